This design comes from an exercise in tuning for small area on the open sky130 flow, not from production work.
At most, simulation tests tie the RTL to the original design; equivalence was not proved.
Runs are listed by start time; runs that overlapped did not see each other's results, and the first one shown may already differ from the original design.
The series may have gaps, and a smaller design here may also do less where the tests do not look.
No functional check of the RTL was part of runs 3 and 4.

**flow/design.v**
```verilog
module top_module (
    input wire clk,               
    input wire rst,               
    input wire white_turn,        
    input wire [7:0] col_in,      
    output wire [2:0] row_addr,   
    output wire row_addr_en,      
    output wire [255:0] piece_values,  
    output wire move_executed,    
    output wire invalid_move,     
    output wire [2:0] start_row,  
    output wire [2:0] start_col,  
    output wire [2:0] end_row,    
    output wire [2:0] end_col,    
    output wire [3:0] lifted_piece  
);
    wire [63:0] sensor_state;           
    wire [255:0] initial_piece_values;  
    wire [63:0] prev_sensor_state;      
    wire [255:0] new_board;             
    wire move_exec_internal;            
    wire invalid_move_internal;         
    wire [2:0] start_row_int, start_col_int;  
    wire [2:0] end_row_int, end_col_int;      
    wire [3:0] lifted_piece_int;              
    localparam CHECK_INITIAL = 1'b0;
    localparam PROCESS_MOVES = 1'b1;
    reg state;                          
    reg [255:0] current_board;          
    reg [63:0] sensor_state_reg;        
    reg move_executed_reg;              
    reg invalid_move_reg;               
    reg [2:0] start_row_reg, start_col_reg;  
    reg [2:0] end_row_reg, end_col_reg;      
    reg [3:0] lifted_piece_reg;              
    wire [63:0] expected_initial_state = 64'hFFFF00000000FFFF;
    top_module_initial initial_module (
        .clk(clk),
        .rst(rst),
        .col_in(col_in),
        .row_addr(row_addr),
        .row_addr_en(row_addr_en),
        .piece_values(initial_piece_values),
        .sensor_state(sensor_state)
    );
    piece_identifier identifier (
        .clk(clk),
        .rst(rst),
        .white_turn(white_turn),
        .sensor_state(sensor_state),
        .prev_sensor_state(prev_sensor_state),
        .board(current_board),
        .new_board(new_board),
        .move_executed(move_exec_internal),
        .invalid_move(invalid_move_internal),
        .start_row(start_row_int),
        .start_col(start_col_int),
        .end_row(end_row_int),
        .end_col(end_col_int),
        .lifted_piece(lifted_piece_int)
    );
    genvar sq;
    generate
        for (sq = 0; sq < 64; sq = sq + 1) begin : occ_gen
            assign prev_sensor_state[sq] = |current_board[sq*4 +: 4];
        end
    endgenerate
    assign piece_values = current_board;
    assign move_executed = move_executed_reg;
    assign invalid_move = invalid_move_reg;
    assign start_row = start_row_reg;
    assign start_col = start_col_reg;
    assign end_row = end_row_reg;
    assign end_col = end_col_reg;
    assign lifted_piece = lifted_piece_reg;
    always @(posedge clk or posedge rst) begin
        if (rst) begin
            state <= CHECK_INITIAL;
            current_board <= 256'b0;
            sensor_state_reg <= 64'b0;
            move_executed_reg <= 1'b0;
            invalid_move_reg <= 1'b0;
            start_row_reg <= 3'b0;
            start_col_reg <= 3'b0;
            end_row_reg <= 3'b0;
            end_col_reg <= 3'b0;
            lifted_piece_reg <= 4'b0;
        end else begin
            sensor_state_reg <= sensor_state;
            move_executed_reg <= 1'b0;
            invalid_move_reg <= invalid_move_internal;
            start_row_reg <= start_row_int;
            start_col_reg <= start_col_int;
            end_row_reg <= end_row_int;
            end_col_reg <= end_col_int;
            lifted_piece_reg <= lifted_piece_int;
            case (state)
                CHECK_INITIAL: begin
                    if (sensor_state == expected_initial_state) begin
                        current_board <= initial_piece_values;  
                        state <= PROCESS_MOVES;  
                    end else begin
                        current_board <= 256'b0;  
                        invalid_move_reg <= 1'b1;  
                    end
                end
                PROCESS_MOVES: begin
                    if (move_exec_internal) begin
                        current_board <= new_board;  
                        move_executed_reg <= 1'b1;  
                    end
                end
            endcase
        end
    end
endmodule
module top_module_initial (
    input wire clk,               
    input wire rst,               
    input wire [7:0] col_in,      
    output wire [2:0] row_addr,   
    output wire row_addr_en,      
    output wire [255:0] piece_values,  
    output wire [63:0] sensor_state    
);
    wire [2:0] internal_row_sel;
    wire internal_row_en;
    wire [63:0] internal_sensor_state;
    reg [2:0] row_addr_reg;
    reg row_addr_en_reg;
    reg [63:0] sensor_state_reg;
    assign row_addr = row_addr_reg;
    assign row_addr_en = row_addr_en_reg;
    assign sensor_state = sensor_state_reg;
    matrix_scanner scanner (
        .clk(clk),
        .rst(rst),
        .col_in(col_in),
        .row_sel(internal_row_sel),
        .row_en(internal_row_en),
        .sensor_state(internal_sensor_state)
    );
    always @(posedge clk or posedge rst) begin
        if (rst) begin
            row_addr_reg <= 3'b000;
            row_addr_en_reg <= 1'b1;   
            sensor_state_reg <= 64'b0;
        end else begin
            row_addr_reg <= internal_row_sel;
            row_addr_en_reg <= internal_row_en;   
            sensor_state_reg <= internal_sensor_state;
        end
    end
    piece_value_converter converter (
        .clk(clk),
        .rst(rst),
        .sensor_state(internal_sensor_state),
        .piece_values(piece_values)
    );
endmodule
module matrix_scanner (
    input wire clk,               
    input wire rst,               
    input wire [7:0] col_in,      
    output reg [2:0] row_sel,     
    output reg row_en,            
    output reg [63:0] sensor_state  
);
    reg [16:0] clk_div;           
    reg scan_en;                  
    integer i;                    
    always @(posedge clk or posedge rst) begin
        if (rst) begin
            clk_div <= 0;
            scan_en <= 0;
        end else begin
            clk_div <= clk_div + 1;
            if (clk_div == 17'd15) begin  
                clk_div <= 0;
                scan_en <= 1;  
            end else begin
                scan_en <= 0;
            end
        end
    end
    always @(posedge clk or posedge rst) begin
        if (rst) begin
            row_sel <= 0;           
            row_en <= 0;            
            sensor_state <= 64'b0;
        end else begin
            row_en <= 0;            
            if (scan_en) begin
                sensor_state[row_sel * 8 +: 8] <= ~col_in;  
                row_sel <= row_sel + 1;
                if (row_sel == 3'd7) begin
                    row_sel <= 0;  
                end
            end
        end
    end
endmodule
`timescale 1ns / 1ps
module piece_value_converter (
    input wire clk,               
    input wire rst,               
    input wire [63:0] sensor_state,  
    output wire [255:0] piece_values  
);
    reg signed [3:0] piece_values_internal [0:7][0:7];
    integer row, col;  
    genvar i, j;
    generate
        for (i = 0; i < 8; i = i + 1) begin : row_gen
            for (j = 0; j < 8; j = j + 1) begin : col_gen
                assign piece_values[(i * 8 + j) * 4 + 3 : (i * 8 + j) * 4] = piece_values_internal[i][j];
            end
        end
    endgenerate
    always @(posedge clk or posedge rst) begin
        if (rst) begin
            for (row = 0; row < 8; row = row + 1) begin
                for (col = 0; col < 8; col = col + 1) begin
                    piece_values_internal[row][col] <= 4'd0;
                end
            end
        end else begin
            for (row = 0; row < 8; row = row + 1) begin
                for (col = 0; col < 8; col = col + 1) begin
                    if (sensor_state[row * 8 + col]) begin
                        if (row == 0) begin
                            case (col)
                                0, 7: piece_values_internal[row][col] <= -4;     
                                1, 6: piece_values_internal[row][col] <= -5;     
                                2, 5: piece_values_internal[row][col] <= -6;     
                                3:    piece_values_internal[row][col] <= -3;     
                                4:    piece_values_internal[row][col] <= -2;     
                                default: piece_values_internal[row][col] <= 4'd0;
                            endcase
                        end else if (row == 1) begin
                            piece_values_internal[row][col] <= -1;               
                        end
                        else if (row == 6) begin
                            piece_values_internal[row][col] <= 1;                
                        end else if (row == 7) begin
                            case (col)
                                0, 7: piece_values_internal[row][col] <= 4;      
                                1, 6: piece_values_internal[row][col] <= 5;      
                                2, 5: piece_values_internal[row][col] <= 6;      
                                3:    piece_values_internal[row][col] <= 3;      
                                4:    piece_values_internal[row][col] <= 2;      
                                default: piece_values_internal[row][col] <= 4'd0;
                            endcase
                        end
                    end else begin
                        piece_values_internal[row][col] <= 4'd0;                 
                    end
                end
            end
        end
    end
endmodule
module piece_identifier(
    input wire clk,                          
    input wire rst,                          
    input wire white_turn,                   
    input wire [63:0] sensor_state,          
    input wire [63:0] prev_sensor_state,     
    input wire [255:0] board,                
    output reg [255:0] new_board,            
    output reg move_executed,                
    output reg invalid_move,                 
    output reg [2:0] start_row, start_col,   
    output reg [2:0] end_row, end_col,       
    output reg [3:0] lifted_piece            
);
    localparam EMPTY = 4'h0;
    localparam W_PAWN = 4'h1;
    localparam W_KING = 4'h2;
    localparam W_QUEEN = 4'h3;
    localparam W_ROOK = 4'h4;
    localparam W_KNIGHT = 4'h5;
    localparam W_BISHOP = 4'h6;
    localparam B_PAWN = 4'hF;    
    localparam B_KING = 4'hE;    
    localparam B_QUEEN = 4'hD;   
    localparam B_ROOK = 4'hC;    
    localparam B_KNIGHT = 4'hB;  
    localparam B_BISHOP = 4'hA;  
    localparam IDLE = 3'b000;
    localparam DETECT_LIFT = 3'b001;
    localparam DETECT_LIFT_SCAN = 3'b010;
    localparam WAIT_PLACEMENT = 3'b011;
    localparam WAIT_PLACEMENT_SCAN = 3'b100;
    localparam VALIDATE_MOVE = 3'b101;
    localparam INVALID_WAIT = 3'b110;
    reg [2:0] state;                     
    reg [2:0] orig_row, orig_col;        
    reg move_in_progress;                
    reg valid_move;                      
    reg [5:0] scan_idx;                  
    reg [5:0] i;                         
    reg cap_valid;                       
    reg [5:0] cap_idx;                   
    reg [255:0] nb;                      
    always @(posedge clk) begin
        if (rst) begin
            state <= IDLE;
            move_executed <= 0;
            invalid_move <= 0;
            move_in_progress <= 0;
            lifted_piece <= EMPTY;
            start_row <= 0;
            start_col <= 0;
            end_row <= 0;
            end_col <= 0;
            orig_row <= 0;
            orig_col <= 0;
            new_board <= board;  
            scan_idx <= 0;
            cap_valid <= 0;
            cap_idx <= 0;
        end else begin
            move_executed <= 0;
            invalid_move <= invalid_move;  
            case (state)
                IDLE: begin
                    if (!move_in_progress) begin
                        state <= DETECT_LIFT;
                        scan_idx <= 0;
                    end
                end
                DETECT_LIFT: begin
                    state <= DETECT_LIFT_SCAN;
                    scan_idx <= 0;
                end
                DETECT_LIFT_SCAN: begin
                    if (scan_idx < 64) begin
                        if (prev_sensor_state[scan_idx] && !sensor_state[scan_idx]) begin
                            if (board[scan_idx*4 +: 4] != EMPTY) begin
                                if ((white_turn && board[scan_idx*4 + 3] == 0) ||
                                    (!white_turn && board[scan_idx*4 + 3] == 1)) begin
                                    lifted_piece <= board[scan_idx*4 +: 4];
                                    start_row <= scan_idx[5:3];
                                    start_col <= scan_idx[2:0];
                                    orig_row <= scan_idx[5:3];
                                    orig_col <= scan_idx[2:0];
                                    move_in_progress <= 1;
                                    invalid_move <= 0;
                                    cap_valid <= 0;
                                    state <= WAIT_PLACEMENT;
                                end else begin
                                    lifted_piece <= board[scan_idx*4 +: 4];
                                    orig_row <= scan_idx[5:3];
                                    orig_col <= scan_idx[2:0];
                                    invalid_move <= 1;
                                    move_in_progress <= 0;
                                    state <= INVALID_WAIT;
                                end
                            end
                        end
                        scan_idx <= scan_idx + 1;
                    end else begin
                        state <= DETECT_LIFT;
                    end
                end
                WAIT_PLACEMENT: begin
                    state <= WAIT_PLACEMENT_SCAN;
                    scan_idx <= 0;
                end
                WAIT_PLACEMENT_SCAN: begin
                    if (scan_idx == orig_row * 8 + orig_col && sensor_state[scan_idx] == 1) begin
                        state <= WAIT_PLACEMENT;
                    end else if (scan_idx < 64) begin
                        if (scan_idx[5:3] != start_row || scan_idx[2:0] != start_col) begin
                            if ((!prev_sensor_state[scan_idx] && sensor_state[scan_idx]) ||  
                                (cap_valid && scan_idx == cap_idx &&
                                 prev_sensor_state[scan_idx] && sensor_state[scan_idx])) begin  
                                end_row <= scan_idx[5:3];
                                end_col <= scan_idx[2:0];
                                state <= VALIDATE_MOVE;
                            end else if (prev_sensor_state[scan_idx] && !sensor_state[scan_idx]) begin
                                cap_valid <= 1;
                                cap_idx <= scan_idx;
                            end
                        end
                        scan_idx <= scan_idx + 1;
                    end else begin
                        state <= WAIT_PLACEMENT;
                    end
                end
                VALIDATE_MOVE: begin
                    valid_move = 0;
                    i = end_row * 8 + end_col;  
                    if (start_row != end_row || start_col != end_col) begin
                        if ((white_turn && (board[i*4 +: 4] == EMPTY || (board[i*4 + 3] == 1 && board[i*4 +: 4] != EMPTY))) ||
                            (!white_turn && (board[i*4 +: 4] == EMPTY || (board[i*4 + 3] == 0 && board[i*4 +: 4] != EMPTY)))) begin
                            case (lifted_piece)
                                W_PAWN, B_PAWN: valid_move = validate_pawn_move(1'b0);
                                W_ROOK, B_ROOK: valid_move = validate_rook_move(1'b0);
                                W_KNIGHT, B_KNIGHT: valid_move = validate_knight_move(1'b0);
                                W_BISHOP, B_BISHOP: valid_move = validate_bishop_move(1'b0);
                                W_QUEEN, B_QUEEN: valid_move = validate_rook_move(1'b0) || validate_bishop_move(1'b0);  
                                W_KING, B_KING: valid_move = validate_king_move(1'b0);
                                default: valid_move = 0;
                            endcase
                        end
                    end
                    if (valid_move) begin
                        nb = board;
                        nb[end_row * 8 * 4 + end_col * 4 +: 4] = lifted_piece;
                        nb[start_row * 8 * 4 + start_col * 4 +: 4] = EMPTY;
                        new_board <= nb;
                        move_executed <= 1;
                        move_in_progress <= 0;
                        invalid_move <= 0;
                        state <= IDLE;
                    end else begin
                        invalid_move <= 1;
                        state <= INVALID_WAIT;
                    end
                end
                INVALID_WAIT: begin
                    i = orig_row * 8 + orig_col;
                    if (sensor_state[i]) begin
                        invalid_move <= 0;
                        move_in_progress <= 0;
                        lifted_piece <= EMPTY;
                        state <= IDLE;
                    end
                end
                default: state <= IDLE;
            endcase
        end
    end
function validate_pawn_move(input reg dummy);
    reg [3:0] delta_row;
    reg [3:0] delta_col;
    reg valid;
    reg [5:0] end_idx, mid_idx;
    begin
        end_idx = end_row * 8 + end_col;
        valid = 0;
        if (white_turn) begin
            if (lifted_piece == W_PAWN) begin
                delta_row = start_row - end_row;  
                delta_col = (end_col > start_col) ? (end_col - start_col) : (start_col - end_col);
                if (delta_row == 1 && delta_col == 0 && board[end_idx*4 +: 4] == EMPTY) begin
                    valid = 1;
                end
                else if (start_row == 6 && delta_row == 2 && delta_col == 0 && 
                         board[end_idx*4 +: 4] == EMPTY) begin
                    mid_idx = (start_row - 1) * 8 + start_col;
                    if (board[mid_idx*4 +: 4] == EMPTY) begin
                        valid = 1;
                    end
                end
                else if (delta_row == 1 && delta_col == 1) begin
                    if (board[end_idx*4 +: 4] != EMPTY && board[end_idx*4 + 3] == 1) begin
                        valid = 1;
                    end
                end
            end
        end else begin
            if (lifted_piece == B_PAWN) begin
                delta_row = end_row - start_row;  
                delta_col = (end_col > start_col) ? (end_col - start_col) : (start_col - end_col);
                if (delta_row == 1 && delta_col == 0 && board[end_idx*4 +: 4] == EMPTY) begin
                    valid = 1;
                end
                else if (start_row == 1 && delta_row == 2 && delta_col == 0 && 
                         board[end_idx*4 +: 4] == EMPTY) begin
                    mid_idx = (start_row + 1) * 8 + start_col;
                    if (board[mid_idx*4 +: 4] == EMPTY) begin
                        valid = 1;
                    end
                end
                else if (delta_row == 1 && delta_col == 1) begin
                    if (board[end_idx*4 +: 4] != EMPTY && board[end_idx*4 + 3] == 0) begin
                        valid = 1;
                    end
                end
            end
        end
        validate_pawn_move = valid;
    end
endfunction
    function validate_rook_move(input reg dummy);
        reg valid;
        reg [5:0] path_idx;
        reg path_clear;
        reg [2:0] delta_row, delta_col;
        begin
            path_clear = 1;
            valid = 0;
            delta_row = (start_row > end_row) ? (start_row - end_row) : (end_row - start_row);
            delta_col = (start_col > end_col) ? (start_col - end_col) : (end_col - start_col);
            if (delta_row == 0 || delta_col == 0) begin  
                if (delta_row == 0) begin  
                    if (start_col < end_col) begin
                        if (start_col + 1 < end_col) begin path_idx = start_row * 8 + (start_col + 1); if (board[path_idx*4 +: 4] != EMPTY) path_clear = 0; end
                        if (start_col + 2 < end_col) begin path_idx = start_row * 8 + (start_col + 2); if (board[path_idx*4 +: 4] != EMPTY) path_clear = 0; end
                        if (start_col + 3 < end_col) begin path_idx = start_row * 8 + (start_col + 3); if (board[path_idx*4 +: 4] != EMPTY) path_clear = 0; end
                        if (start_col + 4 < end_col) begin path_idx = start_row * 8 + (start_col + 4); if (board[path_idx*4 +: 4] != EMPTY) path_clear = 0; end
                        if (start_col + 5 < end_col) begin path_idx = start_row * 8 + (start_col + 5); if (board[path_idx*4 +: 4] != EMPTY) path_clear = 0; end
                        if (start_col + 6 < end_col) begin path_idx = start_row * 8 + (start_col + 6); if (board[path_idx*4 +: 4] != EMPTY) path_clear = 0; end
                    end else begin
                        if (end_col + 1 < start_col) begin path_idx = start_row * 8 + (end_col + 1); if (board[path_idx*4 +: 4] != EMPTY) path_clear = 0; end
                        if (end_col + 2 < start_col) begin path_idx = start_row * 8 + (end_col + 2); if (board[path_idx*4 +: 4] != EMPTY) path_clear = 0; end
                        if (end_col + 3 < start_col) begin path_idx = start_row * 8 + (end_col + 3); if (board[path_idx*4 +: 4] != EMPTY) path_clear = 0; end
                        if (end_col + 4 < start_col) begin path_idx = start_row * 8 + (end_col + 4); if (board[path_idx*4 +: 4] != EMPTY) path_clear = 0; end
                        if (end_col + 5 < start_col) begin path_idx = start_row * 8 + (end_col + 5); if (board[path_idx*4 +: 4] != EMPTY) path_clear = 0; end
                        if (end_col + 6 < start_col) begin path_idx = start_row * 8 + (end_col + 6); if (board[path_idx*4 +: 4] != EMPTY) path_clear = 0; end
                    end
                end else begin  
                    if (start_row < end_row) begin
                        if (start_row + 1 < end_row) begin path_idx = (start_row + 1) * 8 + start_col; if (board[path_idx*4 +: 4] != EMPTY) path_clear = 0; end
                        if (start_row + 2 < end_row) begin path_idx = (start_row + 2) * 8 + start_col; if (board[path_idx*4 +: 4] != EMPTY) path_clear = 0; end
                        if (start_row + 3 < end_row) begin path_idx = (start_row + 3) * 8 + start_col; if (board[path_idx*4 +: 4] != EMPTY) path_clear = 0; end
                        if (start_row + 4 < end_row) begin path_idx = (start_row + 4) * 8 + start_col; if (board[path_idx*4 +: 4] != EMPTY) path_clear = 0; end
                        if (start_row + 5 < end_row) begin path_idx = (start_row + 5) * 8 + start_col; if (board[path_idx*4 +: 4] != EMPTY) path_clear = 0; end
                        if (start_row + 6 < end_row) begin path_idx = (start_row + 6) * 8 + start_col; if (board[path_idx*4 +: 4] != EMPTY) path_clear = 0; end
                    end else begin
                        if (end_row + 1 < start_row) begin path_idx = (end_row + 1) * 8 + start_col; if (board[path_idx*4 +: 4] != EMPTY) path_clear = 0; end
                        if (end_row + 2 < start_row) begin path_idx = (end_row + 2) * 8 + start_col; if (board[path_idx*4 +: 4] != EMPTY) path_clear = 0; end
                        if (end_row + 3 < start_row) begin path_idx = (end_row + 3) * 8 + start_col; if (board[path_idx*4 +: 4] != EMPTY) path_clear = 0; end
                        if (end_row + 4 < start_row) begin path_idx = (end_row + 4) * 8 + start_col; if (board[path_idx*4 +: 4] != EMPTY) path_clear = 0; end
                        if (end_row + 5 < start_row) begin path_idx = (end_row + 5) * 8 + start_col; if (board[path_idx*4 +: 4] != EMPTY) path_clear = 0; end
                        if (end_row + 6 < start_row) begin path_idx = (end_row + 6) * 8 + start_col; if (board[path_idx*4 +: 4] != EMPTY) path_clear = 0; end
                    end
                end
                if (path_clear) begin
                    valid = 1;
                    path_idx = end_row * 8 + end_col;
                    if (board[path_idx*4 +: 4] != EMPTY) begin
                        if ((white_turn && board[path_idx*4 + 3] == 0) || 
                            (!white_turn && board[path_idx*4 + 3] == 1)) begin
                            valid = 0;  
                        end
                    end
                end
            end
            validate_rook_move = valid;
        end
    endfunction
    function validate_knight_move(input reg dummy);
        reg [3:0] delta_row, delta_col;
        reg [5:0] end_idx;
        begin
            end_idx = end_row * 8 + end_col;
            delta_row = (end_row > start_row) ? (end_row - start_row) : (start_row - end_row);
            delta_col = (end_col > start_col) ? (end_col - start_col) : (start_col - end_col);
            validate_knight_move = ((delta_row == 2 && delta_col == 1) || (delta_row == 1 && delta_col == 2));
            if (validate_knight_move && board[end_idx*4 +: 4] != EMPTY) begin
                if ((white_turn && board[end_idx*4 + 3] == 0) || 
                    (!white_turn && board[end_idx*4 + 3] == 1)) begin
                    validate_knight_move = 0;  
                end
            end
        end
    endfunction
    function validate_bishop_move(input reg dummy);
        reg valid;
        reg [5:0] path_idx;
        reg path_clear;
        reg [2:0] delta_row, delta_col;
        reg [2:0] row_step, col_step;
        reg [2:0] check_row, check_col;
        begin
            valid = 0;
            path_clear = 1;
            delta_row = (end_row > start_row) ? (end_row - start_row) : (start_row - end_row);
            delta_col = (end_col > start_col) ? (end_col - start_col) : (start_col - end_col);
            if (delta_row == delta_col) begin
                row_step = (end_row > start_row) ? 1 : -1;
                col_step = (end_col > start_col) ? 1 : -1;
                check_row = start_row + row_step;
                check_col = start_col + col_step;
                if (delta_row > 1) begin
                    path_idx = check_row * 8 + check_col; if (board[path_idx*4 +: 4] != EMPTY) path_clear = 0;
                    check_row = check_row + row_step; check_col = check_col + col_step;
                end
                if (delta_row > 2) begin
                    path_idx = check_row * 8 + check_col; if (board[path_idx*4 +: 4] != EMPTY) path_clear = 0;
                    check_row = check_row + row_step; check_col = check_col + col_step;
                end
                if (delta_row > 3) begin
                    path_idx = check_row * 8 + check_col; if (board[path_idx*4 +: 4] != EMPTY) path_clear = 0;
                    check_row = check_row + row_step; check_col = check_col + col_step;
                end
                if (delta_row > 4) begin
                    path_idx = check_row * 8 + check_col; if (board[path_idx*4 +: 4] != EMPTY) path_clear = 0;
                    check_row = check_row + row_step; check_col = check_col + col_step;
                end
                if (delta_row > 5) begin
                    path_idx = check_row * 8 + check_col; if (board[path_idx*4 +: 4] != EMPTY) path_clear = 0;
                    check_row = check_row + row_step; check_col = check_col + col_step;
                end
                if (delta_row > 6) begin
                    path_idx = check_row * 8 + check_col; if (board[path_idx*4 +: 4] != EMPTY) path_clear = 0;
                end
                if (path_clear) begin
                    valid = 1;
                    path_idx = end_row * 8 + end_col;
                    if (board[path_idx*4 +: 4] != EMPTY) begin
                        if ((white_turn && board[path_idx*4 + 3] == 0) || 
                            (!white_turn && board[path_idx*4 + 3] == 1)) begin
                            valid = 0;  
                        end
                    end
                end
            end
            validate_bishop_move = valid;
        end
    endfunction
    function validate_king_move(input reg dummy);
        reg [3:0] delta_row, delta_col;
        reg [5:0] end_idx;
        begin
            end_idx = end_row * 8 + end_col;
            delta_row = (end_row > start_row) ? (end_row - start_row) : (start_row - end_row);
            delta_col = (end_col > start_col) ? (end_col - start_col) : (start_col - end_col);
            validate_king_move = (delta_row <= 1 && delta_col <= 1 && (delta_row != 0 || delta_col != 0));
            if (validate_king_move && board[end_idx*4 +: 4] != EMPTY) begin
                if ((white_turn && board[end_idx*4 + 3] == 0) || 
                    (!white_turn && board[end_idx*4 + 3] == 1)) begin
                    validate_king_move = 0;  
                end
            end
        end
    endfunction
endmodule
```
**flow/run.sh**
```bash
#!/bin/bash
# synth_recipe.tcl (not shown) runs the flow's synth.tcl, then flattens the netlist and writes it again
# the make line also repeats each setting of config.mk as NAME=value (left out here)
make -C /OpenROAD-flow-scripts/flow DESIGN_CONFIG=/design/flow/config.mk WORK_HOME=/design/flow/orfs CLKGATE_MAP_FILE= SYNTH_SCRIPT=/design/flow/synth_recipe.tcl finish
```
**flow/config.mk**
```make
export PLATFORM = sky130hd
export DESIGN_NAME = top_module
export DESIGN_NICKNAME = top_module
export VERILOG_FILES = /design/flow/design.v
export SDC_FILE = /design/flow/constraint.sdc
export NUM_CORES = 4
export LEC_CHECK = 0
export CAP_MARGIN = 20
export CORE_MARGIN = 2
export CORE_UTILIZATION = 30
export SLEW_MARGIN = 20
```
**flow/constraint.sdc**
```tcl
create_clock -name core_clock -period 12.0 [get_ports {clk}]
set_input_delay 2.4000 -clock core_clock [delete_from_list [all_inputs] [get_ports {clk}]]
set_output_delay 2.4000 -clock core_clock [all_outputs]
set_load 0.01 [all_outputs]
```
==> flow_metrics.env, run 1 <==
export IMPL_status="complete, no violations"
export IMPL_end_kind="flop"
export IMPL_fp_dieW_um=420
export IMPL_fin_crit_sh_pct=90.0
export IMPL_drt_iter0_markers=7530
export IMPL_cts_buffers=79
export IMPL_syn_nets=4982
export IMPL_grt_pass1_vias=45600
export IMPL_cp_slowest_cell="xnor2_4"
export IMPL_fin_worst_skew_ps=44.4
export IMPL_routed_wl_um=287000
export IMPL_hold_path_class="reg -> reg"
export IMPL_ys_flop_type="dfrtp_1"
export IMPL_hold_viol=0
export IMPL_synth_edf_count=256
export IMPL_start_util_pct=30.2
export IMPL_syn_to_final_growth_pct=18.1
export IMPL_final_util_pct=35.7
export IMPL_grt_pass1_wl_um=391000
export IMPL_critPathMaxStageDelay_ps=900
export IMPL_cts_num_sinks=725
export IMPL_grtUsageTotal_pct=31.9
export IMPL_crit_path_max_fanout=64
export IMPL_io_buffers=288
export IMPL_setup_viol=0
export IMPL_drv_slew=0
export IMPL_maxCapViolations=0
export IMPL_slew_headroom_pct=18.1
export IMPL_grt_start_max_net_pins=139
export IMPL_synth_area_um2=52000
export IMPL_cts_tree="yes"
export IMPL_gp_congestion=1.07
export IMPL_core_um2=172000
export IMPL_yosysWarnings=6
export IMPL_reg_largest_list="current_board: 256 flops, identifier.new_board: 256 flops"
export IMPL_yosysTopAreaCell="dfrtp_1"
export IMPL_synth_seq_cells=725
export IMPL_ios=289
export IMPL_startpoint_type="flop"
export IMPL_mostFrequentLayoutCell="nor2_1"
export IMPL_synth_area_leaders="dfrtp_1 21%, mux4_2 19%, edfxtp_1 15%, mux2i_1 7.0%, a22o_1 3.4%"
export IMPL_drc=0
export IMPL_synth_top_cell_area_share_pct=20.6
export IMPL_overflow=0
export IMPL_synth_area_per_cell_um2=10.7
export IMPL_holdBufCountCts=0
export IMPL_dr_pass1_iters=6
export IMPL_clk_latency_ps=730
export IMPL_vias_per_cell=6.54
export IMPL_period_minus_slack_ps=10800
export IMPL_wl_per_cell_um=38.6
export IMPL_rsz0062_at_grt="false"
export IMPL_mostFrequentLayoutCells="432 x nor2_1, 428 x mux4_2, 426 x dfrtp_1"
export IMPL_critPathRequiredTime_ps=12340
export IMPL_clk_path_buf_depth=3
export IMPL_post_cts_resized=0
export IMPL_worstPathArrival_ps=11140
export IMPL_vias=48600
export IMPL_r2r_slack_ps=1200
export IMPL_h_tree_depth=3
export IMPL_critical_path_class="reg -> reg"
export IMPL_dp_hpwl_um=208000
export IMPL_worstMarginPinSlew_ps=1220
export IMPL_fp_row_count=152
export IMPL_drive_gt1_share_pct=18.5
export IMPL_yosysSeqAreaShare_pct=37.0
export IMPL_postSynth_asyncResetShare_pct=59.0
export IMPL_nNetsFinal=5188
export IMPL_ys_types=98
export IMPL_cts_root_buf="clkbuf_16"
export IMPL_die_area_um2=177000
export IMPL_antenna_found_initial=34
export IMPL_timing_fmax_mhz=92.6
export IMPL_die_height_um=420
export IMPL_synthCells=4839
export IMPL_ant_nets=0
export IMPL_cts_setup_buffers=0
export IMPL_clk_pin_slew_worst_paths_ps=70
export IMPL_cpMostUsedCell="fa_1"
## per-layer routing
layer  GRT usage (%)  vias to the layer above  wire length [um]
met5               0                        -               160
met4            20.3                       20             22100
met3            11.9                      861             37300
met2            45.3                     3760            120000
met1            40.6                    25000            108000
li1                -                    19000                 -
## synth_stat cells, types with 18 or more instances
master     count
a21oi_1      186
o211ai_1      46
mux2_2        33
clkbuf_1     245
inv_1        100
and3_1        27
a31oi_1       34
o22ai_1       36
edfxtp_1     256
a22o_1       204
nor3_1       158
mux2i_1      362
nand3_1       80
mux4_2       428
nor2_1       434
a211oi_1      56
nand4_1       38
dfxtp_1       41
ha_1         111
or3_1         18
a2111oi_0     20
buf_1         71
nor2b_1      203
buf_2         44
or4_1         18
dfrtp_1      427
o21ai_0      234
nor4_1       104
nand2_1      410
xor2_1        41
fa_1          21
xnor2_1       59
## metrics by stage
stage,TNS [ps],area [um2],std cells,hold slack (ps),setup slack [ps]
CTS,0,61300,7422,376,1400
finish,0,61400,7436,373,1200
detailed placement,0,58600,7274,362,1420
global route,0,61400,7422,381,767
global placement,0,58600,7272,357,1520
floorplan,-2014980,52400,4839,331,-7870
## final cells by class
class                           instances  area (um2)
Fill cell                           17100      111000
Multi-Input combinational cell       3625       31500
Sequential cell                       725       19300
Timing Repair Buffer                  497        4490
Tap cell                             2310        2890
Clock buffer                          110        2270
Inverter                              117         479
Clock inverter                         38         427
Antenna cell                           14        35.0
## worst max-delay path, delay by kind of cell, from the launching register on
kind / cells / cell delay, ps
and+or+nand+nor: 7 / 1120
AOI/OAI and AO/OA: 7 / 2060
adders and majority gates: 5 / 2410
muxes: 3 / 950
xor gates and xnor gates: 2 / 1220
DFF: 1 / 330
buffers and inverters: 8 / 2200
## cell families (layout without fill, tap and decap cells)
family,after synthesis,after routing,synth area share (%)
compound gates,983,983,12.9
xor+xnor,108,108,2.01
fa+ha+maj,132,132,3.48
buf+inv,489,762,3.75
flops,725,725,37.0
mux,823,823,26.2
other cells,1,15,0.00721
simple gates,1578,1578,14.6
## worst paths after layout
kind                            depth (start not counted)                                    start                             endpoint
worst max-delay path                                   32                  identifier.start_row[0]             identifier.new_board[14]
worst min-delay path                                    0  initial_module.scanner.sensor_state[30]  initial_module.sensor_state_reg[30]
worst max register to register                         32                  identifier.start_row[0]             identifier.new_board[14]
worst min register to register                          0  initial_module.scanner.sensor_state[30]  initial_module.sensor_state_reg[30]
max in group asynchronous                               5                                      rst  initial_module.sensor_state_reg[16]
min in group asynchronous                               2                                      rst                   current_board[237]
Power of run 1 is not shown: the default activity estimate is doubtful for this run.
==> run 2, diff against run 1 <==
==> flow/design.v (replaced) <==
module top_module (
    input  wire         clk,
    input  wire         rst,
    input  wire         white_turn,
    input  wire [7:0]   col_in,
    output reg  [2:0]   row_addr,
    output reg          row_addr_en,
    output wire [255:0] piece_values,
    output reg          move_executed,
    output reg          invalid_move,
    output reg  [2:0]   start_row,
    output reg  [2:0]   start_col,
    output reg  [2:0]   end_row,
    output reg  [2:0]   end_col,
    output reg  [3:0]   lifted_piece
);
    reg  [3:0] div;       
    reg        running;   
    reg  [7:0] col_d;     
    wire [63:0] sn;       
    wire row_step = (div == 4'd1) & running;
    always @(posedge clk or posedge rst) begin
        if (rst) begin
            div         <= 4'd0;
            running     <= 1'b0;
            row_addr    <= 3'd0;
            row_addr_en <= 1'b1;
        end else begin
            div         <= div + 4'd1;
            running     <= running | (div == 4'd15);
            row_addr_en <= 1'b0;
            if (row_step)
                row_addr <= row_addr + 3'd1;
        end
    end
    always @(posedge clk)
        col_d <= col_in;
    genvar gr, gc;
    generate
        for (gr = 0; gr < 8; gr = gr + 1) begin : srow
            for (gc = 0; gc < 8; gc = gc + 1) begin : scol
                reg q;
                assign sn[gr*8+gc] = q;
                if (gr == 7 && gc == 0) begin : rbit
                    always @(posedge clk or posedge rst)
                        if (rst)
                            q <= 1'b1;
                        else if (row_step && row_addr == gr)
                            q <= col_d[gc];
                end else begin : nbit
                    always @(posedge clk)
                        if (row_step && row_addr == gr)
                            q <= col_d[gc];
                end
            end
        end
    endgenerate
    wire match = (sn == 64'h0000_FFFF_FFFF_0000);
    localparam [2:0] S_IDLE_C = 3'd0;   
    localparam [2:0] S_IDLE_M = 3'd1;   
    localparam [2:0] S_DL     = 3'd2;
    localparam [2:0] S_DLS    = 3'd3;
    localparam [2:0] S_WP     = 3'd4;
    localparam [2:0] S_WPS    = 3'd5;
    localparam [2:0] S_VAL    = 3'd6;
    localparam [2:0] S_IW     = 3'd7;
    reg        proc;        
    reg  [2:0] st;
    reg  [5:0] idx;         
    reg        cap_valid;
    reg  [5:0] cap_idx;
    wire [255:0] board;
    assign piece_values = board;
    wire [3:0] bsel  = board[idx*4 +: 4];
    wire       occ_x = bsel[0] | bsel[1] | bsel[2];    
    wire       sens_x = ~sn[idx];
    wire [5:0] sidx  = {start_row, start_col};
    wire       at_start = (idx == sidx);
    wire [2:0] sr = start_row, sc = start_col;
    wire [2:0] er = idx[5:3],  ec = idx[2:0];
    wire [2:0] adr = (sr > er) ? (sr - er) : (er - sr);
    wire [2:0] adc = (sc > ec) ? (sc - ec) : (ec - sc);
    wire hz = (sr == er);
    wire vt = (sc == ec);
    wire dg = (adr == adc);
    wire up_r = (er > sr);
    wire up_c = (ec > sc);
    wire same_sign = (up_r == up_c);
    wire [3:0] d1 = {1'b0, sr} - {1'b0, sc} + 4'd7;   
    wire [3:0] d2 = {1'b0, sr} + {1'b0, sc};          
    wire [7:0] rbt, cbt, rh, cv;
    wire [14:0] p1, p2;
    genvar gk;
    generate
        for (gk = 0; gk < 8; gk = gk + 1) begin : rc
            assign rbt[gk] = (gk > sr && gk < er) || (gk > er && gk < sr);
            assign cbt[gk] = (gk > sc && gk < ec) || (gk > ec && gk < sc);
            assign rh[gk]  = hz && (sr == gk);
            assign cv[gk]  = vt && (sc == gk);
        end
        for (gk = 0; gk < 15; gk = gk + 1) begin : dl
            assign p1[gk] = !vt && same_sign  && (d1 == gk);
            assign p2[gk] = !vt && !same_sign && (d2 == gk);
        end
    endgenerate
    wire [63:0] blk;
    generate
        for (gr = 0; gr < 8; gr = gr + 1) begin : brow
            for (gc = 0; gc < 8; gc = gc + 1) begin : bcol
                wire occ = board[(gr*8+gc)*4] | board[(gr*8+gc)*4+1] | board[(gr*8+gc)*4+2];
                assign blk[gr*8+gc] = occ &
                    ((rbt[gr] & (cv[gc] | p1[gr-gc+7] | p2[gr+gc])) | (rh[gr] & cbt[gc]));
            end
        end
    endgenerate
    wire clear = ~|blk;
    wire dest_ok = !occ_x || (bsel[3] == white_turn);
    wire knight  = (adr == 3'd2 && adc == 3'd1) || (adr == 3'd1 && adc == 3'd2);
    wire king    = (adr <= 3'd1) && (adc <= 3'd1);
    wire rook    = (hz || vt) && clear;
    wire bishop  = dg && clear;
    wire w_fwd1  = ({1'b0, er} + 4'd1) == {1'b0, sr};
    wire b_fwd1  = ({1'b0, sr} + 4'd1) == {1'b0, er};
    wire pawn_w  = white_turn && lifted_piece == 4'h1 &&
                   ((w_fwd1 && vt && !occ_x) ||
                    (sr == 3'd6 && er == 3'd4 && vt && !occ_x && clear) ||
                    (w_fwd1 && adc == 3'd1 && occ_x && bsel[3]));
    wire pawn_b  = !white_turn && lifted_piece == 4'hF &&
                   ((b_fwd1 && vt && !occ_x) ||
                    (sr == 3'd1 && er == 3'd3 && vt && !occ_x && clear) ||
                    (b_fwd1 && adc == 3'd1 && occ_x && !bsel[3]));
    reg rule_ok;
    always @* begin
        case (lifted_piece)
            4'h1, 4'hF: rule_ok = pawn_w | pawn_b;
            4'h4, 4'hC: rule_ok = rook;
            4'h5, 4'hB: rule_ok = knight;
            4'h6, 4'hA: rule_ok = bishop;
            4'h3, 4'hD: rule_ok = rook | bishop;
            4'h2, 4'hE: rule_ok = king;
            default:    rule_ok = 1'b0;
        endcase
    end
    wire valid = dest_ok & rule_ok;
    wire lift     = occ_x & ~sens_x;
    wire own      = white_turn ? ~bsel[3] : bsel[3];
    wire place    = ~at_start & ((~occ_x & sens_x) |
                                 (cap_valid & (idx == cap_idx) & occ_x & sens_x));
    wire returned = at_start & sens_x;
    always @(posedge clk or posedge rst) begin
        if (rst) begin
            st <= S_IDLE_C;
        end else begin
            case (st)
                S_IDLE_C, S_IDLE_M: st <= S_DL;
                S_DL:  st <= S_DLS;
                S_DLS: if (lift) st <= own ? S_WP : S_IW;
                S_WP:  st <= S_WPS;
                S_WPS: if (returned) st <= S_WP; else if (place) st <= S_VAL;
                S_VAL: st <= valid ? S_IDLE_M : S_IW;
                S_IW:  if (sens_x) st <= S_IDLE_C;
            endcase
        end
    end
    always @(posedge clk) begin
        case (st)
            S_DL, S_WP: idx <= 6'd0;
            S_DLS: if (!lift) idx <= idx + 6'd1;
            S_WPS: if (!returned && !place) idx <= idx + 6'd1;
            S_VAL: if (!valid) idx <= sidx;
            default: ;
        endcase
        if (st == S_DLS && lift && own)
            cap_valid <= 1'b0;
        else if (st == S_WPS && !at_start && occ_x && !sens_x) begin
            cap_valid <= 1'b1;
            cap_idx   <= idx;
        end
    end
    always @(posedge clk or posedge rst) begin
        if (rst) begin
            proc          <= 1'b0;
            move_executed <= 1'b0;
            invalid_move  <= 1'b0;
            start_row     <= 3'd0;
            start_col     <= 3'd0;
            end_row       <= 3'd0;
            end_col       <= 3'd0;
            lifted_piece  <= 4'd0;
        end else begin
            proc          <= proc | match;
            move_executed <= proc & (st == S_IDLE_M);
            invalid_move  <= (~proc & ~match) | (st == S_IW);
            if (st == S_WP) begin
                start_row <= idx[5:3];
                start_col <= idx[2:0];
            end
            if (st == S_VAL) begin
                end_row <= idx[5:3];
                end_col <= idx[2:0];
            end
            if (st == S_IDLE_C)
                lifted_piece <= 4'd0;
            else if (st == S_WP || st == S_IW)
                lifted_piece <= bsel;
        end
    end
    localparam [255:0] INIT = {
        32'h45623654, 32'h11111111, 32'h00000000, 32'h00000000,
        32'h00000000, 32'h00000000, 32'hFFFFFFFF, 32'hCBAEDABC };
    wire load = ~proc & match;
    wire upd  = proc & (st == S_IDLE_M);
    wire [5:0] eidx = {end_row, end_col};
    generate
        for (gk = 0; gk < 64; gk = gk + 1) begin : sq
            reg [3:0] q;
            assign board[gk*4 +: 4] = q;
            always @(posedge clk or posedge rst) begin
                if (rst)
                    q <= 4'd0;
                else if (load)
                    q <= INIT[gk*4 +: 4];
                else if (upd && eidx == gk)
                    q <= lifted_piece;
                else if (upd && sidx == gk)
                    q <= 4'd0;
            end
        end
    endgenerate
endmodule
==> run 2 against run 1 <==
Net effect:
- via count decreased by 54%
- routed wire length decreased by 60%
- count of clock-buffer cells in the layout decreased by 50
- critical path depth decreased by 20
- utilization increased by 1.8 points
- critical endpoint is now idx[0]
==> flow_metrics.env, run 2 <==
export IMPL_drv_slew=0
export IMPL_die_area_um2=75600
export IMPL_clk_path_buf_depth=3
export IMPL_synthCells=2433
export IMPL_rsz0062_at_grt="false"
export IMPL_hold_path_class="reg -> reg"
export IMPL_mostFrequentLayoutCells="443 x nand2_1, 288 x clkdlybuf4s50_1, 282 x dfrtp_1"
export IMPL_period_minus_slack_ps=5960
export IMPL_gp_congestion=1.08
export IMPL_dr_pass1_iters=6
export IMPL_largest_reg_flops=256
export IMPL_synth_seq_cells=372
export IMPL_worstMarginPinSlew_ps=1260
export IMPL_worstPathArrival_ps=6250
export IMPL_critPathMaxStageDelay_ps=970
export IMPL_antenna_found_initial=2
export IMPL_synth_most_common_cell="nand2_1"
export IMPL_grt_pass1_vias=21000
export IMPL_synth_edf_count=75
export IMPL_vias_per_cell=6.06
export IMPL_grt_start_max_net_pins=112
export IMPL_final_instance_count_excl_fill=3668
export IMPL_routed_wl_um=115000
export IMPL_yosysWarnings=1
export IMPL_hold_viol=0
export IMPL_critical_path_class="reg -> reg"
export IMPL_fin_crit_sh_pct=49.7
export IMPL_synth_commonest_cells="443 x nand2_1, 286 x dfrtp_1, 253 x o21ai_0, 140 x nor2_1, 139 x nor3_1"
export IMPL_ys_types=92
export IMPL_grt_pass1_wl_um=162000
export IMPL_fin_tns_setup_ps=0
export IMPL_crit_path_max_fanout=21
export IMPL_cp_num_buf_inv=1
export IMPL_dp_hpwl_um=85900
export IMPL_syn_nets=2486
export IMPL_grtUsageTotal_pct=30.0
export IMPL_holdBufCountCts=0
export IMPL_io_buffers=288
export IMPL_reg_largest_list="sq.q: 256 flops, srow.scol.q: 64 flops, col_d: 8 flops"
export IMPL_ant_nets=0
export IMPL_status="complete, no violations"
export IMPL_clk_pin_slew_worst_paths_ps=60
export IMPL_die_height_um=275
export IMPL_synth_area_leaders="dfrtp_1 33%, edfxtp_1 10%, nand2_1 7.6%, o21ai_0 5.8%, nor3_1 3.2%"
export IMPL_postSynth_asyncResetShare_pct=77.4
export IMPL_mostFrequentLayoutCell="nand2_1"
export IMPL_clk_latency_ps=600
export IMPL_core_um2=72800
export IMPL_nNetsFinal=2729
export IMPL_vias=22200
export IMPL_start_util_pct=30.2
export IMPL_top_register="sq.q"
export IMPL_cts_root_buf="clkbuf_16"
export IMPL_wl_per_cell_um=31.5
export IMPL_cts_num_sinks=372
export IMPL_crit_path_cell_trace="inv_1 -> ha_1 -> and3_1 -> a21oi_2 -> xnor2_2 -> or3_1 -> a21oi_1 -> or4_1 -> nor4_1 -> nand4b_1 -> a211oi_1 -> o21ai_1"
export IMPL_cts_buffers=43
export IMPL_cp_slowest_cell="dfrtp_1"
export IMPL_fp_dieW_um=275
export IMPL_slew_headroom_pct=15.6
export IMPL_place_area_um2=25900
export IMPL_maxCapViolations=0
export IMPL_end_kind="flop"
export IMPL_yosysSeqAreaShare_pct=43.8
export IMPL_setup_viol=0
export IMPL_post_cts_resized=0
export IMPL_critPathRequiredTime_ps=12290
export IMPL_crit_family="simple AND/OR/NAND/NOR gates"
export IMPL_synth_area_per_cell_um2=9.05
export IMPL_overflow=0
export IMPL_dp_cells=3590
export IMPL_drc=0
export IMPL_fin_worst_skew_ps=31.7
export IMPL_drive_gt1_share_pct=8.05
export IMPL_h_tree_depth=2
export IMPL_cts_setup_buffers=0
export IMPL_drt_iter0_markers=2948
export IMPL_syn_to_final_growth_pct=24.2
export IMPL_fin_area_um2=27300
export IMPL_startpoint_type="flop"
export IMPL_ios=289
export IMPL_fp_row_count=99
export IMPL_cts_tree="yes"
export IMPL_timing_fmax_mhz=168
export IMPL_synth_top_cell_area_share_pct=32.5
export IMPL_yosysTopAreaCell="dfrtp_1"
export IMPL_synth_area_um2=22000
export IMPL_ys_flop_type="dfrtp_1"
[run 2: cell types whose count changed after synthesis, moves of 54 or more]
cell / delta
a22o_1: -194
dfrtp_1: -141
a21oi_1: -54
nor4_1: -76
nor2b_1: -185
ha_1: -75
edfxtp_1: -181
nor2_1: -294
buf_1: -66
clkbuf_1: -159
mux2i_1: -295
mux4_2: -400
inv_1: -69
[run 2: metal layers]
layer	global-route usage [%]	vias up	wire (um)
li1	-	9512	-
met1	39.8	11100	46800
met2	46.5	1308	52200
met3	5.94	278	9770
met4	15.1	2	6680
met5	0	-	13
[run 2: layout make-up]
| cell class | count | area, um2 |
|---|---|---|
| fillers | 7417 | 45500 |
| multi-input cells | 1881 | 11600 |
| flip-flops and latches | 372 | 9650 |
| repair buffers | 340 | 3300 |
| clock buffers | 60 | 1240 |
| well taps | 959 | 1200 |
| clock inverters | 17 | 225 |
| inverters | 38 | 150 |
| diodes | 1 | 2.50 |
[run 2: kinds of logic (layout without fill, tap and decap cells)]
logic type                 Yosys count  after routing  share of synthesized area (%)
AOI/OAI and AO/OA                  665            665                           18.7
buffers and inverters              180            455                           4.03
and+or+nand+nor                   1021           1021                           21.6
DFF                                372            372                           43.8
xor gates and xnor gates            27             27                           1.07
muxes                              125            125                           8.19
adders and majority gates           42             42                           2.59
other                                1              2                         0.0170
[run 2: final timing paths]
kind                                   end  slack [ps]    startpoint  cells past startpoint
setup / recovery                    idx[0]        6040  start_row[1]                     12
hold / removal                     running         460       running                      1
setup reg to reg                    idx[0]        6040  start_row[1]                     12
hold reg to reg                    running         460       running                      1
max in group asynchronous      sq[12].q[2]        7500           rst                      4
min in group asynchronous  lifted_piece[0]        2300           rst                      2
[run 2: worst reg2reg max path, cell delays in order, from the launching register on]
cell,delay (ps)
dfrtp_1,970
inv_1,460
ha_1,520
and3_1,310
a21oi_2,90
xnor2_2,660
or3_1,420
a21oi_1,100
or4_1,530
nor4_1,630
nand4b_1,430
a211oi_1,320
o21ai_1,230
[run 2: metrics by stage]
| step | hold slack [ps] | setup slack, ps | utilization (%) |
|---|---|---|---|
| 3_3_place_gp | 444 | 6200 | 35.5 |
| 3_5_place_dp | 448 | 6250 | 35.5 |
| 2_1_floorplan | 434 | 1650 | - |
| 6_report | 460 | 6040 | 37.5 |
| 5_1_grt | 485 | 5940 | 37.5 |
| 4_1_cts | 461 | 6220 | 37.5 |
Power of run 2 is not shown: the default activity estimate is doubtful for this run.
==> run 3, diff against run 2 <==
--- a/flow/design.v
+++ b/flow/design.v
@@ -36,21 +36,20 @@
     always @(posedge clk)
         col_d <= col_in;
     genvar gr, gc;
+    wire [7:0] row_we = {8{row_step}} & (8'd1 << row_addr);
     generate
         for (gr = 0; gr < 8; gr = gr + 1) begin : srow
             for (gc = 0; gc < 8; gc = gc + 1) begin : scol
                 reg q;
                 assign sn[gr*8+gc] = q;
+                wire d = (q & ~row_we[gr]) | (col_d[gc] & row_we[gr]);
                 if (gr == 7 && gc == 0) begin : rbit
                     always @(posedge clk or posedge rst)
-                        if (rst)
-                            q <= 1'b1;
-                        else if (row_step && row_addr == gr)
-                            q <= col_d[gc];
+                        if (rst) q <= 1'b1;
+                        else     q <= d;
                 end else begin : nbit
                     always @(posedge clk)
-                        if (row_step && row_addr == gr)
-                            q <= col_d[gc];
+                        q <= d;
                 end
             end
         end
@@ -88,19 +87,18 @@
     wire same_sign = (up_r == up_c);
     wire [3:0] d1 = {1'b0, sr} - {1'b0, sc} + 4'd7;   
     wire [3:0] d2 = {1'b0, sr} + {1'b0, sc};          
-    wire [7:0] rbt, cbt, rh, cv;
-    wire [14:0] p1, p2;
+    wire hv = hz | vt;
+    wire [7:0] rb, cb;
+    wire [14:0] on1, on2;
     genvar gk;
     generate
         for (gk = 0; gk < 8; gk = gk + 1) begin : rc
-            assign rbt[gk] = (gk > sr && gk < er) || (gk > er && gk < sr);
-            assign cbt[gk] = (gk > sc && gk < ec) || (gk > ec && gk < sc);
-            assign rh[gk]  = hz && (sr == gk);
-            assign cv[gk]  = vt && (sc == gk);
+            assign rb[gk] = (gk > sr && gk < er) || (gk > er && gk < sr) || (hz && sr == gk);
+            assign cb[gk] = (gk > sc && gk < ec) || (gk > ec && gk < sc) || (vt && sc == gk);
         end
         for (gk = 0; gk < 15; gk = gk + 1) begin : dl
-            assign p1[gk] = !vt && same_sign  && (d1 == gk);
-            assign p2[gk] = !vt && !same_sign && (d2 == gk);
+            assign on1[gk] = hv || (same_sign  && d1 == gk);
+            assign on2[gk] = hv || (!same_sign && d2 == gk);
         end
     endgenerate
     wire [63:0] blk;
@@ -108,8 +106,7 @@
         for (gr = 0; gr < 8; gr = gr + 1) begin : brow
             for (gc = 0; gc < 8; gc = gc + 1) begin : bcol
                 wire occ = board[(gr*8+gc)*4] | board[(gr*8+gc)*4+1] | board[(gr*8+gc)*4+2];
-                assign blk[gr*8+gc] = occ &
-                    ((rbt[gr] & (cv[gc] | p1[gr-gc+7] | p2[gr+gc])) | (rh[gr] & cbt[gc]));
+                assign blk[gr*8+gc] = occ & rb[gr] & cb[gc] & (on1[gr-gc+7] | on2[gr+gc]);
             end
         end
     endgenerate
@@ -211,19 +208,21 @@
     wire load = ~proc & match;
     wire upd  = proc & (st == S_IDLE_M);
     wire [5:0] eidx = {end_row, end_col};
+    wire [7:0] e_r = {8{upd}} & (8'd1 << end_row);
+    wire [7:0] e_c = 8'd1 << end_col;
+    wire [7:0] s_r = {8{upd}} & (8'd1 << start_row);
+    wire [7:0] s_c = 8'd1 << start_col;
     generate
         for (gk = 0; gk < 64; gk = gk + 1) begin : sq
             reg [3:0] q;
             assign board[gk*4 +: 4] = q;
+            wire wr   = e_r[gk/8] & e_c[gk%8];
+            wire keep = ~(wr | (s_r[gk/8] & s_c[gk%8]));
+            wire [3:0] d = (q & {4{keep}}) | (lifted_piece & {4{wr}}) |
+                           (INIT[gk*4 +: 4] & {4{load}});
             always @(posedge clk or posedge rst) begin
-                if (rst)
-                    q <= 4'd0;
-                else if (load)
-                    q <= INIT[gk*4 +: 4];
-                else if (upd && eidx == gk)
-                    q <= lifted_piece;
-                else if (upd && sidx == gk)
-                    q <= 4'd0;
+                if (rst) q <= 4'd0;
+                else     q <= d;
             end
         end
     endgenerate
==> flow/flow/run.sh (new file) <==
#!/bin/bash
# Own layout flow: the standard flow (standard.sh) with three changes that
# only affect how the layout is made:
#  1. Yosys's ABC step maps the logic with an area-oriented script
#     (flow/abc_area.script) instead of ORFS's; the rest of the synthesis,
#     and so every register, is the standard one.
#  2. Ports are buffered with the smallest buffer (buf_1).
#  3. Clock tree synthesis without dummy loads and with smaller buffers.
# Each step's full output goes to a log file in this folder.
set -euo pipefail
w=$(pwd)
rm -rf "$w/sd"
cp -r "$FLOW_HOME/scripts" "$w/sd"
cp "$w/flow/abc_area.script" "$w/sd/abc_area.script"
export SCRIPTS_DIR="$w/sd"
export ABC_AREA=1
bash standard.sh synth > "$w/synth.log" 2>&1
export BUFFER_PORTS_ARGS="-buffer_cell sky130_fd_sc_hd__buf_1"
export CTS_ARGS="-sink_clustering_enable -repair_clock_nets -dont_use_dummy_load -buf_list {sky130_fd_sc_hd__clkbuf_2 sky130_fd_sc_hd__clkbuf_4}"
bash standard.sh finish > "$w/layout.log" 2>&1
==> flow/flow/abc_area.script (new file) <==
&get -n
&st
&dch -f
&nf -R 1000
&put
topo
==> flow/standard.sh (new file) <==
#!/bin/bash
# synth_recipe.tcl (not shown) runs the flow's synth.tcl, then flattens the netlist and writes it again
# the make line also repeats each setting of config.mk as NAME=value (left out here)
make -C /OpenROAD-flow-scripts/flow DESIGN_CONFIG=/design/flow/config.mk WORK_HOME=/design/flow/orfs CLKGATE_MAP_FILE= SYNTH_SCRIPT=/design/flow/synth_recipe.tcl "${@:-finish}"
==> flow/config.mk (replaced) <==
export PLATFORM = sky130hd
export DESIGN_NAME = top_module
export DESIGN_NICKNAME = top_module
export VERILOG_FILES = /design/flow/design.v
export SDC_FILE = /design/flow/constraint.sdc
export NUM_CORES = 4
export LEC_CHECK = 0
export ABC_AREA = 1
export CAP_MARGIN = 0
export CORE_MARGIN = 2
export CORE_UTILIZATION = 55
export SLEW_MARGIN = 0
removed: flow/run.sh
==> run 3 against run 2 <==
Net effect:
- now fails the layout checks on slew limit
- register-to-register slack got worse by 540 ps
- setup slack got worse by 540 ps
- clock skew rose by 54 ps
- die area fell by 54%
- area after synthesis fell by 16%
- non-clock buffer count fell by 17
- critical path type unchanged
==> flow_metrics.env, run 3 <==
export IMPL_status="finished with violations"
export IMPL_violations="slew limit"
export IMPL_h_tree_depth=3
export IMPL_synth_area_leaders="dfrtp_1 39%, edfxtp_1 12%, a22o_1 9.5%, a22oi_1 6.1%, nand2_1 4.1%"
export IMPL_met2_wirelength_um=32900
export IMPL_cts_root_buf="clkbuf_4"
export IMPL_synth_top_family_by_area="compound AO/OA/AOI/OAI gates"
export IMPL_holdBufCountCts=0
export IMPL_mostFrequentLayoutCell="buf_1"
export IMPL_dr_pass1_iters=8
export IMPL_ys_flop_type="dfrtp_1"
export IMPL_routed_wl_um=76700
export IMPL_n_fill_cell=2688
export IMPL_vias_per_cell=7.22
export IMPL_die_area_um2=34900
export IMPL_nNetsFinal=2217
export IMPL_antenna_found_initial=9
export IMPL_fin_tns_setup_ps=0
export IMPL_synth_edf_count=75
export IMPL_synth_most_common_cell="dfrtp_1"
export IMPL_drv_slew=8
export IMPL_start_util_pct=56.3
export IMPL_wl_per_cell_um=29.4
export IMPL_yosysWarnings=1
export IMPL_hold_viol=0
export IMPL_grtUsageTotal_pct=43.2
export IMPL_clk_latency_ps=850
export IMPL_clk_path_buf_depth=3
export IMPL_synth_area_per_cell_um2=10.6
export IMPL_top_layer="met5"
export IMPL_cts_tree="yes"
export IMPL_hold_path_class="reg -> reg"
export IMPL_fp_dieW_um=187
export IMPL_ant_nets=0
export IMPL_synthAdderAreaFrac_pct=3.24
export IMPL_timing_fmax_mhz=154
export IMPL_critPathRequiredTime_ps=12430
export IMPL_fin_crit_sh_pct=54.2
export IMPL_mostFrequentLayoutCells="288 x buf_1, 282 x dfrtp_1, 202 x nand2_1"
export IMPL_cts_num_sinks=372
export IMPL_fp_row_count=66
export IMPL_yosysTopAreaCell="dfrtp_1"
export IMPL_io_buffers=288
export IMPL_rsz0062_at_grt="false"
export IMPL_ios=289
export IMPL_synth_compound_area_share_pct=26.6
export IMPL_synth_seq_cells=372
export IMPL_worstMarginPinSlew_ps=1540
export IMPL_slew_headroom_pct=-2.47
export IMPL_syn_nets=1799
export IMPL_crit_path_max_fanout=48
export IMPL_synth_simple_area_share_pct=14.8
export IMPL_synth_area_um2=18400
export IMPL_synth_top_cell_area_share_pct=38.9
export IMPL_period_minus_slack_ps=6510
export IMPL_wl_met3_um=10800
export IMPL_synth_commonest_cells="286 x dfrtp_1, 202 x nand2_1, 200 x a22o_1, 150 x a22oi_1, 147 x nor2_1"
export IMPL_grt_pass1_wl_um=113000
export IMPL_startpoint_type="flop"
export IMPL_overflow=0
export IMPL_drt_iter0_markers=3106
export IMPL_fin_worst_skew_ps=86.1
export IMPL_maxCapViolations=0
export IMPL_setup_viol=0
export IMPL_die_height_um=187
export IMPL_synth_xor_area_share_pct=1.29
export IMPL_muxShareOfSynthArea_pct=1.07
export IMPL_critical_path_class="reg -> reg"
export IMPL_postSynth_asyncResetShare_pct=77.4
export IMPL_met1_length_um=28800
export IMPL_post_cts_resized=0
export IMPL_ys_types=53
export IMPL_cts_setup_buffers=0
export IMPL_dp_hpwl_um=53600
export IMPL_clk_pin_slew_worst_paths_ps=50
export IMPL_core_um2=32700
export IMPL_drive_gt1_share_pct=6.99
export IMPL_cts_buffers=93
export IMPL_end_kind="flop"
export IMPL_syn_to_final_growth_pct=14.6
export IMPL_worstPathArrival_ps=6930
export IMPL_yosysSeqAreaShare_pct=52.4
export IMPL_grt_start_max_net_pins=124
export IMPL_vias=18800
export IMPL_synthCells=1744
export IMPL_gp_congestion=1.04
export IMPL_grt_pass1_vias=17500
export IMPL_drc=0
[run 3: cell types whose count changed in the layout (fill, tap and decap cells not counted), moves of 51 or more]
| cell | before | now |
|---|---|---|
| mux2i_1 | 67 | 5 |
| clkbuf_4 | 0 | 93 |
| a22o_1 | 10 | 200 |
| nand2_1 | 443 | 202 |
| o21ai_0 | 253 | 31 |
| clkdlybuf4s50_1 | 288 | 0 |
| nand3_1 | 93 | 42 |
| a22oi_1 | 19 | 150 |
| buf_1 | 0 | 288 |
[run 3: area by class of cell]
cell class / count / area (um2) / share of cell area (%)
Sequential cell: 372 / 9650 / 45.7
Multi-Input combinational cell: 1343 / 8710 / 41.3
Timing Repair Buffer: 323 / 1340 / 6.37
Clock buffer: 93 / 698 / 3.31
Tap cell: 442 / 553 / 2.62
Inverter: 29 / 116 / 0.552
Antenna cell: 10 / 25.0 / 0.119
[run 3: final timing paths]
check	from	to	slack (ps)	cells past startpoint
max in group asynchronous	rst	sq[11].q[1]	8500	3
setup reg to reg	idx[1]	idx[1]	5490	15
hold reg to reg	running	running	470	1
setup / recovery	idx[1]	idx[1]	5490	15
min in group asynchronous	rst	sq[47].q[2]	1790	2
hold / removal	running	running	470	1
[run 3: kinds of logic (layout without fill, tap and decap cells)]
family | Yosys count | in the layout
fa+ha+maj | 44 | 44
mux | 12 | 12
simple gates | 601 | 601
compound gates | 658 | 658
xor+xnor | 27 | 27
flops | 372 | 372
buf+inv | 29 | 445
other cells | 1 | 11
[run 3: critical path, stage by stage (launching register included)]
cell	delay [ps]
edfxtp_1	1030
clkinv_1	690
nor2_4	690
buf_4	660
a22oi_1	150
a21oi_1	430
a2111oi_0	210
a21oi_1	370
or2_0	310
or3_1	320
o21ai_0	140
nand3_1	100
nand2_1	50
o21ai_0	220
nor3_1	90
nor3_1	640
[run 3: routing by layer]
layer | vias to the layer above | GRT usage, %
met5 | - | 0
met4 | 2 | 21.2
met3 | 329 | 14.0
met2 | 1657 | 63.2
met1 | 9039 | 58.4
li1 | 7820 | -
[run 3: through the flow]
stage	std cells	worst slack [ps]	hold WS, ps	instance area (um2)	utilization [%]
6_report	2612	5490	471	21100	64.5
5_1_grt	2605	5280	502	21100	64.4
4_1_cts	2602	5750	477	21100	64.4
3_5_place_dp	2509	5790	464	20400	62.3
3_3_place_gp	2509	5840	451	20400	62.3
2_1_floorplan	1744	4290	439	18400	-
Power of run 3 is not shown: the default activity estimate is doubtful for this run.
==> run 4, diff against run 3 <==
--- a/flow/flow/run.sh
+++ b/flow/flow/run.sh
@@ -16,5 +16,5 @@
 export ABC_AREA=1
 bash standard.sh synth > "$w/synth.log" 2>&1
 export BUFFER_PORTS_ARGS="-buffer_cell sky130_fd_sc_hd__buf_1"
-export CTS_ARGS="-sink_clustering_enable -repair_clock_nets -dont_use_dummy_load -buf_list {sky130_fd_sc_hd__clkbuf_2 sky130_fd_sc_hd__clkbuf_4}"
+export CTS_ARGS="-sink_clustering_enable -repair_clock_nets -dont_use_dummy_load -sink_clustering_size 24 -buf_list {sky130_fd_sc_hd__clkbuf_4}"
 bash standard.sh finish > "$w/layout.log" 2>&1
==> run 4 against run 3 <==
Net effect:
- the layout still fails its checks (slew limit)
- area after synthesis unchanged
- critical path depth unchanged
- sequential cell count unchanged
- routed wire length unchanged
- global-route usage unchanged
- cell area unchanged
- via count unchanged
- die area unchanged
- critical endpoint unchanged
- largest cell class unchanged
- highest routed layer unchanged
==> flow_metrics.env, run 4 <==
export IMPL_status="finished with violations"
export IMPL_violations="slew limit"
export IMPL_vias_per_cell=7.22
export IMPL_synth_commonest_cells="286 x dfrtp_1, 202 x nand2_1, 200 x a22o_1, 150 x a22oi_1, 147 x nor2_1"
export IMPL_synthAdderAreaFrac_pct=3.24
export IMPL_timing_fmax_mhz=154
export IMPL_synth_top_cell_area_share_pct=38.9
export IMPL_rsz0062_at_grt="false"
export IMPL_syn_to_final_growth_pct=14.6
export IMPL_holdPathStages=1
export IMPL_critical_path_class="reg -> reg"
export IMPL_postSynth_asyncResetShare_pct=77.4
export IMPL_ios=289
export IMPL_period_minus_slack_ps=6510
export IMPL_crit_path_cell_trace="clkinv_1 -> nor2_4 -> buf_4 -> a22oi_1 -> a21oi_1 -> a2111oi_0 -> a21oi_1 -> or2_0 -> or3_1 -> o21ai_0 -> nand3_1 -> nand2_1 -> o21ai_0 -> nor3_1 -> nor3_1"
export IMPL_dr_pass1_iters=8
export IMPL_crit_family="simple AND/OR/NAND/NOR gates"
export IMPL_cts_tree="yes"
export IMPL_clk_pin_slew_worst_paths_ps=50
export IMPL_yosysSeqAreaShare_pct=52.4
export IMPL_synth_seq_cells=372
export IMPL_core_um2=32700
export IMPL_worstPathArrival_ps=6930
export IMPL_hold_start="running"
export IMPL_synth_most_common_cell="dfrtp_1"
export IMPL_place_area_um2=20400
export IMPL_critPathRequiredTime_ps=12430
export IMPL_mostFrequentLayoutCells="288 x buf_1, 282 x dfrtp_1, 202 x nand2_1"
export IMPL_cts_setup_buffers=0
export IMPL_drive_gt1_share_pct=6.99
export IMPL_startpoint_type="flop"
export IMPL_io_buffers=288
export IMPL_ys_flop_type="dfrtp_1"
export IMPL_yosysTopAreaCell="dfrtp_1"
export IMPL_synth_top_family_by_area="compound AO/OA/AOI/OAI gates"
export IMPL_synth_xor_area_share_pct=1.29
export IMPL_crit_path_max_fanout=48
export IMPL_timing_rr_start="idx[1]"
export IMPL_gp_congestion=1.04
export IMPL_die_area_um2=34900
export IMPL_cts_buffers=93
export IMPL_fin_area_um2=21100
export IMPL_drc=0
export IMPL_routed_wl_um=76700
export IMPL_synth_area_leaders="dfrtp_1 39%, edfxtp_1 12%, a22o_1 9.5%, a22oi_1 6.1%, nand2_1 4.1%"
export IMPL_syn_nets=1799
export IMPL_h_tree_depth=3
export IMPL_end_kind="flop"
export IMPL_mostFrequentLayoutCell="buf_1"
export IMPL_post_cts_resized=0
export IMPL_start_util_pct=56.3
export IMPL_grt_pass1_vias=17500
export IMPL_fin_crit_sh_pct=54.2
export IMPL_drv_slew=8
export IMPL_cts_num_sinks=372
export IMPL_holdBufCountCts=0
export IMPL_yosysWarnings=1
export IMPL_worstReg2RegEnd="idx[1]"
export IMPL_hold_viol=0
export IMPL_clk_latency_ps=850
export IMPL_synth_area_per_cell_um2=10.6
export IMPL_min_to="running"
export IMPL_hold_path_class="reg -> reg"
export IMPL_clk_path_buf_depth=3
export IMPL_ys_types=53
export IMPL_critPathMaxStageDelay_ps=1030
export IMPL_synthCells=1744
export IMPL_synth_area_um2=18400
export IMPL_synth_compound_area_share_pct=26.6
export IMPL_fin_worst_skew_ps=86.1
export IMPL_r2r_slack_ps=5490
export IMPL_muxShareOfSynthArea_pct=1.07
export IMPL_cp_num_buf_inv=2
export IMPL_synth_edf_count=75
export IMPL_grt_pass1_wl_um=113000
export IMPL_maxCapViolations=0
export IMPL_dp_hpwl_um=53600
export IMPL_grtUsageTotal_pct=43.2
export IMPL_setup_viol=0
export IMPL_drt_iter0_markers=3106
export IMPL_ff2ff_path_depth=15
export IMPL_die_height_um=187
export IMPL_ant_nets=0
export IMPL_synth_simple_area_share_pct=14.8
export IMPL_nNetsFinal=2217
export IMPL_vias=18800
export IMPL_overflow=0
export IMPL_worstMarginPinSlew_ps=1540
export IMPL_fp_dieW_um=187
export IMPL_fp_row_count=66
export IMPL_n_fill_cell=2688
export IMPL_grt_start_max_net_pins=124
export IMPL_fin_tns_setup_ps=0
export IMPL_wl_per_cell_um=29.4
export IMPL_crit_cells=15
export IMPL_slew_headroom_pct=-2.47
export IMPL_cts_root_buf="clkbuf_4"
export IMPL_antenna_found_initial=9
export IMPL_cp_slowest_cell="edfxtp_1"
run 4: final cells by class:
class	instances	area (um2)	area share, %
Antenna cell	10	25.0	0.119
Clock buffer	93	698	3.31
Inverter	29	116	0.552
Multi-Input combinational cell	1343	8710	41.3
Sequential cell	372	9650	45.7
Tap cell	442	553	2.62
Timing Repair Buffer	323	1340	6.37
run 4: worst max-delay path by stage:
| stage | start | end | slack, ps |
|---|---|---|---|
| 4_1_cts | idx[1] | idx[1] | 5750 |
| 6_report | idx[1] | idx[1] | 5490 |
| 3_3_place_gp | start_col[1] | idx[1] | 5840 |
| 3_5_place_dp | idx[1] | idx[1] | 5790 |
| 2_1_floorplan | rst | div[0] | 4290 |
| 5_1_grt | idx[1] | idx[1] | 5280 |
run 4: routing by layer:
metal,vias up,part of all wire (%),track usage (%)
met3,329,14,14.0
met1,9039,38,58.4
met5,-,0.017,0
li1,7820,-,-
met4,2,5.5,21.2
met2,1657,43,63.2
run 4: worst register-to-register path, cell delays in order, from the launching register on:
cell and delay [ps]:
edfxtp_1 1030, clkinv_1 690, nor2_4 700, buf_4 660, a22oi_1 170, a21oi_1 430
a2111oi_0 220, a21oi_1 380, or2_0 310, or3_1 320, o21ai_0 140, nand3_1 100
nand2_1 50, o21ai_0 220, nor3_1 90, nor3_1 640
run 4: logic make-up after synthesis:
kind of cell / Yosys count
AO/OA/AOI/OAI: 658
XOR/XNOR: 27
adder cells (fa/ha/maj): 44
buffers and inverters: 29
flip-flops: 372
multiplexers: 12
other: 1
AND/OR/NAND/NOR: 601
run 4: metrics by stage:
step	setup slack, ps	instances	hold slack (ps)	utilization [%]
2_1_floorplan	4290	1744	439	-
3_3_place_gp	5840	2509	451	62.3
3_5_place_dp	5790	2509	464	62.3
4_1_cts	5750	2602	477	64.4
5_1_grt	5280	2605	502	64.4
6_report	5490	2612	471	64.5
Power of run 4 is not shown: the default activity estimate is doubtful for this run.
==> run 5, diff against run 4 <==
--- a/flow/design.v
+++ b/flow/design.v
@@ -42,14 +42,16 @@
             for (gc = 0; gc < 8; gc = gc + 1) begin : scol
                 reg q;
                 assign sn[gr*8+gc] = q;
-                wire d = (q & ~row_we[gr]) | (col_d[gc] & row_we[gr]);
                 if (gr == 7 && gc == 0) begin : rbit
                     always @(posedge clk or posedge rst)
-                        if (rst) q <= 1'b1;
-                        else     q <= d;
+                        if (rst)
+                            q <= 1'b1;
+                        else if (row_we[gr])
+                            q <= col_d[gc];
                 end else begin : nbit
                     always @(posedge clk)
-                        q <= d;
+                        if (row_we[gr])
+                            q <= col_d[gc];
                 end
             end
         end
==> flow/flow/run.sh (replaced) <==
#!/bin/bash
# Own layout flow: the standard flow (standard.sh) with three changes that
# only affect how the layout is made:
#  1. Yosys's ABC step maps the logic with an area-oriented script
#     (flow/abc_area.script) instead of ORFS's, and adders are left to ABC
#     instead of being mapped to half/full-adder cells; the rest of the
#     synthesis, and so every register, is the standard one.
#  2. Ports are buffered with the smallest buffer (buf_1).
#  3. Clock tree synthesis without dummy loads, with smaller buffers and
#     larger sink clusters.
# Each step's full output goes to a log file in this folder.
set -euo pipefail
w=$(pwd)
rm -rf "$w/sd"
cp -r "$FLOW_HOME/scripts" "$w/sd"
cp "$w/flow/abc_area.script" "$w/sd/abc_area.script"
export SCRIPTS_DIR="$w/sd"
export ABC_AREA=1
export ADDER_MAP_FILE=
bash standard.sh synth > "$w/synth.log" 2>&1
export BUFFER_PORTS_ARGS="-buffer_cell sky130_fd_sc_hd__buf_1"
export CTS_ARGS="-sink_clustering_enable -repair_clock_nets -dont_use_dummy_load -sink_clustering_size 10 -sink_clustering_max_diameter 60 -buf_list {sky130_fd_sc_hd__clkbuf_8}"
bash standard.sh finish > "$w/layout.log" 2>&1
--- a/flow/config.mk
+++ b/flow/config.mk
@@ -6,7 +6,7 @@
 export NUM_CORES = 4
 export LEC_CHECK = 0
 export ABC_AREA = 1
-export CAP_MARGIN = 0
+export CAP_MARGIN = 10
 export CORE_MARGIN = 2
 export CORE_UTILIZATION = 55
-export SLEW_MARGIN = 0
+export SLEW_MARGIN = 10
==> run 5 against run 4 <==
Net effect:
- now clean on timing, DRC and antenna
- setup slack lost 210 ps
- synthesized cell count shrank 2.1%
- clock skew shrank 31 ps
- area after synthesis shrank 3.0%
- non-clock buffer count shrank 6
- fmax shrank 3.1%
- register-to-register slack lost 210 ps
- routed wire length shrank 5.1%
- sequential share of layout area grew 1.7 points
- via count shrank 3.7%
- first-iteration DRC count shrank 11%
==> flow_metrics.env, run 5 <==
export IMPL_fin_worst_skew_ps=55.1
export IMPL_dp_cells=2427
export IMPL_holdWs_ps=483
export IMPL_largest_reg_flops=256
export IMPL_routed_wl_um=72800
export IMPL_mostFrequentLayoutCell="buf_1"
export IMPL_vias_per_cell=7.34
export IMPL_rsz0062_at_grt="false"
export IMPL_hold_viol=0
export IMPL_critical_path_class="reg -> reg"
export IMPL_grtUsageTotal_pct=42.2
export IMPL_fin_crit_sh_pct=55.9
export IMPL_critPathRequiredTime_ps=12150
export IMPL_cts_tree="yes"
export IMPL_cts_num_sinks=372
export IMPL_startpoint_type="flop"
export IMPL_drt_iter0_markers=2763
export IMPL_grt_busiest_layer="met2"
export IMPL_vias=18200
export IMPL_crit_cells=22
export IMPL_yosysWarnings=1
export IMPL_grt_pass1_vias=16500
export IMPL_met3_usage_pct=11.2
export IMPL_use_met2_pct=61.7
export IMPL_ff2ff_path_depth=22
export IMPL_cp_num_buf_inv=1
export IMPL_cts_setup_buffers=0
export IMPL_cts_root_buf="clkbuf_8"
export IMPL_syn_nets=1719
export IMPL_crit_family="simple AND/OR/NAND/NOR gates"
export IMPL_gp_congestion=0.983
export IMPL_ios=289
export IMPL_reg_largest_list="sq.q: 256 flops, srow.scol.q: 64 flops, col_d: 8 flops"
export IMPL_holdBufCountCts=0
export IMPL_die_area_um2=33900
export IMPL_drive_gt1_share_pct=4.35
export IMPL_antenna_found_initial=1
export IMPL_wl_per_cell_um=29.4
export IMPL_setup_viol=0
export IMPL_core_um2=31700
export IMPL_synth_seq_cells=372
export IMPL_top_register="sq.q"
export IMPL_h_tree_depth=2
export IMPL_synth_commonest_cells="286 x dfrtp_1, 207 x a22oi_1, 194 x a22o_1, 176 x nand2_1, 145 x nor2_1"
export IMPL_cts_buffers=43
export IMPL_period_minus_slack_ps=6710
export IMPL_timing_fmax_mhz=149
export IMPL_synthCells=1708
export IMPL_synth_top_cell_area_share_pct=40.1
export IMPL_status="complete, no violations"
export IMPL_crit_path_cell_trace="clkinv_1 -> nand2_1 -> nand2_1 -> and3b_1 -> a21oi_1 -> nand2_1 -> nand2_1 -> xnor2_1 -> a41oi_1 -> a2111oi_0 -> nor4_1 -> and4_1 -> nand4_1 -> nor3_1 -> nand3_1 -> o211ai_1 -> a21oi_1 -> and4_1 -> nor2_1 -> nand2_1 -> nand2_1 -> nor4_1"
export IMPL_io_buffers=288
export IMPL_start_util_pct=56.3
export IMPL_synth_area_per_cell_um2=10.4
export IMPL_cpMostUsedCell="nand2_1"
export IMPL_clk_pin_slew_worst_paths_ps=80
export IMPL_grt_pass1_wl_um=106000
export IMPL_dr_pass1_iters=7
export IMPL_critPathMaxStageDelay_ps=880
export IMPL_nNetsFinal=2081
export IMPL_grt_use_met1_pct=58.1
export IMPL_die_height_um=184
export IMPL_fin_tns_setup_ps=0
export IMPL_drv_slew=0
export IMPL_fp_row_count=65
export IMPL_grt_start_max_net_pins=156
export IMPL_mostFrequentLayoutCells="288 x buf_1, 282 x dfrtp_1, 207 x a22oi_1"
export IMPL_slew_headroom_pct=13.4
export IMPL_holdPathStages=1
export IMPL_drc=0
export IMPL_clk_latency_ps=590
export IMPL_synth_area_um2=17800
export IMPL_fp_dieW_um=184
export IMPL_post_cts_resized=0
export IMPL_postSynth_asyncResetShare_pct=77.4
export IMPL_dp_hpwl_um=48900
export IMPL_ys_flop_type="dfrtp_1"
export IMPL_synth_edf_count=75
export IMPL_crit_path_max_fanout=15
export IMPL_ant_nets=0
export IMPL_worstMarginPinSlew_ps=1290
export IMPL_synth_most_common_cell="dfrtp_1"
export IMPL_n_fill_cell=2662
export IMPL_overflow=0
export IMPL_maxCapViolations=0
export IMPL_final_instance_count_excl_fill=2472
export IMPL_worstPathArrival_ps=6860
export IMPL_yosysTopAreaCell="dfrtp_1"
export IMPL_synth_area_leaders="dfrtp_1 40%, edfxtp_1 13%, a22o_1 9.5%, a22oi_1 8.7%, a21oi_1 3.9%"
export IMPL_ys_types=52
export IMPL_syn_to_final_growth_pct=13.9
export IMPL_cp_slowest_cell="nor4_1"
export IMPL_yosysSeqAreaShare_pct=54.0
export IMPL_clk_path_buf_depth=3
export IMPL_end_kind="flop"
export IMPL_hold_path_class="reg -> reg"
run 5: through the flow:
step	worst slack, ps	utilization, %	area, um2
3_5_place_dp	5500	62.2	19700
2_1_floorplan	4290	-	17800
4_1_cts	5450	64.1	20300
5_1_grt	4870	64.1	20300
3_3_place_gp	5600	62.2	19700
6_report	5290	64.1	20300
run 5: layer usage:
layer	wire length [um]	share of wire (%)
met3	9740	13
met5	0	0
met4	4160	5.7
met1	27600	38
met2	31300	43
run 5: area by class of cell:
class,count,area (um2),area share [%]
sequential,372,9650,47.5
multi-input combinational,1324,8220,40.4
timing repair buffer,317,1310,6.45
clock buffer,43,592,2.91
tap,402,503,2.47
inverter,12,52.6,0.259
antenna,2,5.00,0.0246
run 5: path summary, 6_finish.rpt:
| path | start | endpoint | slack (ps) |
|---|---|---|---|
| max in group asynchronous | rst | sq[0].q[0] | 8610 |
| setup reg to reg | start_col[0] | idx[4] | 5290 |
| setup / recovery | start_col[0] | idx[4] | 5290 |
| hold reg to reg | cap_valid | cap_valid | 480 |
| hold / removal | cap_valid | cap_valid | 480 |
| min in group asynchronous | rst | sq[38].q[2] | 2020 |
run 5: kinds of logic (layout without fill, tap and decap cells):
| kind of cell | count (synthesis) | after routing | synth area share [%] |
|---|---|---|---|
| muxes | 6 | 6 | 0.379 |
| AOI/OAI and AO/OA | 711 | 711 | 29.0 |
| DFF | 372 | 372 | 54.0 |
| xor gates and xnor gates | 30 | 30 | 1.47 |
| and+or+nand+nor | 576 | 576 | 14.8 |
| buffers and inverters | 12 | 372 | 0.252 |
| other | 1 | 3 | 0.0210 |
Power of run 5 is not shown: the default activity estimate is doubtful for this run.
==> run 6, diff against run 5 <==
--- a/flow/design.v
+++ b/flow/design.v
@@ -72,20 +72,41 @@
     reg  [5:0] cap_idx;
     wire [255:0] board;
     assign piece_values = board;
-    wire [3:0] bsel  = board[idx*4 +: 4];
+    wire [7:0] ic = 8'd1 << idx[2:0];
+    wire [7:0] ir = 8'd1 << idx[5:3];
+    wire [39:0] rowsel;    
+    wire [4:0] sel;
+    genvar gm, gn;
+    generate
+        for (gm = 0; gm < 8; gm = gm + 1) begin : mrow
+            wire [39:0] t;
+            for (gn = 0; gn < 8; gn = gn + 1) begin : mcol
+                assign t[gn*5 +: 5] = {sn[gm*8+gn], board[(gm*8+gn)*4 +: 4]} & {5{ic[gn]}};
+            end
+            assign rowsel[gm*5 +: 5] = t[0 +: 5] | t[5 +: 5] | t[10 +: 5] | t[15 +: 5] |
+                                       t[20 +: 5] | t[25 +: 5] | t[30 +: 5] | t[35 +: 5];
+        end
+    endgenerate
+    assign sel = (rowsel[0 +: 5] & {5{ir[0]}}) | (rowsel[5 +: 5] & {5{ir[1]}}) |
+                 (rowsel[10 +: 5] & {5{ir[2]}}) | (rowsel[15 +: 5] & {5{ir[3]}}) |
+                 (rowsel[20 +: 5] & {5{ir[4]}}) | (rowsel[25 +: 5] & {5{ir[5]}}) |
+                 (rowsel[30 +: 5] & {5{ir[6]}}) | (rowsel[35 +: 5] & {5{ir[7]}});
+    wire [3:0] bsel  = sel[3:0];
     wire       occ_x = bsel[0] | bsel[1] | bsel[2];    
-    wire       sens_x = ~sn[idx];
+    wire       sens_x = ~sel[4];
     wire [5:0] sidx  = {start_row, start_col};
     wire       at_start = (idx == sidx);
     wire [2:0] sr = start_row, sc = start_col;
     wire [2:0] er = idx[5:3],  ec = idx[2:0];
-    wire [2:0] adr = (sr > er) ? (sr - er) : (er - sr);
-    wire [2:0] adc = (sc > ec) ? (sc - ec) : (ec - sc);
-    wire hz = (sr == er);
-    wire vt = (sc == ec);
+    wire [3:0] dr = {1'b0, er} - {1'b0, sr};
+    wire [3:0] dc = {1'b0, ec} - {1'b0, sc};
+    wire [2:0] adr = dr[3] ? (3'd0 - dr[2:0]) : dr[2:0];
+    wire [2:0] adc = dc[3] ? (3'd0 - dc[2:0]) : dc[2:0];
+    wire hz = (dr == 4'd0);
+    wire vt = (dc == 4'd0);
     wire dg = (adr == adc);
-    wire up_r = (er > sr);
-    wire up_c = (ec > sc);
+    wire up_r = ~dr[3];
+    wire up_c = ~dc[3];
     wire same_sign = (up_r == up_c);
     wire [3:0] d1 = {1'b0, sr} - {1'b0, sc} + 4'd7;   
     wire [3:0] d2 = {1'b0, sr} + {1'b0, sc};          
@@ -118,8 +139,8 @@
     wire king    = (adr <= 3'd1) && (adc <= 3'd1);
     wire rook    = (hz || vt) && clear;
     wire bishop  = dg && clear;
-    wire w_fwd1  = ({1'b0, er} + 4'd1) == {1'b0, sr};
-    wire b_fwd1  = ({1'b0, sr} + 4'd1) == {1'b0, er};
+    wire w_fwd1  = (dr == 4'hF);
+    wire b_fwd1  = (dr == 4'h1);
     wire pawn_w  = white_turn && lifted_piece == 4'h1 &&
                    ((w_fwd1 && vt && !occ_x) ||
                     (sr == 3'd6 && er == 3'd4 && vt && !occ_x && clear) ||
==> run 6 against run 5 <==
Net effect:
- area after synthesis is 2.3% lower
- non-clock buffer count is 1 higher
- critical path depth is 5 lower
- synthesized cell count is 3.4% lower
- die area is 2.2% lower
- cell area is 1.8% lower
- setup slack better by 670 ps
- global-route usage hardly changed
- cell count is 2.3% lower
- critical path type unchanged
- largest cell class unchanged
- highest routed layer is now met5
==> flow_metrics.env, run 6 <==
export IMPL_critPathRequiredTime_ps=12180
export IMPL_n_fill_cell=2690
export IMPL_dp_hpwl_um=48600
export IMPL_yosysSeqAreaShare_pct=55.3
export IMPL_critical_path_class="reg -> reg"
export IMPL_yosysWarnings=1
export IMPL_fin_tns_setup_ps=0
export IMPL_yosysTopAreaCell="dfrtp_1"
export IMPL_slew_headroom_pct=7.52
export IMPL_die_area_um2=33100
export IMPL_dr_pass1_iters=10
export IMPL_period_minus_slack_ps=6040
export IMPL_critPathMaxStageDelay_ps=770
export IMPL_synth_most_common_cell="dfrtp_1"
export IMPL_vias=17500
export IMPL_clk_latency_ps=610
export IMPL_nNetsFinal=2025
export IMPL_fin_worst_skew_ps=95.0
export IMPL_ys_flop_type="dfrtp_1"
export IMPL_fin_area_um2=20000
export IMPL_r2r_slack_ps=5960
export IMPL_synth_commonest_cells="286 x dfrtp_1, 194 x a22o_1, 190 x nand2_1, 165 x nor2_1, 121 x a21oi_1"
export IMPL_antenna_found_initial=2
export IMPL_drv_slew=0
export IMPL_clk_pin_slew_worst_paths_ps=70
export IMPL_crit_path_cell_trace="clkinv_1 -> a221oi_1 -> a21oi_1 -> xor2_1 -> or3_1 -> o21ai_0 -> a21oi_1 -> o32a_1 -> o311ai_0 -> o21ai_0 -> o2111ai_1 -> nor3_1 -> a221oi_1 -> nor4_1 -> a21oi_1 -> a22oi_1 -> a211oi_1"
export IMPL_drt_iter0_markers=2750
export IMPL_worstPathArrival_ps=6220
export IMPL_synth_area_um2=17400
export IMPL_final_util_pct=63.6
export IMPL_fp_row_count=65
export IMPL_mostFrequentLayoutCells="288 x buf_1, 282 x dfrtp_1, 194 x a22o_1"
export IMPL_end_kind="flop"
export IMPL_largest_reg_flops=256
export IMPL_ant_nets=0
export IMPL_post_cts_resized=0
export IMPL_hold_path_class="reg -> reg"
export IMPL_drive_gt1_share_pct=4.67
export IMPL_routed_wl_um=71300
export IMPL_synth_seq_cells=372
export IMPL_cts_root_buf="clkbuf_8"
export IMPL_synth_area_leaders="dfrtp_1 41%, edfxtp_1 13%, a22o_1 9.7%, a22oi_1 4.6%, nand2_1 4.1%"
export IMPL_cts_setup_buffers=0
export IMPL_io_buffers=288
export IMPL_ys_types=50
export IMPL_syn_to_final_growth_pct=14.5
export IMPL_grtUsageTotal_pct=42.2
export IMPL_cts_num_sinks=372
export IMPL_cpMostUsedCell="a21oi_1"
export IMPL_holdWs_ps=499
export IMPL_rsz0062_at_grt="false"
export IMPL_maxCapViolations=0
export IMPL_wl_per_cell_um=29.5
export IMPL_holdBufCountCts=0
export IMPL_core_um2=31400
export IMPL_status="complete, no violations"
export IMPL_synth_edf_count=75
export IMPL_worstMarginPinSlew_ps=1380
export IMPL_gp_congestion=1.00
export IMPL_setup_viol=0
export IMPL_grt_start_max_net_pins=181
export IMPL_synthCells=1650
export IMPL_synth_area_per_cell_um2=10.6
export IMPL_top_register="sq.q"
export IMPL_crit_path_max_fanout=18
export IMPL_crit_family="compound AO/OA/AOI/OAI gates"
export IMPL_cts_buffers=44
export IMPL_ios=289
export IMPL_clk_path_buf_depth=3
export IMPL_cts_tree="yes"
export IMPL_hold_viol=0
export IMPL_reg_largest_list="sq.q: 256 flops, srow.scol.q: 64 flops, col_d: 8 flops"
export IMPL_grt_pass1_wl_um=104000
export IMPL_cp_slowest_cell="dfrtp_1"
export IMPL_syn_nets=1661
export IMPL_die_height_um=182
export IMPL_timing_fmax_mhz=166
export IMPL_postSynth_asyncResetShare_pct=77.4
export IMPL_grt_pass1_vias=16100
export IMPL_start_util_pct=55.5
export IMPL_mostFrequentLayoutCell="buf_1"
export IMPL_overflow=0
export IMPL_synth_top_cell_area_share_pct=41.0
export IMPL_h_tree_depth=2
export IMPL_vias_per_cell=7.24
export IMPL_drc=0
export IMPL_startpoint_type="flop"
export IMPL_place_area_um2=19400
export IMPL_cp_num_buf_inv=1
export IMPL_fin_crit_sh_pct=50.3
export IMPL_fp_dieW_um=182
[run 6: routing by layer]
| layer | routed length (um) | track usage (%) |
|---|---|---|
| met5 | 13 | 0 |
| met4 | 3840 | 19.8 |
| met3 | 9250 | 11.3 |
| met2 | 30900 | 62.4 |
| met1 | 27300 | 58.3 |
[run 6: area by class of cell]
type / count / area, um2 / area share (%)
antenna: 1 / 2.50 / 0.0125
tap: 402 / 503 / 2.52
inverter: 13 / 56.3 / 0.282
timing repair buffer: 318 / 1320 / 6.61
clock buffer: 44 / 606 / 3.03
multi-input combinational: 1265 / 7830 / 39.2
sequential: 372 / 9650 / 48.3
[run 6: kinds of logic (layout without fill, tap and decap cells)]
group	after synthesis	after routing	synth area share, %
AO/OA/AOI/OAI	638	638	27.0
flip-flops	372	372	55.3
multiplexers	8	8	0.517
other	1	2	0.0215
buffers and inverters	13	375	0.280
XOR/XNOR	37	37	1.86
AND/OR/NAND/NOR	581	581	15.1
[run 6: worst register-to-register path: stages, from the launching register on]
cell	delay, ps
dfrtp_1	770
clkinv_1	410
a221oi_1	400
a21oi_1	190
xor2_1	270
or3_1	460
o21ai_0	680
a21oi_1	90
o32a_1	350
o311ai_0	80
o21ai_0	170
o2111ai_1	170
nor3_1	200
a221oi_1	320
nor4_1	80
a21oi_1	160
a22oi_1	130
a211oi_1	750
[run 6: final timing paths]
check,from,end,depth (start not counted)
max,start_col[2],idx[1],17
min,running,running,1
max reg2reg,start_col[2],idx[1],17
min reg2reg,running,running,1
max in group asynchronous,rst,lifted_piece[0],3
min in group asynchronous,rst,sq[17].q[3],2
[run 6: per-stage QoR]
stage	setup WS, ps	std cells
2_1_floorplan	4290	1650
3_3_place_gp	6280	2370
3_5_place_dp	6040	2370
4_1_cts	6060	2414
5_1_grt	5560	2414
6_report	5960	2415
Power of run 6 is not shown: the default activity estimate is doubtful for this run.
==> run 7, diff against run 6 <==
--- a/flow/design.v
+++ b/flow/design.v
@@ -72,30 +72,9 @@
     reg  [5:0] cap_idx;
     wire [255:0] board;
     assign piece_values = board;
-    wire [7:0] ic = 8'd1 << idx[2:0];
-    wire [7:0] ir = 8'd1 << idx[5:3];
-    wire [39:0] rowsel;    
-    wire [4:0] sel;
-    genvar gm, gn;
-    generate
-        for (gm = 0; gm < 8; gm = gm + 1) begin : mrow
-            wire [39:0] t;
-            for (gn = 0; gn < 8; gn = gn + 1) begin : mcol
-                assign t[gn*5 +: 5] = {sn[gm*8+gn], board[(gm*8+gn)*4 +: 4]} & {5{ic[gn]}};
-            end
-            assign rowsel[gm*5 +: 5] = t[0 +: 5] | t[5 +: 5] | t[10 +: 5] | t[15 +: 5] |
-                                       t[20 +: 5] | t[25 +: 5] | t[30 +: 5] | t[35 +: 5];
-        end
-    endgenerate
-    assign sel = (rowsel[0 +: 5] & {5{ir[0]}}) | (rowsel[5 +: 5] & {5{ir[1]}}) |
-                 (rowsel[10 +: 5] & {5{ir[2]}}) | (rowsel[15 +: 5] & {5{ir[3]}}) |
-                 (rowsel[20 +: 5] & {5{ir[4]}}) | (rowsel[25 +: 5] & {5{ir[5]}}) |
-                 (rowsel[30 +: 5] & {5{ir[6]}}) | (rowsel[35 +: 5] & {5{ir[7]}});
-    wire [3:0] bsel  = sel[3:0];
-    wire       occ_x = bsel[0] | bsel[1] | bsel[2];    
-    wire       sens_x = ~sel[4];
     wire [5:0] sidx  = {start_row, start_col};
     wire       at_start = (idx == sidx);
+    wire       val = (st == S_VAL);
     wire [2:0] sr = start_row, sc = start_col;
     wire [2:0] er = idx[5:3],  ec = idx[2:0];
     wire [3:0] dr = {1'b0, er} - {1'b0, sr};
@@ -105,36 +84,55 @@
     wire hz = (dr == 4'd0);
     wire vt = (dc == 4'd0);
     wire dg = (adr == adc);
-    wire up_r = ~dr[3];
-    wire up_c = ~dc[3];
-    wire same_sign = (up_r == up_c);
+    wire same_sign = (dr[3] == dc[3]);
     wire [3:0] d1 = {1'b0, sr} - {1'b0, sc} + 4'd7;   
     wire [3:0] d2 = {1'b0, sr} + {1'b0, sc};          
-    wire hv = hz | vt;
-    wire [7:0] rb, cb;
-    wire [14:0] on1, on2;
+    wire [7:0] rbt, cbt;
     genvar gk;
     generate
         for (gk = 0; gk < 8; gk = gk + 1) begin : rc
-            assign rb[gk] = (gk > sr && gk < er) || (gk > er && gk < sr) || (hz && sr == gk);
-            assign cb[gk] = (gk > sc && gk < ec) || (gk > ec && gk < sc) || (vt && sc == gk);
-        end
-        for (gk = 0; gk < 15; gk = gk + 1) begin : dl
-            assign on1[gk] = hv || (same_sign  && d1 == gk);
-            assign on2[gk] = hv || (!same_sign && d2 == gk);
-        end
-    endgenerate
-    wire [63:0] blk;
-    generate
-        for (gr = 0; gr < 8; gr = gr + 1) begin : brow
-            for (gc = 0; gc < 8; gc = gc + 1) begin : bcol
-                wire occ = board[(gr*8+gc)*4] | board[(gr*8+gc)*4+1] | board[(gr*8+gc)*4+2];
-                assign blk[gr*8+gc] = occ & rb[gr] & cb[gc] & (on1[gr-gc+7] | on2[gr+gc]);
-            end
-        end
-    endgenerate
-    wire clear = ~|blk;
-    wire dest_ok = !occ_x || (bsel[3] == white_turn);
+            assign rbt[gk] = (gk > sr && gk < er) || (gk > er && gk < sr);
+            assign cbt[gk] = (gk > sc && gk < ec) || (gk > ec && gk < sc);
+        end
+    endgenerate
+    wire [7:0] ic = 8'd1 << idx[2:0];
+    wire [7:0] ir = 8'd1 << idx[5:3];
+    wire [7:0] sr_oh = 8'd1 << sr;
+    wire [7:0] sc_oh = 8'd1 << sc;
+    wire [7:0] rs  = val ? (hz ? sr_oh : rbt) : ir;
+    wire [7:0] csa = val ? (hz ? cbt : (vt ? sc_oh : 8'd0)) : ic;
+    wire diag = val & ~hz & ~vt;
+    wire [14:0] ds1 = {15{diag &  same_sign}} & (15'd1 << d1);   
+    wire [14:0] ds2 = {15{diag & ~same_sign}} & (15'd1 << d2);   
+    wire [39:0] rowsel;    
+    wire [4:0] sel;
+    genvar gm, gn;
+    generate
+        for (gm = 0; gm < 8; gm = gm + 1) begin : mrow
+            wire [39:0] t;
+            for (gn = 0; gn < 8; gn = gn + 1) begin : mcol
+                wire cs = (gm == 0 || gm == 7 || gn == 0 || gn == 7) ? csa[gn] :
+                          (csa[gn] | ds1[gm-gn+7] | ds2[gm+gn]);
+                assign t[gn*5 +: 5] = {sn[gm*8+gn], board[(gm*8+gn)*4 +: 4]} & {5{cs}};
+            end
+            assign rowsel[gm*5 +: 5] = t[0 +: 5] | t[5 +: 5] | t[10 +: 5] | t[15 +: 5] |
+                                       t[20 +: 5] | t[25 +: 5] | t[30 +: 5] | t[35 +: 5];
+        end
+    endgenerate
+    assign sel = (rowsel[0 +: 5] & {5{rs[0]}}) | (rowsel[5 +: 5] & {5{rs[1]}}) |
+                 (rowsel[10 +: 5] & {5{rs[2]}}) | (rowsel[15 +: 5] & {5{rs[3]}}) |
+                 (rowsel[20 +: 5] & {5{rs[4]}}) | (rowsel[25 +: 5] & {5{rs[5]}}) |
+                 (rowsel[30 +: 5] & {5{rs[6]}}) | (rowsel[35 +: 5] & {5{rs[7]}});
+    wire [3:0] bsel  = sel[3:0];
+    wire       occ_x = bsel[0] | bsel[1] | bsel[2];    
+    wire       sens_x = ~sel[4];
+    reg occ_e, blk_e;
+    always @(posedge clk) begin
+        occ_e <= occ_x;
+        blk_e <= bsel[3];
+    end
+    wire clear = ~occ_x;
+    wire dest_ok = !occ_e || (blk_e == white_turn);
     wire knight  = (adr == 3'd2 && adc == 3'd1) || (adr == 3'd1 && adc == 3'd2);
     wire king    = (adr <= 3'd1) && (adc <= 3'd1);
     wire rook    = (hz || vt) && clear;
@@ -142,13 +140,13 @@
     wire w_fwd1  = (dr == 4'hF);
     wire b_fwd1  = (dr == 4'h1);
     wire pawn_w  = white_turn && lifted_piece == 4'h1 &&
-                   ((w_fwd1 && vt && !occ_x) ||
-                    (sr == 3'd6 && er == 3'd4 && vt && !occ_x && clear) ||
-                    (w_fwd1 && adc == 3'd1 && occ_x && bsel[3]));
+                   ((w_fwd1 && vt && !occ_e) ||
+                    (sr == 3'd6 && er == 3'd4 && vt && !occ_e && clear) ||
+                    (w_fwd1 && adc == 3'd1 && occ_e && blk_e));
     wire pawn_b  = !white_turn && lifted_piece == 4'hF &&
-                   ((b_fwd1 && vt && !occ_x) ||
-                    (sr == 3'd1 && er == 3'd3 && vt && !occ_x && clear) ||
-                    (b_fwd1 && adc == 3'd1 && occ_x && !bsel[3]));
+                   ((b_fwd1 && vt && !occ_e) ||
+                    (sr == 3'd1 && er == 3'd3 && vt && !occ_e && clear) ||
+                    (b_fwd1 && adc == 3'd1 && occ_e && !blk_e));
     reg rule_ok;
     always @* begin
         case (lifted_piece)
==> run 7 against run 6 <==
Net effect:
- area after synthesis shrank 3.5%
- first-iteration DRC count is 17% higher
- utilization is essentially flat
- cell area fell by 3.3%
- count of clock-buffer cells in the layout is the same
- clock skew is 28 ps lower
- via count is 5.4% lower
- sequential share of layout area is 1.9 points higher
- cell count down 6.8%
- die area shrank 3.4%
- global-route usage is 0.51 points lower
- sequential cell count up 2
==> flow_metrics.env, run 7 <==
export IMPL_grt_start_max_net_pins=89
export IMPL_fin_worst_skew_ps=66.7
export IMPL_slew_headroom_pct=13.6
export IMPL_drv_slew=0
export IMPL_yosysTopAreaCell="dfrtp_1"
export IMPL_vias=16500
export IMPL_nNetsFinal=1867
export IMPL_fp_dieW_um=179
export IMPL_fp_row_count=64
export IMPL_clk_pin_slew_worst_paths_ps=70
export IMPL_mostFrequentLayoutCell="buf_1"
export IMPL_critical_path_class="reg -> reg"
export IMPL_worst_slack_ps=4730
export IMPL_drt_iter0_markers=3211
export IMPL_overflow=0
export IMPL_worstMarginPinSlew_ps=1290
export IMPL_grt_pass1_vias=15100
export IMPL_clk_latency_ps=590
export IMPL_cts_buffers=44
export IMPL_synth_most_common_cell="dfrtp_1"
export IMPL_grt_pass1_wl_um=97800
export IMPL_ys_flop_type="dfrtp_1"
export IMPL_hold_start="cap_valid"
export IMPL_min_to="cap_valid"
export IMPL_fin_crit_sh_pct=60.6
export IMPL_cp_slowest_cell="nor3_1"
export IMPL_synth_commonest_cells="286 x dfrtp_1, 188 x a22o_1, 137 x nand2_1, 136 x nor2_1, 115 x a22oi_1"
export IMPL_die_area_um2=32000
export IMPL_synth_top_cell_area_share_pct=42.5
export IMPL_grtUsageTotal_pct=41.7
export IMPL_worstPathArrival_ps=7440
export IMPL_wl_per_cell_um=30.1
export IMPL_mostFrequentLayoutCells="288 x buf_1, 282 x dfrtp_1, 188 x a22o_1"
export IMPL_cts_tree="yes"
export IMPL_core_um2=30300
export IMPL_routed_wl_um=67800
export IMPL_n_fill_cell=2520
export IMPL_startpoint_type="flop"
export IMPL_fin_tns_setup_ps=0
export IMPL_top_register="sq.q"
export IMPL_critPathMaxStageDelay_ps=1040
export IMPL_critPathRequiredTime_ps=12170
export IMPL_vias_per_cell=7.35
export IMPL_ys_types=50
export IMPL_ant_nets=0
export IMPL_reg_largest_list="sq.q: 256 flops, srow.scol.q: 64 flops, col_d: 8 flops"
export IMPL_cts_num_sinks=374
export IMPL_period_minus_slack_ps=7270
export IMPL_worstReg2RegEnd="idx[4]"
export IMPL_largest_reg_flops=256
export IMPL_io_buffers=288
export IMPL_cts_setup_buffers=0
export IMPL_r2r_slack_ps=4730
export IMPL_synth_seq_cells=374
export IMPL_crit_path_max_fanout=22
export IMPL_syn_nets=1507
export IMPL_ios=289
export IMPL_start_util_pct=55.5
export IMPL_synth_area_leaders="dfrtp_1 43%, edfxtp_1 13%, a22o_1 9.8%, a22oi_1 5.1%, a222oi_1 5.1%"
export IMPL_ff2ff_path_depth=20
export IMPL_yosysWarnings=1
export IMPL_holdPathStages=2
export IMPL_post_cts_resized=0
export IMPL_dr_pass1_iters=14
export IMPL_timing_rr_start="start_row[0]"
export IMPL_rsz0062_at_grt="false"
export IMPL_synth_edf_count=75
export IMPL_holdBufCountCts=0
export IMPL_synth_area_per_cell_um2=11.2
export IMPL_status="complete, no violations"
export IMPL_clk_path_buf_depth=3
export IMPL_hold_viol=0
export IMPL_synthCells=1496
export IMPL_cts_root_buf="clkbuf_8"
export IMPL_cpMostUsedCell="nand2_1"
export IMPL_drive_gt1_share_pct=4.80
export IMPL_yosysSeqAreaShare_pct=57.5
export IMPL_syn_to_final_growth_pct=14.7
export IMPL_h_tree_depth=2
export IMPL_antenna_found_initial=3
export IMPL_n_antenna_cell=0
export IMPL_dp_hpwl_um=47100
export IMPL_timing_fmax_mhz=138
export IMPL_die_height_um=179
export IMPL_setup_viol=0
export IMPL_postSynth_asyncResetShare_pct=77.0
export IMPL_crit_path_cell_trace="nand2_1 -> maj3_1 -> xor2_1 -> or2_0 -> nand2_1 -> nor3_1 -> nand4_1 -> o311ai_0 -> a222oi_1 -> clkinv_1 -> a221oi_1 -> nand2_1 -> a222oi_1 -> and3_1 -> nand3_1 -> o22ai_1 -> a32oi_1 -> nand3_1 -> and3_1 -> nor4_2"
export IMPL_pre_cts_ws_ps=4620
export IMPL_end_kind="flop"
export IMPL_synth_area_um2=16800
export IMPL_drc=0
export IMPL_gp_congestion=1.01
export IMPL_hold_path_class="reg -> reg"
export IMPL_maxCapViolations=0
run 7: cell type report:
cell class              instances  area (um2)  area share [%]
inverters                      13        56.3           0.292
multi-input cells            1109        7180            37.2
well taps                     396         495            2.57
repair buffers                314        1280            6.61
clock buffers                  44         606            3.14
flip-flops and latches        374        9690            50.2
run 7: cells by family (layout without fill, tap and decap cells):
family / Yosys count / count (layout) / share of synthesized area (%)
adder cells (fa/ha/maj): 1 / 1 / 0.0595
AND/OR/NAND/NOR: 501 / 501 / 13.8
buffers and inverters: 13 / 371 / 0.290
XOR/XNOR: 42 / 42 / 2.19
multiplexers: 4 / 4 / 0.268
other: 1 / 1 / 0.0223
flip-flops: 374 / 374 / 57.5
AO/OA/AOI/OAI: 560 / 560 / 25.9
run 7: critical path, delay by kind of cell, from the launching register on:
kind,cells,cell delay (ps)
AO/OA/AOI/OAI,6,1300
XOR/XNOR,1,380
buffers and inverters,1,90
adder cells (fa/ha/maj),1,430
AND/OR/NAND/NOR,11,3840
flip-flops,1,840
run 7: how the worst max path moves through the flow:
stage                         to  cells after the start    startpoint
after floorplan           div[0]                      1           rst
after global placement    idx[5]                     20  start_row[0]
after detailed placement  idx[0]                     20  start_row[0]
after CTS                 idx[3]                     20  start_row[0]
after global routing      idx[4]                     20  start_row[0]
final                     idx[4]                     20  start_row[0]
run 7: per-stage QoR:
| stage | util (%) | instances | hold slack, ps | cell area (um2) |
|---|---|---|---|---|
| floorplan | - | 1496 | 450 | 16800 |
| global placement | 61.6 | 2206 | 470 | 18700 |
| detailed placement | 61.6 | 2206 | 482 | 18700 |
| CTS | 63.5 | 2250 | 496 | 19300 |
| global route | 63.6 | 2250 | 522 | 19300 |
| finish | 63.6 | 2250 | 500 | 19300 |
run 7: routing by layer:
metal	vias to the layer above	part of all wire, %	GRT usage [%]
li1	6768	-	-
met1	8016	38	59.8
met2	1503	42	57.7
met3	253	15	11.5
met4	6	5.5	21.4
met5	-	0.032	0
Power of run 7 is not shown: the default activity estimate is doubtful for this run.
==> run 8, diff against run 7 <==
--- a/flow/design.v
+++ b/flow/design.v
@@ -17,7 +17,7 @@
     reg  [3:0] div;       
     reg        running;   
     reg  [7:0] col_d;     
-    wire [63:0] sn;       
+    wire [63:0] sd;       
     wire row_step = (div == 4'd1) & running;
     always @(posedge clk or posedge rst) begin
         if (rst) begin
@@ -41,22 +41,22 @@
         for (gr = 0; gr < 8; gr = gr + 1) begin : srow
             for (gc = 0; gc < 8; gc = gc + 1) begin : scol
                 reg q;
-                assign sn[gr*8+gc] = q;
+                assign sd[gr*8+gc] = q;
+                wire din = (gr >= 2 && gr <= 5) ? ~col_d[gc] : col_d[gc];
                 if (gr == 7 && gc == 0) begin : rbit
                     always @(posedge clk or posedge rst)
                         if (rst)
                             q <= 1'b1;
                         else if (row_we[gr])
-                            q <= col_d[gc];
+                            q <= din;
                 end else begin : nbit
                     always @(posedge clk)
                         if (row_we[gr])
-                            q <= col_d[gc];
+                            q <= din;
                 end
             end
         end
     endgenerate
-    wire match = (sn == 64'h0000_FFFF_FFFF_0000);
     localparam [2:0] S_IDLE_C = 3'd0;   
     localparam [2:0] S_IDLE_M = 3'd1;   
     localparam [2:0] S_DL     = 3'd2;
@@ -99,8 +99,8 @@
     wire [7:0] ir = 8'd1 << idx[5:3];
     wire [7:0] sr_oh = 8'd1 << sr;
     wire [7:0] sc_oh = 8'd1 << sc;
-    wire [7:0] rs  = val ? (hz ? sr_oh : rbt) : ir;
-    wire [7:0] csa = val ? (hz ? cbt : (vt ? sc_oh : 8'd0)) : ic;
+    wire [7:0] rs  = ~proc ? 8'hFF : val ? (hz ? sr_oh : rbt) : ir;
+    wire [7:0] csa = ~proc ? 8'hFF : val ? (hz ? cbt : (vt ? sc_oh : 8'd0)) : ic;
     wire diag = val & ~hz & ~vt;
     wire [14:0] ds1 = {15{diag &  same_sign}} & (15'd1 << d1);   
     wire [14:0] ds2 = {15{diag & ~same_sign}} & (15'd1 << d2);   
@@ -113,7 +113,7 @@
             for (gn = 0; gn < 8; gn = gn + 1) begin : mcol
                 wire cs = (gm == 0 || gm == 7 || gn == 0 || gn == 7) ? csa[gn] :
                           (csa[gn] | ds1[gm-gn+7] | ds2[gm+gn]);
-                assign t[gn*5 +: 5] = {sn[gm*8+gn], board[(gm*8+gn)*4 +: 4]} & {5{cs}};
+                assign t[gn*5 +: 5] = {sd[gm*8+gn], board[(gm*8+gn)*4 +: 4]} & {5{cs}};
             end
             assign rowsel[gm*5 +: 5] = t[0 +: 5] | t[5 +: 5] | t[10 +: 5] | t[15 +: 5] |
                                        t[20 +: 5] | t[25 +: 5] | t[30 +: 5] | t[35 +: 5];
@@ -125,7 +125,8 @@
                  (rowsel[30 +: 5] & {5{rs[6]}}) | (rowsel[35 +: 5] & {5{rs[7]}});
     wire [3:0] bsel  = sel[3:0];
     wire       occ_x = bsel[0] | bsel[1] | bsel[2];    
-    wire       sens_x = ~sel[4];
+    wire       sens_x = sel[4] ^ (idx[5] ~^ idx[4]);    
+    wire       match  = ~sel[4];                       
     reg occ_e, blk_e;
     always @(posedge clk) begin
         occ_e <= occ_x;
==> run 8 against run 7 <==
Net effect:
- global-route usage up 0.28 points
- worst hold slack lost 13 ps
- non-clock buffer count shrank 7
- routed wire length grew 0.24%
- cell count is the same
- highest routed layer is now met4
- sequential share of layout area rose by 0.25 points
- still clean
- critical path depth grew 1
- critical path type unchanged
- area after synthesis is 0.22% lower
- utilization rose by 0.70 points
==> flow_metrics.env, run 8 <==
export IMPL_io_buffers=288
export IMPL_reg_largest_list="sq.q: 256 flops, srow.scol.q: 64 flops, col_d: 8 flops"
export IMPL_synth_top_cell_area_share_pct=42.6
export IMPL_ys_flop_type="dfrtp_1"
export IMPL_vias=16500
export IMPL_cp_slowest_cell="dfrtp_1"
export IMPL_startpoint_type="flop"
export IMPL_crit_family="simple AND/OR/NAND/NOR gates"
export IMPL_ant_nets=0
export IMPL_holdBufCountCts=0
export IMPL_n_antenna_cell=0
export IMPL_end_kind="flop"
export IMPL_drive_gt1_share_pct=4.41
export IMPL_hold_viol=0
export IMPL_crit_end="idx[4]"
export IMPL_timing_rr_start="start_row[1]"
export IMPL_worstReg2RegEnd="idx[4]"
export IMPL_fp_dieW_um=179
export IMPL_routed_wl_um=67900
export IMPL_fin_crit_sh_pct=57.6
export IMPL_top_register="sq.q"
export IMPL_dr_pass1_iters=9
export IMPL_grtUsageTotal_pct=41.9
export IMPL_die_height_um=179
export IMPL_nNetsFinal=1873
export IMPL_clk_pin_slew_worst_paths_ps=70
export IMPL_critPathLaunch="start_row[1]"
export IMPL_synthCells=1508
export IMPL_cts_tree="yes"
export IMPL_grt_start_max_net_pins=166
export IMPL_worstPathArrival_ps=7060
export IMPL_ios=289
export IMPL_start_util_pct=56.2
export IMPL_timing_fmax_mhz=145
export IMPL_drc=0
export IMPL_drv_slew=0
export IMPL_synth_edf_count=75
export IMPL_syn_nets=1519
export IMPL_setup_viol=0
export IMPL_mostFrequentLayoutCells="288 x buf_1, 282 x dfrtp_1, 186 x a22o_1"
export IMPL_hold_path_class="reg -> reg"
export IMPL_cpMostUsedCell="nand3_1"
export IMPL_maxCapViolations=0
export IMPL_clk_latency_ps=600
export IMPL_postSynth_asyncResetShare_pct=77.0
export IMPL_fp_row_count=63
export IMPL_fin_worst_skew_ps=95.0
export IMPL_core_um2=29900
export IMPL_r2r_slack_ps=5090
export IMPL_ys_types=49
export IMPL_cts_root_buf="clkbuf_8"
export IMPL_critPathMaxStageDelay_ps=660
export IMPL_synth_area_per_cell_um2=11.1
export IMPL_synth_area_leaders="dfrtp_1 43%, edfxtp_1 13%, a22o_1 9.7%, a222oi_1 5.2%, a22oi_1 5.1%"
export IMPL_critical_path_class="reg -> reg"
export IMPL_worstMarginPinSlew_ps=1370
export IMPL_n_fill_cell=2454
export IMPL_cts_setup_buffers=0
export IMPL_rsz0062_at_grt="false"
export IMPL_wl_per_cell_um=30.2
export IMPL_ff2ff_path_depth=21
export IMPL_yosysTopAreaCell="dfrtp_1"
export IMPL_holdPathStages=1
export IMPL_post_cts_resized=0
export IMPL_overflow=0
export IMPL_grt_pass1_vias=15100
export IMPL_gp_congestion=0.967
export IMPL_status="complete, no violations"
export IMPL_synth_most_common_cell="dfrtp_1"
export IMPL_crit_path_max_fanout=15
export IMPL_period_minus_slack_ps=6910
export IMPL_critPathRequiredTime_ps=12160
export IMPL_synth_commonest_cells="286 x dfrtp_1, 186 x a22o_1, 148 x nand2_1, 144 x nor2_1, 124 x nand3_1"
export IMPL_crit_path_cell_trace="clkinv_1 -> maj3_1 -> a21oi_1 -> nor2_1 -> nand3_1 -> nand2_1 -> nor3b_1 -> buf_4 -> nand4_1 -> nand3_1 -> a222oi_1 -> nand3_1 -> a222oi_1 -> and3_1 -> nand3_1 -> nand3b_1 -> o21ai_0 -> a32oi_1 -> o211ai_1 -> and3_1 -> nor4_2"
export IMPL_yosysSeqAreaShare_pct=57.7
export IMPL_drt_iter0_markers=2906
export IMPL_cp_num_buf_inv=2
export IMPL_dp_hpwl_um=45700
export IMPL_vias_per_cell=7.35
export IMPL_synth_area_um2=16800
export IMPL_syn_to_final_growth_pct=14.4
export IMPL_h_tree_depth=2
export IMPL_synth_seq_cells=374
export IMPL_mostFrequentLayoutCell="buf_1"
export IMPL_largest_reg_flops=256
export IMPL_clk_path_buf_depth=3
export IMPL_slew_headroom_pct=7.29
export IMPL_crit_cells=21
export IMPL_cts_num_sinks=374
export IMPL_fin_tns_setup_ps=0
export IMPL_antenna_found_initial=1
export IMPL_grt_pass1_wl_um=98500
export IMPL_cts_buffers=45
export IMPL_yosysWarnings=1
export IMPL_die_area_um2=31900
==> run 8: cell types whose count changed after synthesis, moves of 5 or more <==
cell and change:
and2_0 -6, and3_1 +5, clkinv_1 +12, nand2_1 +11
nand3_1 +14, nand4_1 -7, nor2_1 +8, nor4_1 -5
o21ai_0 -5
==> run 8: final cells by class <==
class | count | area (um2) | area share (%)
sequential | 374 | 9690 | 50.4
multi-input combinational | 1109 | 7070 | 36.8
timing repair buffer | 307 | 1240 | 6.44
clock buffer | 45 | 619 | 3.23
tap | 390 | 488 | 2.54
inverter | 25 | 101 | 0.528
==> run 8: stage by stage <==
stage               setup WS (ps)  hold WS, ps  utilization, %  cells  cell area [um2]
floorplan                    4290          450               -   1508            16800
global placement             5240          467            62.2   2205            18600
detailed placement           5050          469            62.2   2205            18600
CTS                          5040          485            64.3   2250            19200
global route                 4770          504            64.3   2250            19200
finish                       5090          487            64.3   2250            19200
==> run 8: kinds of logic after synthesis <==
family	count (synthesis)	synth area share, %
simple gates	518	14.1
xor+xnor	39	2.03
flops	374	57.7
mux	3	0.201
compound gates	546	25.3
other cells	1	0.0223
buf+inv	25	0.559
fa+ha+maj	2	0.119
==> run 8: worst min-delay path by stage <==
stage	slack, ps	to	from
6_report	490	running	running
5_1_grt	500	running	running
4_1_cts	480	running	running
3_5_place_dp	470	running	running
3_3_place_gp	470	running	running
2_1_floorplan	450	running	running
==> run 8: per-layer routing <==
metal  up-vias  global-route usage (%)  share of wire [%]
met2      1572                    60.3                 43
li1       6750                       -                  -
met4         0                    20.4                5.7
met1      7965                    59.7                 37
met5         -                       0                  0
met3       240                    10.3                 15
==> run 8: worst reg2reg max path: stages, from the launching register on <==
cell      delay [ps]
dfrtp_1          660
clkinv_1         380
maj3_1           470
a21oi_1          430
nor2_1           120
nand3_1          490
nand2_1          150
nor3b_1          280
buf_4            230
nand4_1          340
nand3_1          510
a222oi_1         210
nand3_1          180
a222oi_1         190
and3_1           310
nand3_1          230
nand3b_1         150
o21ai_0           90
a32oi_1          180
o211ai_1         130
and3_1           200
nor4_2           610
Power of run 8 is not shown: the default activity estimate is doubtful for this run.
==> run 9, diff against run 8 <==
--- a/flow/flow/run.sh
+++ b/flow/flow/run.sh
@@ -19,5 +19,5 @@
 export ADDER_MAP_FILE=
 bash standard.sh synth > "$w/synth.log" 2>&1
 export BUFFER_PORTS_ARGS="-buffer_cell sky130_fd_sc_hd__buf_1"
-export CTS_ARGS="-sink_clustering_enable -repair_clock_nets -dont_use_dummy_load -sink_clustering_size 10 -sink_clustering_max_diameter 60 -buf_list {sky130_fd_sc_hd__clkbuf_8}"
+export CTS_ARGS="-sink_clustering_enable -repair_clock_nets -dont_use_dummy_load -sink_clustering_size 12 -sink_clustering_max_diameter 60 -buf_list {sky130_fd_sc_hd__clkbuf_8}"
 bash standard.sh finish > "$w/layout.log" 2>&1
--- a/flow/config.mk
+++ b/flow/config.mk
@@ -8,5 +8,5 @@
 export ABC_AREA = 1
 export CAP_MARGIN = 10
 export CORE_MARGIN = 2
-export CORE_UTILIZATION = 55
+export CORE_UTILIZATION = 65
 export SLEW_MARGIN = 10
==> run 9 against run 8 <==
Net effect:
- first-iteration DRC count rose by 31%
- register-to-register slack got worse by 620 ps
- setup slack got worse by 620 ps
- fmax decreased by 8.3%
- global-route usage is 7.6 points higher
- count of clock-buffer cells in the layout shrank 7
- non-clock buffer count grew 1
- critical path depth up 1
- sequential share of layout area increased by 0.48 points
- utilization grew 11 points
- critical path type unchanged
- critical endpoint unchanged
==> flow_metrics.env, run 9 <==
export IMPL_mostFrequentLayoutCell="buf_1"
export IMPL_mostFrequentLayoutCells="288 x buf_1, 282 x dfrtp_1, 186 x a22o_1"
export IMPL_die_height_um=165
export IMPL_hold_viol=0
export IMPL_grt_pass1_vias=15700
export IMPL_crit_end="idx[4]"
export IMPL_gp_congestion=1.03
export IMPL_overflow=0
export IMPL_synth_most_common_cell="dfrtp_1"
export IMPL_worstPathArrival_ps=7800
export IMPL_maxCapViolations=0
export IMPL_yosysSeqAreaShare_pct=57.7
export IMPL_fin_tns_setup_ps=0
export IMPL_clk_pin_slew_worst_paths_ps=80
export IMPL_clk_path_buf_depth=3
export IMPL_dp_hpwl_um=45700
export IMPL_critPathRequiredTime_ps=12260
export IMPL_crit_path_max_fanout=15
export IMPL_cts_root_buf="clkbuf_8"
export IMPL_largest_reg_flops=256
export IMPL_die_area_um2=27100
export IMPL_syn_nets=1519
export IMPL_ys_types=49
export IMPL_postSynth_asyncResetShare_pct=77.0
export IMPL_start_util_pct=66.5
export IMPL_holdPathStages=2
export IMPL_cts_setup_buffers=0
export IMPL_nNetsFinal=1867
export IMPL_end_kind="flop"
export IMPL_cts_num_sinks=374
export IMPL_final_util_pct=75.3
export IMPL_top_register="sq.q"
export IMPL_critical_path_class="reg -> reg"
export IMPL_drc=0
export IMPL_synth_edf_count=75
export IMPL_synth_top_cell_area_share_pct=42.6
export IMPL_regArea_um2=9690
export IMPL_drt_iter0_markers=3818
export IMPL_grt_start_max_net_pins=130
export IMPL_status="complete, no violations"
export IMPL_worstReg2RegEnd="idx[4]"
export IMPL_synth_area_leaders="dfrtp_1 43%, edfxtp_1 13%, a22o_1 9.7%, a222oi_1 5.2%, a22oi_1 5.1%"
export IMPL_synth_area_per_cell_um2=11.1
export IMPL_synth_seq_cells=374
export IMPL_multi_input_area_um2=7070
export IMPL_ys_flop_type="dfrtp_1"
export IMPL_routed_wl_um=68000
export IMPL_timing_fmax_mhz=133
export IMPL_clk_latency_ps=590
export IMPL_critPathLaunch="start_row[1]"
export IMPL_n_fill_cell=1715
export IMPL_fin_worst_skew_ps=69.5
export IMPL_post_cts_resized=0
export IMPL_grtUsageTotal_pct=49.5
export IMPL_antenna_found_initial=2
export IMPL_yosysTopAreaCell="dfrtp_1"
export IMPL_syn_to_final_growth_pct=13.3
export IMPL_h_tree_depth=2
export IMPL_slew_headroom_pct=15.6
export IMPL_drive_gt1_share_pct=3.99
export IMPL_synth_area_um2=16800
export IMPL_vias=17100
export IMPL_reg_largest_list="sq.q: 256 flops, srow.scol.q: 64 flops, col_d: 8 flops"
export IMPL_startpoint_type="flop"
export IMPL_cts_tree="yes"
export IMPL_dr_pass1_iters=12
export IMPL_timing_rr_start="start_row[1]"
export IMPL_ant_nets=0
export IMPL_ff2ff_path_depth=22
export IMPL_fin_crit_sh_pct=62.8
export IMPL_synthCells=1508
export IMPL_drv_slew=0
export IMPL_io_buffers=288
export IMPL_rsz0062_at_grt="false"
export IMPL_setup_viol=0
export IMPL_grt_pass1_wl_um=98800
export IMPL_yosysWarnings=1
export IMPL_synth_commonest_cells="286 x dfrtp_1, 186 x a22o_1, 148 x nand2_1, 144 x nor2_1, 124 x nand3_1"
export IMPL_wl_per_cell_um=31.1
export IMPL_holdBufCountCts=0
export IMPL_cts_buffers=38
export IMPL_fp_dieW_um=165
export IMPL_r2r_slack_ps=4470
export IMPL_ios=289
export IMPL_fp_row_count=58
export IMPL_vias_per_cell=7.82
export IMPL_hold_path_class="reg -> reg"
export IMPL_worstMarginPinSlew_ps=1260
export IMPL_core_um2=25300
export IMPL_period_minus_slack_ps=7530
==> run 9: critical path, stage by stage (launching register included) <==
cell and delay (ps):
dfrtp_1 660, clkinv_1 340, maj3_1 460, a21oi_1 440
nor2_1 120, nand3_1 460, nand2_1 140, nor3b_1 960
nand4_1 630, nand3_1 430, a22o_1 180, a221oi_1 50
nand3_1 130, a222oi_1 70, and3_1 220, nand3_1 310
nand3b_1 160, o21ai_0 80, a32oi_1 150, o211ai_1 120
and3_1 190, nor4_1 640, clkbuf_2 270
==> run 9: worst min-delay path by stage <==
stage,slack [ps],start,end
after global routing,520,cap_valid,cap_valid
final,500,cap_valid,cap_valid
after CTS,500,running,running
after detailed placement,480,running,running
after floorplan,450,running,running
after global placement,460,running,running
==> run 9: metal layers <==
metal / global-route usage, % / routed length (um) / vias to the layer above
met2: 70.6 / 28400 / 1953
met1: 65.6 / 22400 / 7969
li1: - / - / 6730
met4: 29.1 / 5150 / 2
met3: 17.9 / 12000 / 432
met5: 0 / 18 / -
==> run 9: kinds of logic after synthesis <==
logic type / Yosys count / synth area share (%)
mux: 3 / 0.201
compound gates: 546 / 25.3
xor+xnor: 39 / 2.03
buf+inv: 25 / 0.559
flops: 374 / 57.7
other cells: 1 / 0.0223
simple gates: 518 / 14.1
fa+ha+maj: 2 / 0.119
==> run 9: stage by stage <==
| stage | setup WS [ps] | cells | hold slack [ps] | area [um2] |
|---|---|---|---|---|
| floorplan | 4290 | 1508 | 450 | 16800 |
| global placement | 4880 | 2145 | 465 | 18500 |
| detailed placement | 4650 | 2145 | 479 | 18500 |
| CTS | 4630 | 2183 | 497 | 19000 |
| global route | 3930 | 2184 | 520 | 19000 |
| finish | 4470 | 2185 | 504 | 19000 |
==> run 9: final cells by class <==
cell class	count	area share, %
Antenna cell	1	0.0132
Clock buffer	38	2.75
Inverter	25	0.533
Multi-Input combinational cell	1109	37.2
Sequential cell	374	50.9
Tap cell	330	2.17
Timing Repair Buffer	308	6.46
Power of run 9 is not shown: the default activity estimate is doubtful for this run.
==> run 10, diff against run 9 <==
--- a/flow/flow/run.sh
+++ b/flow/flow/run.sh
@@ -19,5 +19,5 @@
 export ADDER_MAP_FILE=
 bash standard.sh synth > "$w/synth.log" 2>&1
 export BUFFER_PORTS_ARGS="-buffer_cell sky130_fd_sc_hd__buf_1"
-export CTS_ARGS="-sink_clustering_enable -repair_clock_nets -dont_use_dummy_load -sink_clustering_size 12 -sink_clustering_max_diameter 60 -buf_list {sky130_fd_sc_hd__clkbuf_8}"
+export CTS_ARGS="-sink_clustering_enable -repair_clock_nets -dont_use_dummy_load -sink_clustering_size 14 -sink_clustering_max_diameter 60 -buf_list {sky130_fd_sc_hd__clkbuf_8}"
 bash standard.sh finish > "$w/layout.log" 2>&1
==> run 10 against run 9 <==
Net effect:
- still clean
- die area did not move
- utilization down 0.16 points
- register-to-register slack worse by 80 ps
- first-iteration DRC count fell by 1.7%
- critical endpoint unchanged
- highest routed layer is now met4
==> flow_metrics.env, run 10 <==
export IMPL_io_buffers=288
export IMPL_dp_hpwl_um=45700
export IMPL_drv_slew=0
export IMPL_grt_start_max_net_pins=130
export IMPL_grt_pass1_vias=15500
export IMPL_maxCapViolations=0
export IMPL_regArea_um2=9690
export IMPL_ant_nets=0
export IMPL_die_height_um=165
export IMPL_gp_congestion=1.03
export IMPL_worstPathArrival_ps=7880
export IMPL_drt_iter0_markers=3753
export IMPL_hold_viol=0
export IMPL_final_util_pct=75.2
export IMPL_ff2ff_path_depth=22
export IMPL_yosysSeqAreaShare_pct=57.7
export IMPL_die_area_um2=27100
export IMPL_postSynth_asyncResetShare_pct=77.0
export IMPL_setup_viol=0
export IMPL_cp_num_buf_inv=2
export IMPL_grt_pass1_wl_um=97800
export IMPL_yosysWarnings=1
export IMPL_cp_slowest_cell="nor3b_1"
export IMPL_cts_num_sinks=374
export IMPL_synth_edf_count=75
export IMPL_core_um2=25300
export IMPL_critical_path_class="reg -> reg"
export IMPL_place_area_um2=18500
export IMPL_vias_per_cell=7.81
export IMPL_worstMarginPinSlew_ps=1300
export IMPL_overflow=0
export IMPL_synth_most_common_cell="dfrtp_1"
export IMPL_cts_tree="yes"
export IMPL_fin_area_um2=19000
export IMPL_wl_per_cell_um=30.7
export IMPL_clk_path_buf_depth=3
export IMPL_nNetsFinal=1864
export IMPL_syn_to_final_growth_pct=13.0
export IMPL_vias=17000
export IMPL_rsz0062_at_grt="false"
export IMPL_synthCells=1508
export IMPL_mostFrequentLayoutCells="288 x buf_1, 282 x dfrtp_1, 186 x a22o_1"
export IMPL_cts_setup_buffers=0
export IMPL_synth_area_per_cell_um2=11.1
export IMPL_fp_row_count=58
export IMPL_synth_seq_cells=374
export IMPL_mostFrequentLayoutCell="buf_1"
export IMPL_holdBufCountCts=0
export IMPL_drc=0
export IMPL_drive_gt1_share_pct=3.84
export IMPL_antenna_found_initial=0
export IMPL_dp_cells=2145
export IMPL_status="complete, no violations"
export IMPL_syn_nets=1519
export IMPL_holdPathStages=1
export IMPL_slew_headroom_pct=13.1
export IMPL_ios=289
export IMPL_cts_buffers=35
export IMPL_h_tree_depth=2
export IMPL_multi_input_area_um2=7070
export IMPL_cts_root_buf="clkbuf_8"
export IMPL_crit_cells=22
export IMPL_crit_path_cell_trace="clkinv_1 -> maj3_1 -> a21oi_1 -> nor2_1 -> nand3_1 -> nand2_1 -> nor3b_1 -> nand4_1 -> nand3_1 -> a22o_1 -> a221oi_1 -> nand3_1 -> a222oi_1 -> and3_1 -> nand3_1 -> nand3b_1 -> o21ai_0 -> a32oi_1 -> o211ai_1 -> and3_1 -> nor4_1 -> clkbuf_2"
export IMPL_cpMostUsedCell="nand3_1"
export IMPL_grtUsageTotal_pct=49.0
export IMPL_synth_area_leaders="dfrtp_1 43%, edfxtp_1 13%, a22o_1 9.7%, a222oi_1 5.2%, a22oi_1 5.1%"
export IMPL_ys_types=49
export IMPL_fp_dieW_um=165
export IMPL_clk_pin_slew_worst_paths_ps=90
export IMPL_end_kind="flop"
export IMPL_crit_path_max_fanout=15
export IMPL_startpoint_type="flop"
export IMPL_synth_top_cell_area_share_pct=42.6
export IMPL_critPathMaxStageDelay_ps=990
export IMPL_ys_flop_type="dfrtp_1"
export IMPL_dr_pass1_iters=10
export IMPL_period_minus_slack_ps=7620
export IMPL_n_fill_cell=1726
export IMPL_hold_path_class="reg -> reg"
export IMPL_clk_latency_ps=580
export IMPL_start_util_pct=66.5
export IMPL_fin_tns_setup_ps=0
export IMPL_timing_fmax_mhz=131
export IMPL_synth_commonest_cells="286 x dfrtp_1, 186 x a22o_1, 148 x nand2_1, 144 x nor2_1, 124 x nand3_1"
export IMPL_synth_area_um2=16800
export IMPL_routed_wl_um=67000
export IMPL_largest_reg_flops=256
export IMPL_yosysTopAreaCell="dfrtp_1"
export IMPL_top_register="sq.q"
export IMPL_post_cts_resized=0
export IMPL_fin_crit_sh_pct=63.5
export IMPL_final_instance_count_excl_fill=2182
export IMPL_crit_family="simple AND/OR/NAND/NOR gates"
export IMPL_critPathRequiredTime_ps=12270
export IMPL_fin_worst_skew_ps=70.9
export IMPL_reg_largest_list="sq.q: 256 flops, srow.scol.q: 64 flops, col_d: 8 flops"
-- run 10: final timing paths --
path / startpoint / slack [ps] / end
max in group asynchronous: rst / 7480 / sq[1].q[0]
max reg2reg: start_row[1] / 4380 / idx[4]
max: start_row[1] / 4380 / idx[4]
min reg2reg: running / 500 / running
min: running / 500 / running
min in group asynchronous: rst / 1980 / st[1]
-- run 10: cell type report --
type | instances | share of cell area (%)
Tap cell | 330 | 2.18
Timing Repair Buffer | 308 | 6.47
Antenna cell | 1 | 0.0132
Inverter | 25 | 0.534
Sequential cell | 374 | 51.0
Multi-Input combinational cell | 1109 | 37.2
Clock buffer | 35 | 2.54
-- run 10: layer usage --
layer	routed length (um)	global-route usage (%)	up-vias
met5	0	0	-
met4	5350	28.1	0
met3	11300	16.4	425
met2	27900	70.0	1877
met1	22500	65.9	8008
li1	-	-	6725
-- run 10: logic make-up after synthesis --
family | synth area share [%]
muxes | 0.201
and+or+nand+nor | 14.1
AOI/OAI and AO/OA | 25.3
DFF | 57.7
buffers and inverters | 0.559
xor gates and xnor gates | 2.03
adders and majority gates | 0.119
other | 0.0223
-- run 10: through the flow --
step | setup slack, ps | hold slack, ps
after floorplan | 4290 | 450
after global placement | 4880 | 465
after detailed placement | 4650 | 479
after CTS | 4620 | 498
after global routing | 3910 | 521
final | 4380 | 502
Power of run 10 is not shown: the default activity estimate is doubtful for this run.

==> re-timing with driven ports <==
Ports are ideal in the flow. The routed layouts listed here were re-timed in OpenROAD. Step 1 sets driving cells, clkbuf_16 on the clock port and buf_2 on the other inputs (assumed; they add their load-dependent delay and slew). Step 2 moves the port delays by t, midway between the first and last clock arrival at a register: inputs arrive t later, outputs are due t later. That takes back most of the time a late clock gives input paths. a / b / c = no drivers / after step 1 / after step 2; a / b = the first two.
run | t, ns | setup slack, ns | clock arrival spread, ns
run 1 | 0.795 | 1.199 / 1.199 / 1.199 | 0.045 / 0.044
run 2 | 0.643 | 6.037 / 6.037 / 6.037 | 0.031 / 0.031
run 3 | 0.861 | 5.494 / 5.494 / 5.494 | 0.086 / 0.086
run 4 | 0.861 | 5.494 / 5.494 / 5.494 | 0.086 / 0.086
run 5 | 0.613 | 5.288 / 5.288 / 5.288 | 0.055 / 0.055
run 6 | 0.613 | 5.960 / 5.960 / 5.960 | 0.096 / 0.095
run 7 | 0.605 | 4.734 / 4.734 / 4.734 | 0.067 / 0.067
run 8 | 0.606 | 5.092 / 5.092 / 5.092 | 0.096 / 0.095
run 9 | 0.601 | 4.467 / 4.467 / 4.467 | 0.070 / 0.070
run 10 | 0.590 | 4.382 / 4.382 / 4.382 | 0.071 / 0.071
